This is an optimization exercise on Yosys and OpenROAD, whose aim is small area, not a production implementation.
In this exercise RTL edits were held to simulation tests only and were not proved equivalent to the original.
Runs are listed by start time; runs that overlapped did not see each other's results, and the first one shown may already differ from the original design.
Some runs may be left out. An edit can pass the tests and still lose a function that they never use.

==> flow/design.v <==
module sync_fifo
#(
	parameter integer WIDTH = 8,
	parameter integer DEPTH = 32,
	parameter integer FWFT  = 0
)
(
	input  wire             clk,
	input  wire             srst,
	input  wire [WIDTH-1:0] din,
	input  wire             wr_en,
	input  wire             rd_en,
	output wire [WIDTH-1:0] dout,
	output wire             full,
	output wire             almost_full,
	output wire             empty,
	output wire             almost_empty
);
localparam integer AW = (DEPTH > 1) ? $clog2(DEPTH) : 1;
localparam integer CW = $clog2(DEPTH + 1);
reg [WIDTH-1:0] mem [0:DEPTH-1];
reg [AW-1:0] wr_ptr, rd_ptr;
reg [CW-1:0] count;
reg [WIDTH-1:0] dout_r;
wire do_rd = rd_en && (count != 0);
wire do_wr = wr_en && ((count != DEPTH) || do_rd);
assign full         = (count == DEPTH);
assign almost_full  = (count >= DEPTH - 1);
assign empty        = (count == 0);
assign almost_empty = (count <= 1);
always @(posedge clk)
begin
	if(do_wr)
		mem[wr_ptr] <= din;
end
always @(posedge clk)
begin
	if(srst)
		begin
			wr_ptr <= 0;
			rd_ptr <= 0;
			count  <= 0;
			dout_r <= 0;
		end
	else
		begin
			if(do_wr)
				wr_ptr <= (wr_ptr == DEPTH - 1) ? {AW{1'b0}} : wr_ptr + 1'b1;
			if(do_rd)
				begin
					rd_ptr <= (rd_ptr == DEPTH - 1) ? {AW{1'b0}} : rd_ptr + 1'b1;
					dout_r <= mem[rd_ptr];
				end
			count <= count + (do_wr ? 1'b1 : 1'b0) - (do_rd ? 1'b1 : 1'b0);
		end
end
assign dout = (FWFT != 0) ? mem[rd_ptr] : dout_r;
endmodule
module line_shift_register
#(
	parameter integer WIDTH = 8,
	parameter integer DEPTH = 32
)
(
	input  wire             CLK,
	input  wire             RST,
	input  wire             CE,
	input  wire [WIDTH-1:0] D,
	output wire [WIDTH-1:0] Q
);
reg [WIDTH-1:0] sr [0:DEPTH-1];
integer i;
always @(posedge CLK)
begin
	if(!RST)
		begin
			for(i=0;i<DEPTH;i=i+1)
				sr[i]<=0;
		end
	else if(CE)
		begin
			sr[0]<=D;
			for(i=1;i<DEPTH;i=i+1)
				sr[i]<=sr[i-1];
		end
end
assign Q = sr[DEPTH-1];
endmodule
module gray_shift
(
	input clk,
	input rst,
	input ce,
	input [23:0] rgb,
	output reg [7:0] gray
);
wire [7:0] red;
wire [7:0] green;
wire [7:0] blue;
reg [15:0] gray_r,gray_g,gray_b;
wire [15:0] gray_w;
assign red = rgb[23:16];
assign green = rgb[15:8];
assign blue = rgb[7:0];
assign gray_w = gray_r + gray_g + gray_b;
always@(posedge clk)
begin
    if(!rst)
		begin
			gray_r <= 0;
			gray_g <= 0;
			gray_b <= 0;
		end
    else if(ce)
		begin
			gray_r <= (red <<6) + (red <<3) + (red <<2) + red     ;
			gray_g <= (green<<7) + (green<<4) + (green<<2) + green;
			gray_b <= (blue <<4) + (blue <<3) + (blue <<2) + 1'b1 ;
		end
	else
		begin
			gray_r <= gray_r;
			gray_g <= gray_g;
			gray_b <= gray_b;
		end
end
always@(posedge clk)
begin
    if(!rst)
        gray <= 0;
    else if(ce)
		gray <= gray_w[15:8];
	else
		gray <= gray;
end
endmodule
module u_sort
(  
input	clk,
input	rst,
input	ce,    
input  [7:0] data1, data2, data3,  
output reg [7:0] max_data, mid_data, min_data 
); 
always@(posedge clk) 
begin  
	if(!rst)   
		begin   
			max_data <= 0;   
			mid_data <= 0;   
			min_data <= 0;   
		end  
	else if(ce)
		begin
			if(data1 >= data2 && data1 >= data3)    
				max_data <= data1;   
			else if(data2 >= data1 && data2 >= data3)    
				max_data <= data2;   
			else   
				max_data <= data3; 
			if((data1 >= data2 && data1 <= data3) || (data1 >= data3 && data1 <= data2))    
				mid_data <= data1;   
			else if((data2 >= data1 && data2 <= data3) || (data2 >= data3 && data2 <= data1))   
				mid_data <= data2;   
			else   
				mid_data <= data3;   
			if(data1 <= data2 && data1 <= data3)    
				min_data <= data1;   
			else if(data2 <= data1 && data2 <= data3)    
				min_data <= data2;   
			else    
				min_data <= data3;  
		end
	else	
		begin      
			max_data <= max_data;   
			mid_data <= mid_data;   
			min_data <= min_data;   		
		end 
end 
endmodule
module u_media_value
(
	input clk,
	input rst,
	input ce,
	input [7:0] data11,data12,data13,data21,data22,data23,data31,data32,data33,
	output [7:0] final_media_data
);
wire [7:0] max_data1, mid_data1, min_data1; 
wire [7:0] max_data2, mid_data2, min_data2;
wire [7:0] max_data3, mid_data3, min_data3;
wire [7:0] max_min_data, mid_mid_data, min_max_data; 
u_sort unit0 
(  
.clk  (clk),  
.rst  (rst), 
.ce   (ce),   
.data1  (data11),   
.data2  (data12),   
.data3  (data13),    
.max_data (max_data1),  
.mid_data (mid_data1),  
.min_data (min_data1) 
); 
u_sort unit1
(  
.clk  (clk),  
.rst  (rst),  
.ce   (ce),   
.data1  (data21),   
.data2  (data22),   
.data3  (data23),    
.max_data (max_data2),  
.mid_data (mid_data2),  
.min_data (min_data2) 
); 
u_sort unit2
(  
.clk  (clk),  
.rst  (rst),  
.ce   (ce),   
.data1  (data31),   
.data2  (data32),   
.data3  (data33),    
.max_data (max_data3),  
.mid_data (mid_data3),  
.min_data (min_data3) 
); 
u_sort unit3
(  
.clk  (clk),  
.rst  (rst), 
.ce   (ce),    
.data1  (max_data1),   
.data2  (max_data2),   
.data3  (max_data3),    
.max_data (),  
.mid_data (),  
.min_data (max_min_data) 
); 
u_sort unit4
(  
.clk  (clk),  
.rst  (rst), 
.ce   (ce),    
.data1  (mid_data1),   
.data2  (mid_data2),   
.data3  (mid_data3),    
.max_data (),  
.mid_data (mid_mid_data),  
.min_data () 
); 
u_sort unit5
(  
.clk  (clk), 
.rst  (rst), 
.ce   (ce),    
.data1  (min_data1),   
.data2  (min_data2),   
.data3  (min_data3),    
.max_data (min_max_data),  
.mid_data (),  
.min_data ()
);
u_sort unit6
(  
.clk  (clk),  
.rst  (rst),  
.ce   (ce),   
.data1  (max_min_data),   
.data2  (mid_mid_data),   
.data3  (min_max_data),    
.max_data (),  
.mid_data (final_media_data),  
.min_data   () 
);
endmodule
module u_3_3_matrix
(
	input clk,
	input rst,
	input ce,
	input [7:0] data_line_0,data_line_1,data_line_2,
	output reg [7:0] data11,data12,data13,data21,data22,data23,data31,data32,data33
);
always @(posedge clk)
begin
	if(!rst)
		begin
			data11<=0;
			data12<=0;
			data13<=0;
			data21<=0;
			data22<=0;
			data23<=0;
			data31<=0;
			data32<=0;
			data33<=0;
		end
	else if(ce)
		begin
			data11<=data_line_0;
			data12<=data_line_1;
			data13<=data_line_2;
			data21<=data11;
			data22<=data12;
			data23<=data13;
			data31<=data21;
			data32<=data22;
			data33<=data23;		
		end
	else
		begin
			data11<=data11;
			data12<=data12;
			data13<=data13;
			data21<=data21;
			data22<=data22;
			data23<=data23;
			data31<=data31;
			data32<=data32;
			data33<=data33;		
		end
end
endmodule
module u_2_2_matrix
(
	input clk,
	input rst,
	input ce,
	input [7:0] data_line_0,data_line_1,
	output reg [7:0] data11,data12,data21,data22
);
always @(posedge clk)
begin
	if(!rst)
		begin
			data11<=0;
			data12<=0;
			data21<=0;
			data22<=0;
		end
	else if(ce)
		begin
			data11<=data_line_0;
			data12<=data_line_1;
			data21<=data11;
			data22<=data12;
		end
	else
		begin
			data11<=data11;
			data12<=data12;
			data21<=data21;
			data22<=data22;
		end
end
endmodule
module u_average_value
(
	input clk,
	input rst,
	input ce,
	input [7:0] data11,data12,data21,data22,
	output reg [9:0] average_value
);
reg [8:0] av_buffer1,av_buffer2;
always @(posedge clk)
begin
	if(!rst)
		begin
		av_buffer1<=0;
		av_buffer2<=0;
		average_value<=0;
		end
	else if(ce)
		begin
		av_buffer1<=data11+data12;
		av_buffer2<=data21+data22;
		average_value<=av_buffer1+av_buffer2;
		end
	else
		begin
		av_buffer1<=av_buffer1;
		av_buffer2<=av_buffer2;
		average_value<=average_value;
		end
end 
endmodule
module u_block_value_generator
#(
	parameter integer IMG_W = 32,
	parameter integer IMG_H = 24
)
(
	input clk,
	input rst,
	input ce,
	input [9:0] average_value,
	input [7:0] gray_int,
	output reg [23:0] threshold_data
);
reg [9:0] x1_ns,x2_ns;
reg [8:0] y1_ns,y2_ns;
reg [9:0] x1_cs,x2_cs;
reg [8:0] y1_cs,y2_cs;
reg [9:0] cnt_x;
reg [8:0] cnt_y;
reg [10:0] cnt;
reg [16:0] bf_cnt;
reg [9:0] value_generated,bf_generated;
reg wr;
wire rd;
wire [9:0] fifo_gen,fifo_gen_bf;
reg backframe_rd_valid;
wire [9:0] back_pixel;
reg [9:0] sub_data1,sub_data2;
reg [9:0] abs_data;
reg [7:0] gray_bf_0,gray_bf_1,gray_bf_2;
assign rd = (cnt>=IMG_W) && ce;
always @(posedge clk)
begin
    if(!rst)
        wr<=0;
    else 
        wr<=(cnt<IMG_W) && ce;
end
always @(posedge clk)
begin
	if(!rst)
		cnt<=0;
	else if( ce && (cnt==(2*IMG_W-1)) )
		cnt<=0;
	else if( ce && (cnt!=(2*IMG_W-1)) )
		cnt<=cnt+1;
	else
	   cnt<=cnt;
end
always @(posedge clk)
begin
	if(!rst)
		bf_cnt<=0;
	else if( (cnt[0]==0) && (cnt<IMG_W) && ce && (bf_cnt==(IMG_W/2)*(IMG_H/2)-1) )
		bf_cnt<=(IMG_W/2)*(IMG_H/2);
	else if( (cnt[0]==0) && (cnt<IMG_W) && ce && (bf_cnt<(IMG_W/2)*(IMG_H/2)-1) )
		bf_cnt<=bf_cnt+1;
	else
	    bf_cnt<=bf_cnt;
end
always @(posedge clk)
begin
    if(!rst)
        backframe_rd_valid<=0;
    else if( ce && (bf_cnt==(IMG_W/2)*(IMG_H/2)-1) )
        backframe_rd_valid<=1;
    else
        backframe_rd_valid<=backframe_rd_valid;
end
sync_fifo #(.WIDTH(10), .DEPTH(IMG_W), .FWFT(0)) unit_fifo_block_av_gen
(
.clk(clk),
.srst(!rst),
.din(value_generated),
.wr_en(wr),
.rd_en(rd),
.dout(fifo_gen),
.full(),
.almost_full(),
.empty(),
.almost_empty()
);
sync_fifo #(.WIDTH(10), .DEPTH(IMG_W), .FWFT(0)) unit_fifo_block_bf_gen
(
.clk(clk),
.srst(!rst),
.din(bf_generated),
.wr_en(wr),
.rd_en(rd),
.dout(fifo_gen_bf),
.full(),
.almost_full(),
.empty(),
.almost_empty()
);
sync_fifo #(.WIDTH(10), .DEPTH((IMG_W/2)*(IMG_H/2)), .FWFT(0)) unit_fifo_backframe
(
.clk(clk),
.srst(!rst),
.din(average_value), 
.wr_en( (cnt[0]==0) && (cnt<IMG_W) && ce),
.rd_en( (cnt[0]==0) && (cnt<IMG_W) && ce && backframe_rd_valid),
.dout(back_pixel),
.full(),
.almost_full(),
.empty(),
.almost_empty()
);
always @(posedge clk)
begin
	if(!rst)
		value_generated<=0;
	else if( (cnt[0]==0) && (cnt<IMG_W) && ce ) 
		value_generated<=average_value;
	else if( (cnt[0]==1) && (cnt<IMG_W) && ce )
		value_generated<=value_generated;
	else if( (cnt>=IMG_W) && ce )
		value_generated<=fifo_gen;	
	else
		value_generated<=value_generated;
end
always @(posedge clk)
begin
    if(!rst)
        gray_bf_0<=0;
    else if(ce)
        gray_bf_0<=gray_int;
    else
        gray_bf_0<=gray_bf_0;
end
always @(posedge clk)
begin
	if(!rst)
		bf_generated<=0;
	else if( (cnt[0]==0) && (cnt<IMG_W) && ce ) 
		bf_generated<=back_pixel;
	else if( (cnt[0]==1) && (cnt<IMG_W) && ce )
		bf_generated<=bf_generated;
	else if( (cnt>=IMG_W) && ce )
		bf_generated<=fifo_gen_bf;	
	else
		bf_generated<=bf_generated;
end
always @(posedge clk)
begin
    if(!rst)
        begin
            sub_data1<=0;
            sub_data2<=0;
        end
    else if(ce)
        begin
            sub_data1<=value_generated;
            sub_data2<=bf_generated;
        end
    else
        begin
            sub_data1<=sub_data1;
            sub_data2<=sub_data2;
        end
end
always @(posedge clk)
begin
    if(!rst)
        gray_bf_1<=0;
    else if(ce)
        gray_bf_1<=gray_bf_0;
    else
        gray_bf_1<=gray_bf_1;
end
always @(posedge clk)
begin
    if(!rst)
        abs_data<=0;
    else if(ce)
        begin
            if(sub_data1>sub_data2)
                abs_data<=sub_data1-sub_data2;
            else
                abs_data<=sub_data2-sub_data1;
        end
    else
        abs_data<=abs_data;
end
always @(posedge clk)
begin
    if(!rst)
        gray_bf_2<=0;
    else if(ce)
        gray_bf_2<=gray_bf_1;
    else
        gray_bf_2<=gray_bf_2;
end
reg [7:0] gray_buffer;
wire gray_1bit_end;
assign gray_1bit_end = (sub_data1[2] || sub_data1[1]);
always @(posedge clk)
begin
    if(!rst)
        gray_buffer<=0;
    else if(ce)
        gray_buffer<={sub_data1[9:3],gray_1bit_end};
    else
        gray_buffer<=gray_buffer;
end
reg ce_buf;
reg ce_0,ce_1;
always @(posedge clk)
begin
    if(!rst)
        begin
        ce_0<=0;
        ce_1<=0;
        ce_buf<=0;
        end
    else
        begin
        ce_0<=ce;
        ce_1<=ce_0;
        ce_buf<=ce_1;
        end
end
always  @(posedge clk)
begin
    if(!rst)
        cnt_x<=0;
    else if(cnt_x<(IMG_W-1) && ce_buf)
        cnt_x<=cnt_x+1;
    else if(cnt_x==(IMG_W-1) && ce_buf)
        cnt_x<=0;
    else
        cnt_x<=cnt_x;
end
always  @(posedge clk)
begin
    if(!rst)
        cnt_y<=0;
    else if(cnt_y<(IMG_H-1) && ce_buf && cnt_x==(IMG_W-1))
        cnt_y<=cnt_y+1;
    else if(cnt_y==(IMG_H-1) && ce_buf && cnt_x==(IMG_W-1))
        cnt_y<=0;
    else
        cnt_y<=cnt_y;
end
always @(posedge clk)
begin
    if(!rst)
        begin
            x1_cs<=0;
            x2_cs<=0;
            y1_cs<=0;
            y2_cs<=0;
        end
     else if(cnt_y==(IMG_H-1) && ce_buf && cnt_x==(IMG_W-1))
        begin
            x1_cs<=x1_ns;
            x2_cs<=x2_ns;
            y1_cs<=y1_ns;
            y2_cs<=y2_ns;      
        end
     else
        begin
            x1_cs<=x1_cs;
            x2_cs<=x2_cs;
            y1_cs<=y1_cs;
            y2_cs<=y2_cs;   
        end
end
always @(posedge clk)
begin
    if(!rst)
        x1_ns<=0;
    else if(cnt_y==(IMG_H-1) && ce_buf && cnt_x==(IMG_W-1))
        x1_ns<=(IMG_W-1);
    else if(cnt_x<x1_ns && (abs_data>70) && ce_buf && (cnt_x>5) && (cnt_x<(IMG_W-6)))
        x1_ns<=cnt_x;
    else
        x1_ns<=x1_ns;
end         
always @(posedge clk)
begin
    if(!rst)
        x2_ns<=0;
    else if(cnt_y==(IMG_H-1) && ce_buf && cnt_x==(IMG_W-1))
        x2_ns<=0;
    else if(cnt_x>x2_ns && (abs_data>70) && ce_buf && (cnt_x>5) && (cnt_x<(IMG_W-6)))
        x2_ns<=cnt_x;
    else
        x2_ns<=x2_ns;
end         
always @(posedge clk)
begin
    if(!rst)
        y1_ns<=0;
    else if(cnt_y==(IMG_H-1) && ce_buf && cnt_x==(IMG_W-1))
        y1_ns<=(IMG_H-11);
    else if(cnt_y<y1_ns && (abs_data>70) && ce_buf  && (cnt_y>5) && (cnt_y<(IMG_H-6)))
        y1_ns<=cnt_y;
    else
        y1_ns<=y1_ns;
end  
always @(posedge clk)
begin
    if(!rst)
        y2_ns<=0;
    else if(cnt_y==(IMG_H-1) && ce_buf && cnt_x==(IMG_W-1))
        y2_ns<=0;
    else if(cnt_y>y2_ns && (abs_data>70) && ce_buf && (cnt_y>5) && (cnt_y<(IMG_H-6))  )
        y2_ns<=cnt_y;
    else
        y2_ns<=y2_ns;
end  
always @(posedge clk)
begin
    if(!rst)
        threshold_data<=0;
    else if(ce)
        begin
            if( (cnt_x<10) ||(cnt_x>(IMG_W-11)) || (cnt_y<10) || (cnt_y>(IMG_H-11)) )
                threshold_data<=24'd0;
            if(abs_data>70)
                threshold_data<={8'd255,8'd0,8'd0};
            else if(cnt_y==y1_cs && cnt_x<=x2_cs && cnt_x>=x1_cs)
                threshold_data<={8'd0,8'd0,8'd255};
            else if(cnt_y==y2_cs && cnt_x<=x2_cs && cnt_x>=x1_cs)
                threshold_data<={8'd0,8'd0,8'd255};          
            else if(cnt_x==x1_cs && cnt_y<y2_cs && cnt_y>y1_cs)
                threshold_data<={8'd0,8'd0,8'd255};            
            else if(cnt_x==x2_cs && cnt_y<y2_cs && cnt_y>y1_cs)
                threshold_data<={8'd0,8'd0,8'd255};              
            else 
                threshold_data<={gray_bf_2,gray_bf_2,gray_bf_2};
        end
    else
        threshold_data<=threshold_data;
end
endmodule
module image_process_v1_0 #
(
	parameter integer IMG_W = 32,
	parameter integer IMG_H = 24,
	parameter integer C_M00_AXIS_TDATA_WIDTH	= 32,
	parameter integer C_M00_AXIS_START_COUNT	= 32,
	parameter integer C_S00_AXIS_TDATA_WIDTH	= 32
)
(
	input wire  m00_axis_aclk,
	input wire  m00_axis_aresetn,
	output reg  m00_axis_tvalid,
	output wire [C_M00_AXIS_TDATA_WIDTH-1 : 0] m00_axis_tdata,
	output wire [(C_M00_AXIS_TDATA_WIDTH/8)-1 : 0] m00_axis_tstrb,
	output wire  m00_axis_tlast,
	input wire  m00_axis_tready,
	output reg  s00_axis_tready,
	input wire [C_S00_AXIS_TDATA_WIDTH-1 : 0] s00_axis_tdata,
	input wire [(C_S00_AXIS_TDATA_WIDTH/8)-1 : 0] s00_axis_tstrb,
	input wire  s00_axis_tlast,
	input wire  s00_axis_tvalid
);
wire ce;
wire [7:0] gray_r;
wire [7:0] gray_data0;
wire [7:0] gray_data1;
wire [7:0] gray_data2;	
wire rnext,wnext;
wire [7:0] data11,data12,data13,data21,data22,data23,data31,data32,data33;
wire [7:0] media_value;
wire [23:0] data_out;
wire signal_empty,signal_full,signal_almost_empty,signal_almost_full;
reg [9:0] cnt;
wire [9:0] average_value;
wire [7:0] av_din0,av_din1;
wire [7:0] av_11,av_12,av_21,av_22;
wire [23:0] threshold_data;
assign rnext = s00_axis_tready && s00_axis_tvalid;
assign wnext = m00_axis_tvalid && m00_axis_tready;
assign ce = rnext;
assign m00_axis_tdata = {8'd0, data_out};
assign m00_axis_tstrb = {(C_M00_AXIS_TDATA_WIDTH/8){1'b1}};
always @(posedge m00_axis_aclk)
begin
	if(!m00_axis_aresetn)
		cnt<=0;
	else if(cnt==IMG_W-1 && wnext)
		cnt<=0;
	else if( (cnt!=IMG_W-1) && wnext)
		cnt<=cnt+1;
	else 
		cnt<=cnt;
end
assign m00_axis_tlast = wnext && (cnt==IMG_W-1);
always @(posedge m00_axis_aclk)
begin
	if(!m00_axis_aresetn)
		m00_axis_tvalid<=1'b0;
	else if(signal_empty)
		m00_axis_tvalid<=1'b0;
	else if( signal_almost_empty && wnext )
		m00_axis_tvalid<=1'b0;
	else if( (!signal_empty) && (!m00_axis_tvalid) && m00_axis_tready )
		m00_axis_tvalid<=1'b1;
	else 
		m00_axis_tvalid<=1'b1;
end
always @(posedge m00_axis_aclk)
begin
	if(!m00_axis_aresetn)
		s00_axis_tready<=1'b0;
	else if(signal_full)
		s00_axis_tready<=1'b0;
	else if( signal_almost_full && rnext )
		s00_axis_tready<=1'b0;
	else if( (!signal_full) && (!s00_axis_tready) && s00_axis_tvalid )
		s00_axis_tready<=1'b1;
	else 
		s00_axis_tready<=1'b1;
end
gray_shift unit_gray_shift 
(
.clk(m00_axis_aclk),
.rst(m00_axis_aresetn),
.ce(ce),
.rgb(s00_axis_tdata[23:0]),
.gray(gray_r)
);
line_shift_register #(.DEPTH(IMG_W)) unit_line_shift_register_0
(
.RST(m00_axis_aresetn),
.D(gray_r),
.CLK(m00_axis_aclk),
.CE(ce),
.Q(gray_data0)
);
line_shift_register #(.DEPTH(IMG_W)) unit_line_shift_register_1
(
.RST(m00_axis_aresetn),
.D(gray_data0),
.CLK(m00_axis_aclk),
.CE(ce),
.Q(gray_data1)
);
line_shift_register #(.DEPTH(IMG_W)) unit_line_shift_register_2
(
.RST(m00_axis_aresetn),
.D(gray_data1),
.CLK(m00_axis_aclk),
.CE(ce),
.Q(gray_data2)
);
u_3_3_matrix unit_3_3_matrix
(
.clk(m00_axis_aclk),
.rst(m00_axis_aresetn),
.ce(ce),
.data_line_0(gray_data0),
.data_line_1(gray_data1),
.data_line_2(gray_data2),
.data11(data11),
.data12(data12),
.data13(data13),
.data21(data21),
.data22(data22),
.data23(data23),
.data31(data31),
.data32(data32),
.data33(data33)
);
u_media_value unit_media_value
(
.clk(m00_axis_aclk),
.rst(m00_axis_aresetn),
.ce(ce),
.data11(data11),
.data12(data12),
.data13(data13),
.data21(data21),
.data22(data22),
.data23(data23),
.data31(data31),
.data32(data32),
.data33(data33),
.final_media_data(media_value)
);
reg fifo_wr_valid,av_valid;
reg [11:0] valid_cnt;
always @(posedge m00_axis_aclk)
begin
	if(!m00_axis_aresetn)
		valid_cnt<=0;
    else if(rnext)
        valid_cnt<=valid_cnt+1;
	else 
		valid_cnt<=valid_cnt;
end
always @(posedge m00_axis_aclk)
begin
	if(!m00_axis_aresetn)
		av_valid<=1'b0;
	else if(valid_cnt==4*IMG_W+10)
		av_valid<=1'b1;
	else 
		av_valid<=av_valid;
end
always @(posedge m00_axis_aclk)
begin
	if(!m00_axis_aresetn)
		fifo_wr_valid<=1'b0;
	else if(valid_cnt==4*IMG_W+15)
		fifo_wr_valid<=1'b1;
	else 
		fifo_wr_valid<=fifo_wr_valid;
end
line_shift_register #(.DEPTH(IMG_W)) unit_line_average_0
(
.RST(m00_axis_aresetn),
.D(media_value),
.CLK(m00_axis_aclk),
.CE(ce),
.Q(av_din0)
);
line_shift_register #(.DEPTH(IMG_W)) unit_line_average_1
(
.RST(m00_axis_aresetn),
.D(av_din0),
.CLK(m00_axis_aclk),
.CE(ce),
.Q(av_din1)
);
u_2_2_matrix unit_2_2_matrix
(
.clk(m00_axis_aclk),
.rst(m00_axis_aresetn),
.ce(ce),
.data_line_0(av_din0),
.data_line_1(av_din1),
.data11(av_11),
.data12(av_12),
.data21(av_21),
.data22(av_22)
);
u_average_value unit_average_value
(
.clk(m00_axis_aclk),
.rst(m00_axis_aresetn),
.ce(ce),
.data11(av_11),
.data12(av_12),
.data21(av_21),
.data22(av_22),
.average_value(average_value)
);
u_block_value_generator #(.IMG_W(IMG_W), .IMG_H(IMG_H)) unit_block_value_generator_av
(
.clk(m00_axis_aclk),
.rst(m00_axis_aresetn),
.ce(ce && av_valid),
.average_value(average_value),
.gray_int(av_22),
.threshold_data(threshold_data)
);
sync_fifo #(.WIDTH(24), .DEPTH(32), .FWFT(1)) unit_fifo_0
(
.clk(m00_axis_aclk),
.srst(!m00_axis_aresetn),
.din(threshold_data), 
.wr_en(ce && fifo_wr_valid),
.rd_en(wnext),
.dout(data_out),
.full(signal_full),
.almost_full(signal_almost_full),
.empty(signal_empty),
.almost_empty(signal_almost_empty)
);
endmodule
==> flow/run.sh <==
#!/bin/bash
# synth_recipe.tcl (not shown) runs the flow's synth.tcl, then flattens the netlist and writes it again
# the make line also repeats each setting of config.mk as NAME=value (left out here)
make -C /OpenROAD-flow-scripts/flow DESIGN_CONFIG=/design/flow/config.mk WORK_HOME=/design/flow/orfs CLKGATE_MAP_FILE= SYNTH_SCRIPT=/design/flow/synth_recipe.tcl finish
==> flow/config.mk <==
export PLATFORM = sky130hd
export DESIGN_NAME = image_process_v1_0
export DESIGN_NICKNAME = image_process_v1_0
export VERILOG_FILES = /design/flow/design.v
export SDC_FILE = /design/flow/constraint.sdc
export NUM_CORES = 4
export LEC_CHECK = 0
export CAP_MARGIN = 20
export CORE_MARGIN = 2
export CORE_UTILIZATION = 45
export PLACE_DENSITY = 0.6
export SLEW_MARGIN = 20
==> flow/constraint.sdc <==
create_clock -name core_clock -period 10.0 [get_ports {m00_axis_aclk}]
set_input_delay 2.0000 -clock core_clock [delete_from_list [all_inputs] [get_ports {m00_axis_aclk}]]
set_output_delay 2.0000 -clock core_clock [all_outputs]
set_load 0.01 [all_outputs]
==> results.sh, run 1 <==
export IMPL_status="timing/DRC/antenna clean"
export IMPL_portBuffers=54
export IMPL_ant_nets=0
export IMPL_drive_gt1_frac=0.137
export IMPL_crit_type="flip-flop to output pin"
export IMPL_start_kind="flip-flop"
export IMPL_worstSkewPairLatency_ps=1060
export IMPL_syn_to_final_growth_pct=11.6
export IMPL_skew_ps=62.0
export IMPL_syn_cell_area_mm2=0.206
export IMPL_finalHoldViolations=0
export IMPL_synth_flop_cell="edfxtp_1"
export IMPL_synthDistinctLibCells=91
export IMPL_firstDrtPassIters=5
export IMPL_wl_per_cell_um=21.4
export IMPL_cts_buffer_depth=4
export IMPL_n_fill_cell=38600
export IMPL_cts_tree="built"
export IMPL_cp_arrival_ps=4650
export IMPL_grt_overflow_total=0
export IMPL_grt_use_total=0.194
export IMPL_cts_max_level=6
export IMPL_worstHoldPathType="flip-flop to flip-flop"
export IMPL_hpwl_um=266000
export IMPL_rsz0062_at_grt="no"
export IMPL_numCtsBuffers=548
export IMPL_worstMarginPinSlew_ps=1110
export IMPL_gp_congestion=0.802
export IMPL_first_global_vias=115000
export IMPL_ctsHoldBuffers=0
export IMPL_cts_setup_buffers=0
export IMPL_ys_seq_area_frac=0.668
export IMPL_die_area_mm2=0.462
export IMPL_syn_inst=15000
export IMPL_maxCapViolations=0
export IMPL_fp_dieW_um=680
export IMPL_synth_warnings=12
export IMPL_io_pins=80
export IMPL_synth_seq_cells=5192
export IMPL_drc_errors=0
export IMPL_relSlewSlack=0.255
export IMPL_nNetsFinal=15400
export IMPL_core_area_mm2=0.456
export IMPL_async_flop_share=0
export IMPL_rows=248
export IMPL_tns_ps=0
export IMPL_required_ps=8000
export IMPL_start_util=0.451
export IMPL_grt_pass1_wl_um=699000
export IMPL_max_freq_mhz=150
export IMPL_cts_resized=0
export IMPL_cp_end_kind="output pin"
export IMPL_via_count=117000
export IMPL_slew_violations=0
export IMPL_cts_root_buf="clkbuf_16"
export IMPL_die_height_um=680
export IMPL_period_minus_slack_ps=6650
export IMPL_cp_max_fo=137
export IMPL_routed_wl_um=456000
export IMPL_synth_edff_count=3328
export IMPL_grt_max_degree=243
export IMPL_setup_viol=0
export IMPL_antenna_found_initial=9
export IMPL_avgSynthCellArea_um2=13.7
export IMPL_clock_sinks=5192
export IMPL_finalCritPeriodShare=0.665
export IMPL_clkSlewWorstSetupHoldPaths_ps=60
export IMPL_first_iter_violations=10900
export IMPL_viasPerCell=5.49
==> cells in the final DEF (no fill, tap or decap), types with 23 or more instances in the layout <==
master           instances
a211oi_1                39
a21o_1                  91
a21oi_1               1660
a22oi_1                 90
and2_1                  36
buf_12                  23
buf_4                  171
bufinv_16               24
clkbuf_1               167
clkbuf_16              562
clkbuf_8                39
clkdlybuf4s50_1         53
clkinv_1                74
clkinv_2                59
dfxtp_1               1823
edfxtp_1              3328
fa_1                    38
ha_1                   433
inv_1                  331
mux2_2                  60
mux2i_1                360
mux4_2                 936
nand2_1               3099
nand2b_1                26
nand3_1                198
nand4_1                 83
nor2_1                 509
nor2_4                  34
nor2b_1                 48
nor3_1                  63
o21a_1                  42
o21ai_0                222
o21bai_1                27
o221ai_1                24
xnor2_1                 61
xor2_1                  62
==> registers in the layout, summed over array words and instances, names as in the netlist, 232 cells and up, named ones only <==
signal and count:
unit_line_shift_register_1.sr 232, unit_line_shift_register_2.sr 232, unit_line_shift_register_0.sr 256, unit_fifo_0.mem 768, unit_block_value_generator_av.unit_fifo_block_bf_gen.mem 320, unit_line_average_1.sr 248
unit_block_value_generator_av.unit_fifo_backframe.mem 1920, unit_line_average_0.sr 256, unit_block_value_generator_av.unit_fifo_block_av_gen.mem 320
==> worst paths after layout <==
check        cells after the start  slack [ps]                     startpoint                       endpoint
max                              5        3350                      flip-flop             m00_axis_tdata[19]
min                              2         410  unit_line_average_1.sr[28][2]  unit_line_average_1.sr[29][2]
min reg2reg                      2         410  unit_line_average_1.sr[28][2]  unit_line_average_1.sr[29][2]
max reg2reg                      7        4990                s00_axis_tready                      flip-flop
==> layer usage <==
layer | vias to the layer above | global-route usage | share of wire
met1 | 59100 | 0.272 | 0.44
met5 | - | 0 | 0.000028
met3 | 644 | 0.0268 | 0.052
li1 | 54800 | - | -
met2 | 2651 | 0.319 | 0.48
met4 | 2 | 0.0480 | 0.023
==> cells in the mapped netlist, types with 39 or more instances <==
master       n  area share
mux4_2     936        0.10
nor2b_1     50      0.0015
buf_2       98      0.0024
a21oi_1   1661       0.040
mux2i_1    360       0.018
nand4_1     83      0.0025
clkbuf_1   677       0.012
xor2_1      62      0.0026
mux2_2      60      0.0033
nor3_1      67      0.0016
buf_1       83      0.0015
inv_1      332      0.0061
xnor2_1     61      0.0026
a22oi_1     90      0.0033
o21ai_0    222      0.0054
a21o_1      91      0.0033
buf_4       56      0.0020
nand3_1    198      0.0048
dfxtp_1   1864        0.18
nor2_1     558       0.010
edfxtp_1  3328        0.49
a211oi_1    39      0.0014
ha_1       433       0.026
o21a_1      42      0.0015
nand2_1   3105       0.057
==> cells by family after synthesis <==
family	count (synthesis)	share of synthesized area
muxes	1358	0.124
buffers and inverters	1252	0.0246
adders and majority gates	471	0.0301
and+or+nand+nor	4257	0.0841
other	2	0.0000365
AOI/OAI and AO/OA	2370	0.0647
xor gates and xnor gates	123	0.00524
DFF	5192	0.668
==> worst max-delay path, cell delays in order (launching register included) <==
cell,delay [ps]
dfxtp_4,930
buf_12,590
mux4_2,450
mux4_2,510
mux2_2,300
clkdlybuf4s50_1,530
==> layout make-up <==
| cell class | count | area, um^2 | share of cell area |
|---|---|---|---|
| sequential | 5192 | 137000 | 0.599 |
| tap | 6000 | 7510 | 0.0327 |
| clock buffer | 769 | 15200 | 0.0664 |
| multi-input combinational | 8593 | 63600 | 0.277 |
| inverter | 336 | 1270 | 0.00553 |
| antenna | 3 | 7.51 | 0.0000327 |
| timing repair buffer | 251 | 2330 | 0.0101 |
| clock inverter | 213 | 2050 | 0.00896 |
==> through the flow <==
step	utilization	hold slack [ps]	setup WS, ps	area, um^2	cells
global route	0.504	415	3160	229000	21400
finish	0.504	407	3350	229000	21400
global placement	0.465	420	3000	212000	20400
floorplan	-	412	5100	206000	15000
CTS	0.503	385	3210	229000	21300
detailed placement	0.465	420	2860	212000	20400
Power of run 1 is not shown: the default activity estimate is doubtful for this run.
==> inputs of run 2 (changes only) <==
==> flow/design.v (replaced) <==
module image_process_v1_0 #
(
	parameter integer IMG_W = 32,
	parameter integer IMG_H = 24,
	parameter integer C_M00_AXIS_TDATA_WIDTH	= 32,
	parameter integer C_M00_AXIS_START_COUNT	= 32,
	parameter integer C_S00_AXIS_TDATA_WIDTH	= 32
)
(
	input wire  m00_axis_aclk,
	input wire  m00_axis_aresetn,
	output reg  m00_axis_tvalid,
	output wire [C_M00_AXIS_TDATA_WIDTH-1 : 0] m00_axis_tdata,
	output wire [(C_M00_AXIS_TDATA_WIDTH/8)-1 : 0] m00_axis_tstrb,
	output wire  m00_axis_tlast,
	input wire  m00_axis_tready,
	output reg  s00_axis_tready,
	input wire [C_S00_AXIS_TDATA_WIDTH-1 : 0] s00_axis_tdata,
	input wire [(C_S00_AXIS_TDATA_WIDTH/8)-1 : 0] s00_axis_tstrb,
	input wire  s00_axis_tlast,
	input wire  s00_axis_tvalid
);
localparam integer NBLK = (IMG_W/2)*(IMG_H/2);	 
localparam integer GLEN = 3*IMG_W + 3;			 
localparam integer MLEN = 2*IMG_W + 5;			 
wire clk = m00_axis_aclk;
wire rst = m00_axis_aresetn;			 
wire rnext = s00_axis_tready && s00_axis_tvalid;
wire wnext = m00_axis_tvalid && m00_axis_tready;
wire ce    = rnext;
reg [7:0] n;
always @(posedge clk)
begin
	if(!rst)
		n<=0;
	else if(ce && n!=4*IMG_W+16)
		n<=n+1'b1;
end
reg av_valid, fifo_wr_valid;
always @(posedge clk)
begin
	if(!rst)
		begin
			av_valid<=1'b0;
			fifo_wr_valid<=1'b0;
		end
	else
		begin
			if(n==4*IMG_W+10)
				av_valid<=1'b1;
			if(n==4*IMG_W+15)
				fifo_wr_valid<=1'b1;
		end
end
wire [15:0] gray_w = s00_axis_tdata[23:16]*8'd77 + s00_axis_tdata[15:8]*8'd149
                   + s00_axis_tdata[7:0]*8'd28 + 16'd1;
reg [8*GLEN-1:0] dch;
always @(posedge clk)
begin
	if(ce)
		dch<={dch[8*GLEN-9:0],gray_w[15:8]};
end
wire [7:0] t1 = (n>IMG_W+2)   ? dch[8*(IMG_W+2)+:8]   : 8'd0;
wire [7:0] t2 = (n>2*IMG_W+2) ? dch[8*(2*IMG_W+2)+:8] : 8'd0;
wire [7:0] t3 = (n>3*IMG_W+2) ? dch[8*(3*IMG_W+2)+:8] : 8'd0;
function [7:0] max3;
	input [7:0] a,b,c;
	reg [7:0] m;
	begin
		m = (a>b) ? a : b;
		max3 = (m>c) ? m : c;
	end
endfunction
function [7:0] min3;
	input [7:0] a,b,c;
	reg [7:0] m;
	begin
		m = (a<b) ? a : b;
		min3 = (m<c) ? m : c;
	end
endfunction
function [7:0] mid3;
	input [7:0] a,b,c;
	reg [7:0] hi,lo;
	begin
		hi = (a>b) ? a : b;
		lo = (a>b) ? b : a;
		mid3 = (c>=hi) ? hi : ((c<=lo) ? lo : c);
	end
endfunction
reg [7:0] mx0,md0,mn0,mx1,md1,mn1,mx2,md2,mn2;
reg [7:0] min_max,mid_mid,max_min;
reg [7:0] med;
always @(posedge clk)
begin
	if(!rst)
		begin
			mx0<=0; md0<=0; mn0<=0;
			mx1<=0; md1<=0; mn1<=0;
			mx2<=0; md2<=0; mn2<=0;
			min_max<=0; mid_mid<=0; max_min<=0;
			med<=0;
		end
	else if(ce)
		begin
			mx0<=max3(t1,t2,t3);
			md0<=mid3(t1,t2,t3);
			mn0<=min3(t1,t2,t3);
			mx1<=mx0; md1<=md0; mn1<=mn0;
			mx2<=mx1; md2<=md1; mn2<=mn1;
			min_max<=min3(mx0,mx1,mx2);
			mid_mid<=mid3(md0,md1,md2);
			max_min<=max3(mn0,mn1,mn2);
			med<=mid3(min_max,mid_mid,max_min);
		end
end
reg [8*MLEN-1:0] ech;
always @(posedge clk)
begin
	if(ce)
		ech<={ech[8*MLEN-9:0],med};
end
wire [7:0] e35 = ech[8*(IMG_W+2)+:8];
wire [7:0] e36 = ech[8*(IMG_W+3)+:8];
wire [7:0] e67 = ech[8*(2*IMG_W+2)+:8];
wire [7:0] e68 = ech[8*(2*IMG_W+3)+:8];
wire [9:0] average_value = e35 + e36 + e67 + e68;
wire [7:0] gray_bf_2 = ech[8*(2*IMG_W+4)+:8];		 
wire ceb = ce && av_valid;
reg [5:0] cnt;
always @(posedge clk)
begin
	if(!rst)
		cnt<=0;
	else if(ceb)
		cnt<=cnt+1'b1;
end
wire row_a = (cnt<IMG_W);
wire wcond = ceb && row_a && !cnt[0];
reg [7:0] bf_cnt;
always @(posedge clk)
begin
	if(!rst)
		bf_cnt<=0;
	else if(wcond && bf_cnt!=NBLK)
		bf_cnt<=bf_cnt+1'b1;
end
reg [10*NBLK-1:0] bg;
always @(posedge clk)
begin
	if(wcond)
		bg<={bg[10*NBLK-11:0],average_value};
end
wire [9:0] back_pixel = (bf_cnt==NBLK) ? bg[10*NBLK-1-:10] : 10'd0;
wire [10:0] diff = {1'b0,average_value} - {1'b0,back_pixel};
wire [10:0] ndiff = {1'b0,back_pixel} - {1'b0,average_value};
wire moving = (!diff[10] && diff>11'd70) || (!ndiff[10] && ndiff>11'd70);
reg [IMG_W/2-1:0] rowflag;
reg rf_out;
reg flag, flag_1, flag_2;
always @(posedge clk)
begin
	if(wcond)
		rowflag<={rowflag[IMG_W/2-2:0],moving};
	else if(ceb && !row_a && cnt[0])
		rowflag<={rowflag[IMG_W/2-2:0],1'b0};
end
always @(posedge clk)
begin
	if(!rst)
		begin
			rf_out<=0;
			flag<=0;
			flag_1<=0;
			flag_2<=0;
		end
	else if(ceb)
		begin
			if(!row_a)
				rf_out<=rowflag[IMG_W/2-1];
			if(row_a && !cnt[0])
				flag<=moving;
			else if(!row_a)
				flag<=rf_out;
			flag_1<=flag;
			flag_2<=flag_1;
		end
end
reg ce_0,ce_1,ce_buf;
always @(posedge clk)
begin
	if(!rst)
		begin
			ce_0<=0;
			ce_1<=0;
			ce_buf<=0;
		end
	else
		begin
			ce_0<=ceb;
			ce_1<=ce_0;
			ce_buf<=ce_1;
		end
end
reg [4:0] cnt_x,cnt_y;
reg [4:0] x1_ns,x2_ns,y1_ns,y2_ns;
reg [4:0] x1_cs,x2_cs,y1_cs,y2_cs;
wire x_end = (cnt_x==IMG_W-1);
wire f_end = (cnt_y==IMG_H-1) && x_end && ce_buf;
wire x_in  = (cnt_x>5) && (cnt_x<IMG_W-6);
wire y_in  = (cnt_y>5) && (cnt_y<IMG_H-6);
wire trk   = flag_2 && ce_buf;
always @(posedge clk)
begin
	if(!rst)
		begin
			cnt_x<=0;
			cnt_y<=0;
		end
	else if(ce_buf)
		begin
			cnt_x<=x_end ? 5'd0 : cnt_x+1'b1;
			if(x_end)
				cnt_y<=(cnt_y==IMG_H-1) ? 5'd0 : cnt_y+1'b1;
		end
end
always @(posedge clk)
begin
	if(!rst)
		begin
			x1_cs<=0; x2_cs<=0; y1_cs<=0; y2_cs<=0;
			x1_ns<=0; x2_ns<=0; y1_ns<=0; y2_ns<=0;
		end
	else if(f_end)
		begin
			x1_cs<=x1_ns; x2_cs<=x2_ns; y1_cs<=y1_ns; y2_cs<=y2_ns;
			x1_ns<=IMG_W-1; x2_ns<=0; y1_ns<=IMG_H-11; y2_ns<=0;
		end
	else if(trk)
		begin
			if(x_in && cnt_x<x1_ns) x1_ns<=cnt_x;
			if(x_in && cnt_x>x2_ns) x2_ns<=cnt_x;
			if(y_in && cnt_y<y1_ns) y1_ns<=cnt_y;
			if(y_in && cnt_y>y2_ns) y2_ns<=cnt_y;
		end
end
wire in_x = (cnt_x<=x2_cs) && (cnt_x>=x1_cs);
wire in_y = (cnt_y<y2_cs) && (cnt_y>y1_cs);
wire blue = ((cnt_y==y1_cs || cnt_y==y2_cs) && in_x) ||
            ((cnt_x==x1_cs || cnt_x==x2_cs) && in_y);
reg [8:0] th;
always @(posedge clk)
begin
	if(!rst)
		th<=0;
	else if(ceb)
		begin
			if(flag_2)
				th<=9'h100;
			else if(blue)
				th<=9'h101;
			else
				th<={1'b0,gray_bf_2};
		end
end
reg [8:0] mem [0:31];
reg [5:0] wp, rp;
wire [5:0] count = wp - rp;
wire do_wr = ce && fifo_wr_valid;
wire do_rd = wnext;
always @(posedge clk)
begin
	if(do_wr)
		mem[wp[4:0]]<=th;
end
always @(posedge clk)
begin
	if(!rst)
		begin
			wp<=0;
			rp<=0;
		end
	else
		begin
			if(do_wr)
				wp<=wp+1'b1;
			if(do_rd)
				rp<=rp+1'b1;
		end
end
wire empty        = (count==0);
wire almost_empty = (count<=1);
wire full         = (count==32);
wire almost_full  = (count>=31);
wire [8:0] q = mem[rp[4:0]];
wire [7:0] r_o = q[8] ? {8{~q[0]}} : q[7:0];
wire [7:0] g_o = q[8] ? 8'd0 : q[7:0];
wire [7:0] b_o = q[8] ? {8{q[0]}} : q[7:0];
assign m00_axis_tdata = {8'd0, r_o, g_o, b_o};
assign m00_axis_tstrb = {(C_M00_AXIS_TDATA_WIDTH/8){1'b1}};
reg [4:0] ocnt;
always @(posedge clk)
begin
	if(!rst)
		ocnt<=0;
	else if(wnext)
		ocnt<=ocnt+1'b1;
end
assign m00_axis_tlast = wnext && (ocnt==IMG_W-1);
always @(posedge clk)
begin
	if(!rst)
		begin
			m00_axis_tvalid<=1'b0;
			s00_axis_tready<=1'b0;
		end
	else
		begin
			m00_axis_tvalid<=!empty && !(almost_empty && wnext);
			s00_axis_tready<=!full && !(almost_full && rnext);
		end
end
endmodule
==> run 2 against run 1 <==
  * Worst setup slack lost 400 ps
  * Highest routed layer is now met4
  * Critical endpoint is now m00_axis_tdata[23]
  * Die area shrank 38%
  * Critical path type unchanged
  * Cell area shrank 37%
  * Via count shrank 57%
==> results.sh, run 2 <==
export IMPL_cp_end_kind="output pin"
export IMPL_drive_gt1_frac=0.111
export IMPL_avgSynthCellArea_um2=21.6
export IMPL_async_flop_share=0
export IMPL_start_kind="flip-flop"
export IMPL_portBuffers=54
export IMPL_routed_wl_um=173000
export IMPL_slew_violations=0
export IMPL_synth_warnings=1
export IMPL_worstSkewPairLatency_ps=890
export IMPL_via_count=50200
export IMPL_die_area_mm2=0.288
export IMPL_finalCritPeriodShare=0.704
export IMPL_maxCapViolations=0
export IMPL_relSlewSlack=0.280
export IMPL_gp_congestion=0.791
export IMPL_grt_pass1_wl_um=277000
export IMPL_reg_top3="bg x1920, dch x792, ech x552"
export IMPL_yosys_area_top_type="edfxtp_1"
export IMPL_grt_use_total=0.119
export IMPL_cts_root_buf="clkbuf_16"
export IMPL_regMostFlops="bg"
export IMPL_grt_max_degree=195
export IMPL_start_util=0.452
export IMPL_synth_most_common_cell="edfxtp_1"
export IMPL_final_common_cell="edfxtp_1"
export IMPL_skew_ps=69.0
export IMPL_finalHoldViolations=0
export IMPL_period_minus_slack_ps=7040
export IMPL_synth_edff_count=3568
export IMPL_post_place_ws_ps=2200
export IMPL_core_area_mm2=0.282
export IMPL_synth_seq_cells=3786
export IMPL_cts_buffer_depth=4
export IMPL_required_ps=8000
export IMPL_synthDistinctLibCells=76
export IMPL_synth_area_leaders="edfxtp_1 84%, dfxtp_1 3.4%, ha_1 2.7%"
export IMPL_cp_max_fo=43
export IMPL_cp_arrival_ps=5040
export IMPL_syn_cell_area_mm2=0.128
export IMPL_viasPerCell=4.86
export IMPL_rsz0062_at_grt="no"
export IMPL_max_freq_mhz=142
export IMPL_status="timing/DRC/antenna clean"
export IMPL_firstDrtPassIters=5
export IMPL_cts_max_level=5
export IMPL_ant_nets=0
export IMPL_first_global_vias=49800
export IMPL_nNetsFinal=6682
export IMPL_ctsHoldBuffers=0
export IMPL_antenna_found_initial=5
export IMPL_io_pins=80
export IMPL_synth_top_cell_area_share=0.840
export IMPL_worstHoldPathType="flip-flop to flip-flop"
export IMPL_worstMarginPinSlew_ps=1080
export IMPL_first_iter_violations=4703
export IMPL_ys_seq_area_frac=0.874
export IMPL_rows=195
export IMPL_largest_register_ffs=1920
export IMPL_fp_dieW_um=536
export IMPL_final_cell_mix="3568 x edfxtp_1, 379 x clkbuf_16, 280 x inv_1, 272 x nand2_1, 271 x ha_1"
export IMPL_clkSlewWorstSetupHoldPaths_ps=60
export IMPL_setup_slack_ps=2960
export IMPL_hpwl_um=90700
export IMPL_numCtsBuffers=377
export IMPL_cts_tree="built"
export IMPL_synth_flop_cell="edfxtp_1"
export IMPL_drc_errors=0
export IMPL_cts_setup_buffers=0
export IMPL_setup_viol=0
export IMPL_cts_resized=0
export IMPL_ys_top_cells_by_count="3568 x edfxtp_1, 282 x inv_1, 274 x nand2_1"
export IMPL_syn_inst=5909
export IMPL_die_height_um=536
export IMPL_grt_overflow_total=0
export IMPL_clock_sinks=3786
export IMPL_crit_type="flip-flop to output pin"
export IMPL_wl_per_cell_um=16.8
export IMPL_tns_ps=0
export IMPL_syn_to_final_growth_pct=13.7
-- run 2: cell families after synthesis --
family | share of synthesized area
buffers and inverters | 0.0122
multiplexers | 0.0251
adder cells (fa/ha/maj) | 0.0382
XOR/XNOR | 0.00425
flip-flops | 0.874
other | 0.0000589
AND/OR/NAND/NOR | 0.0248
AO/OA/AOI/OAI | 0.0212
-- run 2: metrics by stage --
stage / hold WS (ps) / instance area (um^2) / std cells / utilization
2_1_floorplan: 400 / 128000 / 5919 / -
3_3_place_gp: 401 / 133000 / 9657 / 0.472
3_5_place_dp: 405 / 133000 / 9658 / 0.472
4_1_cts: 348 / 145000 / 10300 / 0.514
5_1_grt: 365 / 145000 / 10300 / 0.514
6_report: 358 / 145000 / 10300 / 0.514
-- run 2: final timing paths --
path | cells after the start | endpoint | start | slack, ps
setup / recovery | 7 | m00_axis_tdata[23] | flip-flop | 2960
hold / removal | 0 | bg[584] | bg[574] | 360
setup reg to reg | 23 | md0[0] | n[0] | 4200
hold reg to reg | 0 | bg[584] | bg[574] | 360
-- run 2: critical path, cell delays in order, from the launching register on --
cell             delay [ps]
dfxtp_4                 740
buf_4                   770
mux4_2                  640
mux4_2                  540
mux2_2                  410
ha_1                    270
or2_1                   250
clkdlybuf4s50_1         480
-- run 2: routing by layer --
metal | share of wire | up-vias | global-route usage
li1 | - | 23600 | -
met1 | 0.51 | 25400 | 0.190
met2 | 0.42 | 847 | 0.164
met3 | 0.048 | 332 | 0.0246
met4 | 0.023 | 0 | 0.0370
met5 | 0 | - | 0
-- run 2: layout make-up --
| type | count | area (um^2) |
|---|---|---|
| Antenna cell | 3 | 7.51 |
| Clock buffer | 455 | 9790 |
| Clock inverter | 219 | 2090 |
| Fill cell | 21900 | 137000 |
| Inverter | 282 | 1080 |
| Multi-Input combinational cell | 1736 | 14600 |
| Sequential cell | 3786 | 112000 |
| Tap cell | 3743 | 4680 |
| Timing Repair Buffer | 113 | 1270 |
Power of run 2 is not shown: the default activity estimate is doubtful for this run.
==> inputs of run 3 (changes only) <==
--- a/flow/design.v
+++ b/flow/design.v
@@ -23,3 +23,3 @@
 localparam integer NBLK = (IMG_W/2)*(IMG_H/2);	 
-localparam integer GLEN = 3*IMG_W + 3;			 
+localparam integer GLEN = 3*IMG_W + 8;			 
 localparam integer MLEN = 2*IMG_W + 5;			 
@@ -54,4 +54,180 @@
 end
-wire [15:0] gray_w = s00_axis_tdata[23:16]*8'd77 + s00_axis_tdata[15:8]*8'd149
-                   + s00_axis_tdata[7:0]*8'd28 + 16'd1;
+wire [7:0] gr = s00_axis_tdata[23:16];
+wire [7:0] gg = s00_axis_tdata[15:8];
+wire [7:0] gb = s00_axis_tdata[7:0];
+wire gray_n1 = gr[0] ^ gg[0] ^ 1'b1;
+wire gray_n2 = (gr[0] & gg[0]) | (gr[0] & 1'b1) | (gg[0] & 1'b1);
+wire gray_n3 = gr[0] ^ gr[2] ^ gg[0];
+wire gray_n4 = (gr[0] & gr[2]) | (gr[0] & gg[0]) | (gr[2] & gg[0]);
+wire gray_n5 = gg[2] ^ ~gb[0] ^ 1'b1;
+wire gray_n6 = (gg[2] & ~gb[0]) | (gg[2] & 1'b1) | (~gb[0] & 1'b1);
+wire gray_n7 = gr[0] ^ gr[1] ^ gr[3];
+wire gray_n8 = (gr[0] & gr[1]) | (gr[0] & gr[3]) | (gr[1] & gr[3]);
+wire gray_n9 = gg[1] ^ gg[3] ^ ~gb[1];
+wire gray_n10 = (gg[1] & gg[3]) | (gg[1] & ~gb[1]) | (gg[3] & ~gb[1]);
+wire gray_n11 = gr[1] ^ gr[2] ^ gr[4];
+wire gray_n12 = (gr[1] & gr[2]) | (gr[1] & gr[4]) | (gr[2] & gr[4]);
+wire gray_n13 = gg[0] ^ gg[2] ^ gg[4];
+wire gray_n14 = (gg[0] & gg[2]) | (gg[0] & gg[4]) | (gg[2] & gg[4]);
+wire gray_n15 = gr[2] ^ gr[3] ^ gr[5];
+wire gray_n16 = (gr[2] & gr[3]) | (gr[2] & gr[5]) | (gr[3] & gr[5]);
+wire gray_n17 = gg[1] ^ gg[3] ^ gg[5];
+wire gray_n18 = (gg[1] & gg[3]) | (gg[1] & gg[5]) | (gg[3] & gg[5]);
+wire gray_n19 = gb[0] ^ ~gb[3];
+wire gray_n20 = gb[0] & ~gb[3];
+wire gray_n21 = gr[0] ^ gr[3] ^ gr[4];
+wire gray_n22 = (gr[0] & gr[3]) | (gr[0] & gr[4]) | (gr[3] & gr[4]);
+wire gray_n23 = gr[6] ^ gg[2] ^ gg[4];
+wire gray_n24 = (gr[6] & gg[2]) | (gr[6] & gg[4]) | (gg[2] & gg[4]);
+wire gray_n25 = gg[6] ^ gb[1] ^ ~gb[4];
+wire gray_n26 = (gg[6] & gb[1]) | (gg[6] & ~gb[4]) | (gb[1] & ~gb[4]);
+wire gray_n27 = gr[1] ^ gr[4] ^ gr[5];
+wire gray_n28 = (gr[1] & gr[4]) | (gr[1] & gr[5]) | (gr[4] & gr[5]);
+wire gray_n29 = gr[7] ^ gg[0] ^ gg[3];
+wire gray_n30 = (gr[7] & gg[0]) | (gr[7] & gg[3]) | (gg[0] & gg[3]);
+wire gray_n31 = gg[5] ^ gg[7] ^ gb[2];
+wire gray_n32 = (gg[5] & gg[7]) | (gg[5] & gb[2]) | (gg[7] & gb[2]);
+wire gray_n33 = gr[2] ^ gr[5] ^ gr[6];
+wire gray_n34 = (gr[2] & gr[5]) | (gr[2] & gr[6]) | (gr[5] & gr[6]);
+wire gray_n35 = gg[1] ^ gg[4] ^ gg[6];
+wire gray_n36 = (gg[1] & gg[4]) | (gg[1] & gg[6]) | (gg[4] & gg[6]);
+wire gray_n37 = gb[3] ^ ~gb[6];
+wire gray_n38 = gb[3] & ~gb[6];
+wire gray_n39 = gr[3] ^ gr[6] ^ gr[7];
+wire gray_n40 = (gr[3] & gr[6]) | (gr[3] & gr[7]) | (gr[6] & gr[7]);
+wire gray_n41 = gg[2] ^ gg[5] ^ gg[7];
+wire gray_n42 = (gg[2] & gg[5]) | (gg[2] & gg[7]) | (gg[5] & gg[7]);
+wire gray_n43 = gb[4] ^ ~gb[7];
+wire gray_n44 = gb[4] & ~gb[7];
+wire gray_n45 = gr[4] ^ gr[7] ^ gg[3];
+wire gray_n46 = (gr[4] & gr[7]) | (gr[4] & gg[3]) | (gr[7] & gg[3]);
+wire gray_n47 = gg[6] ^ gb[5] ^ 1'b1;
+wire gray_n48 = (gg[6] & gb[5]) | (gg[6] & 1'b1) | (gb[5] & 1'b1);
+wire gray_n49 = gr[5] ^ gg[4] ^ gg[7];
+wire gray_n50 = (gr[5] & gg[4]) | (gr[5] & gg[7]) | (gg[4] & gg[7]);
+wire gray_n51 = gb[6] ^ 1'b1;
+wire gray_n52 = gb[6] & 1'b1;
+wire gray_n53 = gr[6] ^ gg[5] ^ gb[7];
+wire gray_n54 = (gr[6] & gg[5]) | (gr[6] & gb[7]) | (gg[5] & gb[7]);
+wire gray_n55 = gr[7] ^ gg[6] ^ 1'b1;
+wire gray_n56 = (gr[7] & gg[6]) | (gr[7] & 1'b1) | (gg[6] & 1'b1);
+wire gray_n57 = gray_n2 ^ gr[1] ^ gg[1];
+wire gray_n58 = (gray_n2 & gr[1]) | (gray_n2 & gg[1]) | (gr[1] & gg[1]);
+wire gray_n59 = gray_n4 ^ gray_n6 ^ gray_n7;
+wire gray_n60 = (gray_n4 & gray_n6) | (gray_n4 & gray_n7) | (gray_n6 & gray_n7);
+wire gray_n61 = gray_n8 ^ gray_n10 ^ gray_n11;
+wire gray_n62 = (gray_n8 & gray_n10) | (gray_n8 & gray_n11) | (gray_n10 & gray_n11);
+wire gray_n63 = gray_n13 ^ ~gb[2];
+wire gray_n64 = gray_n13 & ~gb[2];
+wire gray_n65 = gray_n12 ^ gray_n14 ^ gray_n15;
+wire gray_n66 = (gray_n12 & gray_n14) | (gray_n12 & gray_n15) | (gray_n14 & gray_n15);
+wire gray_n67 = gray_n17 ^ gray_n19;
+wire gray_n68 = gray_n17 & gray_n19;
+wire gray_n69 = gray_n16 ^ gray_n18 ^ gray_n20;
+wire gray_n70 = (gray_n16 & gray_n18) | (gray_n16 & gray_n20) | (gray_n18 & gray_n20);
+wire gray_n71 = gray_n21 ^ gray_n23 ^ gray_n25;
+wire gray_n72 = (gray_n21 & gray_n23) | (gray_n21 & gray_n25) | (gray_n23 & gray_n25);
+wire gray_n73 = gray_n22 ^ gray_n24 ^ gray_n26;
+wire gray_n74 = (gray_n22 & gray_n24) | (gray_n22 & gray_n26) | (gray_n24 & gray_n26);
+wire gray_n75 = gray_n27 ^ gray_n29 ^ gray_n31;
+wire gray_n76 = (gray_n27 & gray_n29) | (gray_n27 & gray_n31) | (gray_n29 & gray_n31);
+wire gray_n77 = gray_n28 ^ gray_n30 ^ gray_n32;
+wire gray_n78 = (gray_n28 & gray_n30) | (gray_n28 & gray_n32) | (gray_n30 & gray_n32);
+wire gray_n79 = gray_n33 ^ gray_n35 ^ gray_n37;
+wire gray_n80 = (gray_n33 & gray_n35) | (gray_n33 & gray_n37) | (gray_n35 & gray_n37);
+wire gray_n81 = gray_n34 ^ gray_n36 ^ gray_n38;
+wire gray_n82 = (gray_n34 & gray_n36) | (gray_n34 & gray_n38) | (gray_n36 & gray_n38);
+wire gray_n83 = gray_n39 ^ gray_n41 ^ gray_n43;
+wire gray_n84 = (gray_n39 & gray_n41) | (gray_n39 & gray_n43) | (gray_n41 & gray_n43);
+wire gray_n85 = gray_n40 ^ gray_n42 ^ gray_n44;
+wire gray_n86 = (gray_n40 & gray_n42) | (gray_n40 & gray_n44) | (gray_n42 & gray_n44);
+wire gray_n87 = gray_n45 ^ gray_n47;
+wire gray_n88 = gray_n45 & gray_n47;
+wire gray_n89 = gray_n46 ^ gray_n48 ^ gray_n49;
+wire gray_n90 = (gray_n46 & gray_n48) | (gray_n46 & gray_n49) | (gray_n48 & gray_n49);
+wire gray_n91 = gray_n50 ^ gray_n52 ^ gray_n53;
+wire gray_n92 = (gray_n50 & gray_n52) | (gray_n50 & gray_n53) | (gray_n52 & gray_n53);
+wire gray_n93 = gray_n56 ^ gg[7] ^ 1'b1;
+wire gray_n94 = (gray_n56 & gg[7]) | (gray_n56 & 1'b1) | (gg[7] & 1'b1);
+wire gray_n95 = gray_n58 ^ gray_n3 ^ gray_n5;
+wire gray_n96 = (gray_n58 & gray_n3) | (gray_n58 & gray_n5) | (gray_n3 & gray_n5);
+wire gray_n97 = gray_n60 ^ gray_n61 ^ gray_n63;
+wire gray_n98 = (gray_n60 & gray_n61) | (gray_n60 & gray_n63) | (gray_n61 & gray_n63);
+wire gray_n99 = gray_n62 ^ gray_n64 ^ gray_n65;
+wire gray_n100 = (gray_n62 & gray_n64) | (gray_n62 & gray_n65) | (gray_n64 & gray_n65);
+wire gray_n101 = gray_n66 ^ gray_n68 ^ gray_n69;
+wire gray_n102 = (gray_n66 & gray_n68) | (gray_n66 & gray_n69) | (gray_n68 & gray_n69);
+wire gray_n103 = gray_n70 ^ gray_n72 ^ gray_n73;
+wire gray_n104 = (gray_n70 & gray_n72) | (gray_n70 & gray_n73) | (gray_n72 & gray_n73);
+wire gray_n105 = gray_n75 ^ ~gb[5];
+wire gray_n106 = gray_n75 & ~gb[5];
+wire gray_n107 = gray_n74 ^ gray_n76 ^ gray_n77;
+wire gray_n108 = (gray_n74 & gray_n76) | (gray_n74 & gray_n77) | (gray_n76 & gray_n77);
+wire gray_n109 = gray_n78 ^ gray_n80 ^ gray_n81;
+wire gray_n110 = (gray_n78 & gray_n80) | (gray_n78 & gray_n81) | (gray_n80 & gray_n81);
+wire gray_n111 = gray_n82 ^ gray_n84 ^ gray_n85;
+wire gray_n112 = (gray_n82 & gray_n84) | (gray_n82 & gray_n85) | (gray_n84 & gray_n85);
+wire gray_n113 = gray_n86 ^ gray_n88 ^ gray_n89;
+wire gray_n114 = (gray_n86 & gray_n88) | (gray_n86 & gray_n89) | (gray_n88 & gray_n89);
+wire gray_n115 = gray_n90 ^ gray_n91 ^ 1'b1;
+wire gray_n116 = (gray_n90 & gray_n91) | (gray_n90 & 1'b1) | (gray_n91 & 1'b1);
+wire gray_n117 = gray_n92 ^ gray_n54 ^ gray_n55;
+wire gray_n118 = (gray_n92 & gray_n54) | (gray_n92 & gray_n55) | (gray_n54 & gray_n55);
+wire gray_n119 = gray_n96 ^ gray_n59 ^ gray_n9;
+wire gray_n120 = (gray_n96 & gray_n59) | (gray_n96 & gray_n9) | (gray_n59 & gray_n9);
+wire gray_n121 = gray_n98 ^ gray_n99 ^ gray_n67;
+wire gray_n122 = (gray_n98 & gray_n99) | (gray_n98 & gray_n67) | (gray_n99 & gray_n67);
+wire gray_n123 = gray_n100 ^ gray_n101 ^ gray_n71;
+wire gray_n124 = (gray_n100 & gray_n101) | (gray_n100 & gray_n71) | (gray_n101 & gray_n71);
+wire gray_n125 = gray_n102 ^ gray_n103 ^ gray_n105;
+wire gray_n126 = (gray_n102 & gray_n103) | (gray_n102 & gray_n105) | (gray_n103 & gray_n105);
+wire gray_n127 = gray_n104 ^ gray_n106 ^ gray_n107;
+wire gray_n128 = (gray_n104 & gray_n106) | (gray_n104 & gray_n107) | (gray_n106 & gray_n107);
+wire gray_n129 = gray_n108 ^ gray_n109 ^ gray_n83;
+wire gray_n130 = (gray_n108 & gray_n109) | (gray_n108 & gray_n83) | (gray_n109 & gray_n83);
+wire gray_n131 = gray_n110 ^ gray_n111 ^ gray_n87;
+wire gray_n132 = (gray_n110 & gray_n111) | (gray_n110 & gray_n87) | (gray_n111 & gray_n87);
+wire gray_n133 = gray_n112 ^ gray_n113 ^ gray_n51;
+wire gray_n134 = (gray_n112 & gray_n113) | (gray_n112 & gray_n51) | (gray_n113 & gray_n51);
+wire gray_n135 = gray_n126 ^ gray_n127 ^ gray_n79;
+wire gray_n136 = (gray_n126 & gray_n127) | (gray_n126 & gray_n79) | (gray_n127 & gray_n79);
+wire gray_n137 = gray_n134 ^ gray_n114 ^ gray_n115;
+wire gray_n138 = (gray_n134 & gray_n114) | (gray_n134 & gray_n115) | (gray_n114 & gray_n115);
+wire gray_n139 = gray_n136 ^ gray_n128 ^ gray_n129;
+wire gray_n140 = (gray_n136 & gray_n128) | (gray_n136 & gray_n129) | (gray_n128 & gray_n129);
+wire gray_n141 = gray_n138 ^ gray_n116 ^ gray_n117;
+wire gray_n142 = (gray_n138 & gray_n116) | (gray_n138 & gray_n117) | (gray_n116 & gray_n117);
+wire gray_n143 = gray_n140 ^ gray_n130 ^ gray_n131;
+wire gray_n144 = (gray_n140 & gray_n130) | (gray_n140 & gray_n131) | (gray_n130 & gray_n131);
+wire gray_n145 = gray_n142 ^ gray_n118 ^ gray_n93;
+wire gray_n146 = (gray_n142 & gray_n118) | (gray_n142 & gray_n93) | (gray_n118 & gray_n93);
+wire gray_n147 = gray_n144 ^ gray_n132 ^ gray_n133;
+wire gray_n148 = (gray_n144 & gray_n132) | (gray_n144 & gray_n133) | (gray_n132 & gray_n133);
+wire gray_n149 = gray_n146 ^ gray_n94 ^ 1'b1;
+wire gray_n150 = (gray_n146 & gray_n94) | (gray_n146 & 1'b1) | (gray_n94 & 1'b1);
+wire gray_n151 = gray_n120 ^ gray_n97;
+wire gray_n152 = gray_n120 & gray_n97;
+wire gray_n153 = gray_n121 ^ gray_n152;
+wire gray_n154 = gray_n121 & gray_n152;
+wire gray_n155 = gray_n122 ^ gray_n123 ^ gray_n154;
+wire gray_n156 = (gray_n122 & gray_n123) | (gray_n122 & gray_n154) | (gray_n123 & gray_n154);
+wire gray_n157 = gray_n124 ^ gray_n125 ^ gray_n156;
+wire gray_n158 = (gray_n124 & gray_n125) | (gray_n124 & gray_n156) | (gray_n125 & gray_n156);
+wire gray_n159 = gray_n135 ^ gray_n158;
+wire gray_n160 = gray_n135 & gray_n158;
+wire gray_n161 = gray_n139 ^ gray_n160;
+wire gray_n162 = gray_n139 & gray_n160;
+wire gray_n163 = gray_n143 ^ gray_n162;
+wire gray_n164 = gray_n143 & gray_n162;
+wire gray_n165 = gray_n147 ^ gray_n164;
+wire gray_n166 = gray_n147 & gray_n164;
+wire gray_n167 = gray_n148 ^ gray_n137 ^ gray_n166;
+wire gray_n168 = (gray_n148 & gray_n137) | (gray_n148 & gray_n166) | (gray_n137 & gray_n166);
+wire gray_n169 = gray_n141 ^ gray_n168;
+wire gray_n170 = gray_n141 & gray_n168;
+wire gray_n171 = gray_n145 ^ gray_n170;
+wire gray_n172 = gray_n145 & gray_n170;
+wire gray_n173 = gray_n149 ^ gray_n172;
+wire gray_n174 = gray_n149 & gray_n172;
+wire [7:0] gray = {gray_n173, gray_n171, gray_n169, gray_n167, gray_n165, gray_n163, gray_n161, gray_n159};
 reg [8*GLEN-1:0] dch;
@@ -60,22 +236,35 @@
 	if(ce)
-		dch<={dch[8*GLEN-9:0],gray_w[15:8]};
+		dch<={dch[8*GLEN-9:0],gray};
 end
-wire [7:0] t1 = (n>IMG_W+2)   ? dch[8*(IMG_W+2)+:8]   : 8'd0;
-wire [7:0] t2 = (n>2*IMG_W+2) ? dch[8*(2*IMG_W+2)+:8] : 8'd0;
-wire [7:0] t3 = (n>3*IMG_W+2) ? dch[8*(3*IMG_W+2)+:8] : 8'd0;
-function [7:0] max3;
-	input [7:0] a,b,c;
-	reg [7:0] m;
+function [7:0] tap;
+	input [8*GLEN-1:0] ch;
+	input [7:0] cnt;
+	input integer p;
+	tap = (cnt>p) ? ch[8*p+:8] : 8'd0;
+endfunction
+function gt;
+	input [7:0] a,b;
+	integer i;
+	reg g;
 	begin
-		m = (a>b) ? a : b;
-		max3 = (m>c) ? m : c;
+		g = 1'b0;
+		for(i=0;i<8;i=i+1)
+			g = (a[i] & ~b[i]) | ((a[i] | ~b[i]) & g);
+		gt = g;
 	end
 endfunction
+function [7:0] sel3;
+	input [7:0] a,b,c;
+	input sa,sb,sc;
+	sel3 = ({8{sa}} & a) | ({8{sb}} & b) | ({8{sc}} & c);
+endfunction
+function [7:0] max3;
+	input [7:0] a,b,c;
+	input ab,ac,bc;
+	max3 = sel3(a,b,c, ab&ac, ~ab&bc, ~(ab&ac)&~(~ab&bc));
+endfunction
 function [7:0] min3;
 	input [7:0] a,b,c;
-	reg [7:0] m;
-	begin
-		m = (a<b) ? a : b;
-		min3 = (m<c) ? m : c;
-	end
+	input ab,ac,bc;
+	min3 = sel3(a,b,c, ~ab&~ac, ab&~bc, (ab&bc)|(~ab&ac));
 endfunction
@@ -83,12 +272,22 @@
 	input [7:0] a,b,c;
-	reg [7:0] hi,lo;
-	begin
-		hi = (a>b) ? a : b;
-		lo = (a>b) ? b : a;
-		mid3 = (c>=hi) ? hi : ((c<=lo) ? lo : c);
-	end
+	input ab,ac,bc;
+	mid3 = sel3(a,b,c, (ab&~bc&~ac)|(~ab&ac), (ab&bc)|(~ab&~ac&~bc), (ab&~bc&ac)|(~ab&~ac&bc));
 endfunction
-reg [7:0] mx0,md0,mn0,mx1,md1,mn1,mx2,md2,mn2;
-reg [7:0] min_max,mid_mid,max_min;
-reg [7:0] med;
+wire [7:0] a0 = dch[8*(IMG_W+5)+:8], a1 = dch[8*(IMG_W+6)+:8], a2 = dch[8*(IMG_W+7)+:8];
+wire [7:0] b0 = tap(dch,n,2*IMG_W+5), b1 = tap(dch,n,2*IMG_W+6), b2 = tap(dch,n,2*IMG_W+7);
+wire [7:0] c0 = tap(dch,n,3*IMG_W+5), c1 = tap(dch,n,3*IMG_W+6), c2 = tap(dch,n,3*IMG_W+7);
+wire ab0 = gt(a0,b0), ac0 = gt(a0,c0), bc0 = gt(b0,c0);
+reg  ab1,ac1,bc1,ab2,ac2,bc2;
+wire [7:0] mx0 = max3(a0,b0,c0,ab0,ac0,bc0), md0 = mid3(a0,b0,c0,ab0,ac0,bc0), mn0 = min3(a0,b0,c0,ab0,ac0,bc0);
+wire [7:0] mx1 = max3(a1,b1,c1,ab1,ac1,bc1), md1 = mid3(a1,b1,c1,ab1,ac1,bc1), mn1 = min3(a1,b1,c1,ab1,ac1,bc1);
+wire [7:0] mx2 = max3(a2,b2,c2,ab2,ac2,bc2), md2 = mid3(a2,b2,c2,ab2,ac2,bc2), mn2 = min3(a2,b2,c2,ab2,ac2,bc2);
+wire x01 = gt(mx0,mx1), x02 = gt(mx0,mx2);
+wire d01 = gt(md0,md1), d02 = gt(md0,md2);
+wire n01 = gt(mn0,mn1), n02 = gt(mn0,mn2);
+reg  x12, d12, n12;
+wire [7:0] min_max = min3(mx0,mx1,mx2,x01,x02,x12);
+wire [7:0] mid_mid = mid3(md0,md1,md2,d01,d02,d12);
+wire [7:0] max_min = max3(mn0,mn1,mn2,n01,n02,n12);
+wire [7:0] med = mid3(min_max,mid_mid,max_min,
+                      gt(min_max,mid_mid),gt(min_max,max_min),gt(mid_mid,max_min));
 always @(posedge clk)
@@ -97,7 +296,5 @@
 		begin
-			mx0<=0; md0<=0; mn0<=0;
-			mx1<=0; md1<=0; mn1<=0;
-			mx2<=0; md2<=0; mn2<=0;
-			min_max<=0; mid_mid<=0; max_min<=0;
-			med<=0;
+			ab1<=0; ac1<=0; bc1<=0;
+			ab2<=0; ac2<=0; bc2<=0;
+			x12<=0; d12<=0; n12<=0;
 		end
@@ -105,11 +302,5 @@
 		begin
-			mx0<=max3(t1,t2,t3);
-			md0<=mid3(t1,t2,t3);
-			mn0<=min3(t1,t2,t3);
-			mx1<=mx0; md1<=md0; mn1<=mn0;
-			mx2<=mx1; md2<=md1; mn2<=mn1;
-			min_max<=min3(mx0,mx1,mx2);
-			mid_mid<=mid3(md0,md1,md2);
-			max_min<=max3(mn0,mn1,mn2);
-			med<=mid3(min_max,mid_mid,max_min);
+			ab1<=ab0; ac1<=ac0; bc1<=bc0;
+			ab2<=ab1; ac2<=ac1; bc2<=bc1;
+			x12<=x01; d12<=d01; n12<=n01;
 		end
@@ -155,4 +346,3 @@
 wire [10:0] diff = {1'b0,average_value} - {1'b0,back_pixel};
-wire [10:0] ndiff = {1'b0,back_pixel} - {1'b0,average_value};
-wire moving = (!diff[10] && diff>11'd70) || (!ndiff[10] && ndiff>11'd70);
+wire moving = diff[10] ? (diff < 11'h7ba) : (diff > 11'd70);	 
 reg [IMG_W/2-1:0] rowflag;
@@ -265,5 +455,4 @@
 end
-reg [8:0] mem [0:31];
-reg [5:0] wp, rp;
-wire [5:0] count = wp - rp;
+reg [9*32-1:0] fq;
+reg [5:0] count;
 wire do_wr = ce && fifo_wr_valid;
@@ -273,3 +462,3 @@
 	if(do_wr)
-		mem[wp[4:0]]<=th;
+		fq<={fq[9*31-1:0],th};
 end
@@ -278,13 +467,7 @@
 	if(!rst)
-		begin
-			wp<=0;
-			rp<=0;
-		end
-	else
-		begin
-			if(do_wr)
-				wp<=wp+1'b1;
-			if(do_rd)
-				rp<=rp+1'b1;
-		end
+		count<=0;
+	else if(do_wr && !do_rd)
+		count<=count+1'b1;
+	else if(!do_wr && do_rd)
+		count<=count-1'b1;
 end
@@ -294,3 +477,4 @@
 wire almost_full  = (count>=31);
-wire [8:0] q = mem[rp[4:0]];
+wire [4:0] ridx = count[4:0]-1'b1;
+wire [8:0] q = fq[9*ridx+:9];
 wire [7:0] r_o = q[8] ? {8{~q[0]}} : q[7:0];
==> flow/flow/run.sh (new file) <==
#!/bin/bash
# Layout: the standard flow (standard.sh), with these changes:
#  - ports are buffered with buf_1 instead of the default buffer;
set -uo pipefail
here=$(pwd)
export BUFFER_PORTS_ARGS="-buffer_cell sky130_fd_sc_hd__buf_1"
results=$here/orfs/results/sky130hd/image_process_v1_0/base
for cfg in "30 60" "24 50" "20 45"; do
  set -- $cfg
  tag=cts_${1}_${2}
  export CTS_ARGS="-sink_clustering_enable -repair_clock_nets -sink_clustering_size $1 -sink_clustering_max_diameter $2 -buf_list sky130_fd_sc_hd__clkbuf_16 -dont_use_dummy_load"
  rm -rf "$here/orfs" "$here/out/final.def"
  if ! bash standard.sh > "standard_$tag.log" 2>&1; then
    echo "standard flow failed for $tag"
    continue
  fi
  openroad -no_init -exit flow/clkslew.tcl > "clkslew_$tag.log" 2>&1 || true
  slew=$(sed -n 's/^MAXCLKSLEW //p' "clkslew_$tag.log")
  echo "$tag: max clock pin slew ${slew:-unknown} ns"
  if [[ -n "$slew" ]] && awk -v s="$slew" 'BEGIN { exit !(s <= 0.118) }'; then
    exit 0
  fi
done
# keep the last layout
exit 0
==> flow/flow/clkslew.tcl (new file) <==
# Largest slew at a flip-flop clock pin of the routed layout.
set res orfs/results/sky130hd/image_process_v1_0/base
read_db $res/6_final.odb
read_liberty $::env(FLOW_HOME)/platforms/sky130hd/lib/sky130_fd_sc_hd__tt_025C_1v80.lib
read_sdc $res/6_final.sdc
read_spef $res/6_final.spef
set mx 0
foreach p [get_pins -hierarchical */CLK] {
  set s [get_property $p slew_max]
  if {$s > $mx} { set mx $s }
}
puts "MAXCLKSLEW $mx"
==> flow/standard.sh (new file) <==
#!/bin/bash
# synth_recipe.tcl (not shown) runs the flow's synth.tcl, then flattens the netlist and writes it again
# the make line also repeats each setting of config.mk as NAME=value (left out here)
make -C /OpenROAD-flow-scripts/flow DESIGN_CONFIG=/design/flow/config.mk WORK_HOME=/design/flow/orfs CLKGATE_MAP_FILE= SYNTH_SCRIPT=/design/flow/synth_recipe.tcl "${@:-finish}"
--- a/flow/config.mk
+++ b/flow/config.mk
@@ -7,6 +7,6 @@
 export LEC_CHECK = 0
-export CAP_MARGIN = 20
+export CAP_MARGIN = 0
 export CORE_MARGIN = 2
-export CORE_UTILIZATION = 45
-export PLACE_DENSITY = 0.6
-export SLEW_MARGIN = 20
+export CORE_UTILIZATION = 70
+export PLACE_DENSITY = 0.8
+export SLEW_MARGIN = 0
removed: flow/run.sh
==> run 3 against run 2 <==
  * Synthesized cell count shrank 4.5%
  * Non-clock buffer count is 10 lower
  * Synthesized area fell by 2.3%
  * Critical path type is now flip-flop to flip-flop
  * Highest routed layer is now met5
==> results.sh, run 3 <==
export IMPL_avgSynthCellArea_um2=22.1
export IMPL_crit_type="flip-flop to flip-flop"
export IMPL_fp_dieW_um=426
export IMPL_synth_top_cell_area_share=0.869
export IMPL_worstSkewPairLatency_ps=860
export IMPL_firstDrtPassIters=6
export IMPL_slew_violations=0
export IMPL_synth_seq_cells=3720
export IMPL_design_area_mm2=0.133
export IMPL_timing_rr_end="ech[3]"
export IMPL_ctsHoldBuffers=0
export IMPL_period_minus_slack_ps=9280
export IMPL_clkSlewWorstSetupHoldPaths_ps=100
export IMPL_via_count=51000
export IMPL_die_height_um=426
export IMPL_r2r_setup_slack_ps=720
export IMPL_synth_edff_count=3608
export IMPL_nNetsFinal=6062
export IMPL_hpwl_um=112000
export IMPL_maxCapViolations=0
export IMPL_grt_use_total=0.247
export IMPL_synth_area_leaders="edfxtp_1 87%, dfxtp_1 1.8%, mux4_2 1.6%"
export IMPL_finalCritPeriodShare=0.928
export IMPL_antenna_found_initial=14
export IMPL_synth_most_common_cell="edfxtp_1"
export IMPL_max_freq_mhz=108
export IMPL_final_cell_mix="3608 x edfxtp_1, 284 x nand2_1, 210 x clkbuf_16, 175 x inv_1, 169 x nor2_1"
export IMPL_cts_tree="built"
export IMPL_portBuffers=54
export IMPL_worstHoldPathType="flip-flop to flip-flop"
export IMPL_syn_inst=5645
export IMPL_tns_ps=0
export IMPL_ys_top_cells_by_count="3608 x edfxtp_1, 286 x nand2_1, 176 x inv_1"
export IMPL_syn_to_final_growth_pct=6.89
export IMPL_synthDistinctLibCells=105
export IMPL_routed_wl_um=222000
export IMPL_finalHoldViolations=0
export IMPL_gp_congestion=0.852
export IMPL_cts_max_level=4
export IMPL_worstRegToRegCells=26
export IMPL_required_ps=10630
export IMPL_synth_flop_cell="edfxtp_1"
export IMPL_die_area_mm2=0.181
export IMPL_first_global_vias=51400
export IMPL_syn_cell_area_mm2=0.125
export IMPL_rows=154
export IMPL_cp_max_fo=17
export IMPL_ys_seq_area_frac=0.887
export IMPL_final_common_cell="edfxtp_1"
export IMPL_clock_sinks=3720
export IMPL_viasPerCell=6.22
export IMPL_grt_pass1_wl_um=329000
export IMPL_drive_gt1_frac=0.0742
export IMPL_start_kind="flip-flop"
export IMPL_critPathCapture="ech[3]"
export IMPL_cts_root_buf="clkbuf_16"
export IMPL_io_pins=80
export IMPL_grt_overflow_total=0
export IMPL_relSlewSlack=0.0765
export IMPL_cts_resized=0
export IMPL_ant_nets=0
export IMPL_skew_ps=84.3
export IMPL_grt_max_degree=250
export IMPL_cts_buffer_depth=3
export IMPL_cts_setup_buffers=0
export IMPL_crit_start="n[0]"
export IMPL_first_iter_violations=6496
export IMPL_regMostFlops="bg"
export IMPL_synth_warnings=1
export IMPL_drc_errors=0
export IMPL_cp_end_kind="flip-flop"
export IMPL_setup_viol=0
export IMPL_cp_arrival_ps=9910
export IMPL_yosys_area_top_type="edfxtp_1"
export IMPL_async_flop_share=0
export IMPL_status="timing/DRC/antenna clean"
export IMPL_place_area_mm2=0.128
export IMPL_wl_per_cell_um=27.1
export IMPL_rsz0062_at_grt="no"
export IMPL_start_util=0.706
export IMPL_numCtsBuffers=210
export IMPL_largest_register_ffs=1920
export IMPL_worstMarginPinSlew_ps=1390
export IMPL_r2r_start="n[0]"
export IMPL_reg_top3="bg x1920, dch x832, ech x552"
export IMPL_core_area_mm2=0.176
==> run 3: cell count changes after synthesis, moves of 21 or more <==
cell / delta
a211oi_1: +26
and2_1: +21
dfxtp_1: -106
edfxtp_1: +40
ha_1: -175
inv_1: -106
mux2i_1: -45
o21ai_0: +57
o221ai_1: +21
==> run 3: logic make-up after synthesis <==
group	count (synthesis)	synth area share
AO/OA/AOI/OAI	572	0.0315
XOR/XNOR	47	0.00336
adder cells (fa/ha/maj)	179	0.0223
buffers and inverters	299	0.00974
flip-flops	3720	0.887
multiplexers	141	0.0205
other	2	0.0000603
AND/OR/NAND/NOR	685	0.0251
==> run 3: area by class of cell <==
class                      instances  area [um^2]
sequential                      3720       111000
fill                            9106        43300
multi-input combinational       1636        13000
clock buffer                     210         5260
tap                             2340         2930
timing repair buffer             103          783
inverter                         179          698
antenna                            1         2.50
==> run 3: per-layer routing <==
metal | routed length (um) | track usage
met3 | 12100 | 0.0368
met5 | 64 | 0
met1 | 90900 | 0.353
met2 | 111000 | 0.404
met4 | 7310 | 0.0806
==> run 3: worst max-delay path: stages (launching register included) <==
cell and delay [ps]:
dfxtp_1 460, inv_1 100, ha_1 230, or3b_1 430, o211ai_1 880, nand2_1 370, a22oi_1 320, o31ai_1 160
a21boi_1 430, nor3_1 150, o21ai_0 530, a21oi_1 210, a22oi_1 340, o2111ai_1 270, a31oi_1 330, nor2_1 100
o21ai_2 690, mux2_2 350, nor2_1 50, a311oi_1 640, o31ai_1 180, a31oi_1 340, o221ai_1 220, nand3_1 340
xor2_2 550, nand2_1 210, o221ai_1 170
==> run 3: worst min path at each step <==
| stage | start | to | depth (start not counted) | slack, ps |
|---|---|---|---|---|
| after CTS | ech[416] | ech[424] | 0 | 360 |
| after global placement | dch[453] | dch[461] | 0 | 400 |
| after floorplan | bg[990] | bg[1000] | 0 | 400 |
| final | ech[169] | ech[177] | 0 | 360 |
| after global routing | ech[169] | ech[177] | 0 | 360 |
| after detailed placement | bg[1063] | bg[1073] | 0 | 400 |
==> run 3: metrics by stage <==
step,instances,hold WS [ps],utilization,setup WS [ps]
floorplan,5655,400,-,-41910
global placement,7978,401,0.725,1810
detailed placement,7978,405,0.725,1360
CTS,8188,355,0.755,1030
global route,8189,359,0.755,279
finish,8189,361,0.755,715
Power of run 3 is not shown: the default activity estimate is doubtful for this run.
==> inputs of run 4 (changes only) <==
--- a/flow/flow/run.sh
+++ b/flow/flow/run.sh
@@ -19,3 +19,3 @@
   echo "$tag: max clock pin slew ${slew:-unknown} ns"
-  if [[ -n "$slew" ]] && awk -v s="$slew" 'BEGIN { exit !(s <= 0.118) }'; then
+  if [[ -n "$slew" ]] && awk -v s="$slew" 'BEGIN { exit !(s <= 0.124) }'; then
     exit 0
==> run 4 against run 3 <==
  * Die area is the same
  * Flip-flop and latch count unchanged
  * Synthesized area unchanged
  * Non-clock buffer count stayed put
  * Still clean on timing, DRC and antenna
  * Critical path depth is 1 lower
  * Via count down 1.1%
==> results.sh, run 4 <==
export IMPL_fp_dieW_um=426
export IMPL_drc_errors=0
export IMPL_yosys_area_top_type="edfxtp_1"
export IMPL_io_pins=80
export IMPL_crit_path_max_incr_delay_ps=1050
export IMPL_avgSynthCellArea_um2=22.1
export IMPL_synth_warnings=1
export IMPL_antenna_found_initial=8
export IMPL_regMostFlops="bg"
export IMPL_synth_edff_count=3608
export IMPL_crit_start="n[0]"
export IMPL_async_flop_share=0
export IMPL_synth_flop_cell="edfxtp_1"
export IMPL_first_iter_violations=6354
export IMPL_timing_rr_end="ech[3]"
export IMPL_ys_seq_area_frac=0.887
export IMPL_gr_usage_met1=0.348
export IMPL_n_fill_cell=9201
export IMPL_rows=154
export IMPL_critPathCapture="ech[3]"
export IMPL_largest_register_ffs=1920
export IMPL_grtUsageMet3=0.0309
export IMPL_worstRegToRegCells=25
export IMPL_viasPerCell=6.18
export IMPL_hpwl_um=112000
export IMPL_worstHoldPathType="flip-flop to flip-flop"
export IMPL_final_common_cell="edfxtp_1"
export IMPL_cp_arrival_ps=9940
export IMPL_max_freq_mhz=106
export IMPL_portBuffers=54
export IMPL_wl_per_cell_um=26.6
export IMPL_clkSlewWorstSetupHoldPaths_ps=100
export IMPL_cts_resized=0
export IMPL_firstDrtPassIters=8
export IMPL_cts_tree="built"
export IMPL_grt_overflow_total=0
export IMPL_start_kind="flip-flop"
export IMPL_synth_seq_cells=3720
export IMPL_ctsHoldBuffers=0
export IMPL_worstSkewPairLatency_ps=850
export IMPL_clock_sinks=3720
export IMPL_syn_to_final_growth_pct=6.19
export IMPL_die_height_um=426
export IMPL_die_area_mm2=0.181
export IMPL_setup_viol=0
export IMPL_r2r_start="n[0]"
export IMPL_via_count=50400
export IMPL_syn_inst=5645
export IMPL_synth_top_cell_area_share=0.869
export IMPL_ys_top_cells_by_count="3608 x edfxtp_1, 286 x nand2_1, 176 x inv_1"
export IMPL_grt_use_total=0.242
export IMPL_reg_top3="bg x1920, dch x832, ech x552"
export IMPL_worstMarginPinSlew_ps=1330
export IMPL_period_minus_slack_ps=9440
export IMPL_busiest_layer="met2"
export IMPL_tns_ps=0
export IMPL_synth_area_leaders="edfxtp_1 87%, dfxtp_1 1.8%, mux4_2 1.6%"
export IMPL_synth_most_common_cell="edfxtp_1"
export IMPL_cp_end_kind="flip-flop"
export IMPL_r2r_setup_slack_ps=560
export IMPL_finalCritPeriodShare=0.944
export IMPL_critPathTopFamily="compound AO/OA/AOI/OAI gates"
export IMPL_cts_setup_buffers=0
export IMPL_skew_ps=102
export IMPL_numCtsBuffers=175
export IMPL_synthDistinctLibCells=105
export IMPL_cts_buffer_depth=3
export IMPL_core_area_mm2=0.176
export IMPL_status="timing/DRC/antenna clean"
export IMPL_cts_max_level=4
export IMPL_multi_input_area_mm2=0.0130
export IMPL_first_global_vias=50200
export IMPL_syn_cell_area_mm2=0.125
export IMPL_start_util=0.706
export IMPL_slew_violations=0
export IMPL_cts_root_buf="clkbuf_16"
export IMPL_seq_area_mm2=0.111
export IMPL_cp_max_fo=14
export IMPL_cp_num_buf_inv=1
export IMPL_gp_congestion=0.852
export IMPL_final_cell_mix="3608 x edfxtp_1, 284 x nand2_1, 175 x inv_1, 175 x clkbuf_16, 170 x nor2_1"
export IMPL_drive_gt1_frac=0.0685
export IMPL_required_ps=10500
export IMPL_gr_usage_met2=0.401
export IMPL_grt_max_degree=250
export IMPL_crit_path_top_delay_cell="a221oi_1"
export IMPL_crit_type="flip-flop to flip-flop"
export IMPL_ant_nets=0
export IMPL_routed_wl_um=217000
export IMPL_grt_pass1_wl_um=322000
export IMPL_finalHoldViolations=0
export IMPL_maxCapViolations=0
export IMPL_cp_depth=25
export IMPL_nNetsFinal=6027
export IMPL_rsz0062_at_grt="no"
export IMPL_relSlewSlack=0.111
-- run 4: cell counts after synthesis --
Identical to the previous run, type by type.
-- run 4: cells by family (layout without fill, tap and decap cells) --
family | count (synthesis) | after routing | share of synthesized area
AND/OR/NAND/NOR | 685 | 685 | 0.0251
other | 2 | 15 | 0.0000603
XOR/XNOR | 47 | 47 | 0.00336
multiplexers | 141 | 141 | 0.0205
adder cells (fa/ha/maj) | 179 | 179 | 0.0223
flip-flops | 3720 | 3720 | 0.887
AO/OA/AOI/OAI | 572 | 572 | 0.0315
buffers and inverters | 299 | 457 | 0.00974
-- run 4: final cells by class --
type	instances	share of cell area
Antenna cell	3	0.0000567
Clock buffer	175	0.0331
Inverter	179	0.00528
Multi-Input combinational cell	1636	0.0979
Sequential cell	3720	0.836
Tap cell	2340	0.0221
Timing Repair Buffer	103	0.00592
-- run 4: layer usage --
metal	vias up	wire, um
met5	-	13
met4	2	6690
met3	445	11400
met2	1871	110000
met1	25900	89300
li1	22200	-
-- run 4: worst min-delay path by stage --
stage               slack, ps        to  cells past startpoint  startpoint
floorplan                 400  bg[1000]                      0     bg[990]
global route              360  dch[586]                      0    dch[578]
finish                    360   bg[998]                      0     bg[988]
global placement          400  dch[461]                      0    dch[453]
CTS                       360   bg[998]                      0     bg[988]
detailed placement        400  bg[1073]                      0    bg[1063]
-- run 4: worst register-to-register path, delay by kind of cell, from the launching register on --
kind                     cells  cell delay (ps)
AO/OA/AOI/OAI               17             6310
XOR/XNOR                     1              510
adder cells (fa/ha/maj)      2              570
buffers and inverters        1              100
flip-flops                   1              460
AND/OR/NAND/NOR              4             1190
-- run 4: stage by stage --
stage / cell area (um^2) / worst slack [ps] / hold WS [ps] / std cells / util
after floorplan: 125000 / -41910 / 400 / 5655 / -
after global routing: 132000 / 175 / 364 / 8153 / 0.750
after CTS: 132000 / 898 / 361 / 8153 / 0.750
final: 132000 / 561 / 361 / 8156 / 0.750
after global placement: 128000 / 1810 / 401 / 7978 / 0.725
after detailed placement: 128000 / 1360 / 405 / 7978 / 0.725
Power of run 4 is not shown: the default activity estimate is doubtful for this run.
==> inputs of run 5 (changes only) <==
--- a/flow/flow/run.sh
+++ b/flow/flow/run.sh
@@ -2,2 +2,6 @@
 # Layout: the standard flow (standard.sh), with these changes:
+#  - synthesis maps logic with ABC using flow/abc_area.script (an
+#    area-oriented script) in place of ORFS's; everything else in synthesis,
+#    and every other step, is ORFS's own script (a copy of ORFS's scripts
+#    folder in which only abc_area.script is replaced);
 #  - ports are buffered with buf_1 instead of the default buffer;
@@ -5,4 +9,7 @@
 here=$(pwd)
+scripts=$here/orfs_scripts
+rm -rf "$scripts"
+cp -r "$FLOW_HOME/scripts" "$scripts"
+cp flow/abc_area.script "$scripts/abc_area.script"
 export BUFFER_PORTS_ARGS="-buffer_cell sky130_fd_sc_hd__buf_1"
-results=$here/orfs/results/sky130hd/image_process_v1_0/base
 for cfg in "30 60" "24 50" "20 45"; do
@@ -12,3 +19,3 @@
   rm -rf "$here/orfs" "$here/out/final.def"
-  if ! bash standard.sh > "standard_$tag.log" 2>&1; then
+  if ! bash standard.sh SCRIPTS_DIR="$scripts" finish > "standard_$tag.log" 2>&1; then
     echo "standard flow failed for $tag"
==> flow/flow/abc_area.script (new file) <==
strash; &get -n; &fraig -x; &put; scorr; dc2; dretime; strash; &get -n; &dch -f; &nf -R 1000; &put; topo; dnsize
--- a/flow/config.mk
+++ b/flow/config.mk
@@ -7,2 +7,3 @@
 export LEC_CHECK = 0
+export ABC_AREA = 1
 export CAP_MARGIN = 0
==> run 5 against run 4 <==
  * Clock skew increased by 2.7 ps
  * Routed wire length decreased by 5.4%
  * Critical path type unchanged
  * Still clean
  * Non-clock buffer count increased by 134
==> results.sh, run 5 <==
export IMPL_status="timing/DRC/antenna clean"
export IMPL_syn_cell_area_mm2=0.122
export IMPL_cts_buffer_depth=3
export IMPL_cp_end_kind="flip-flop"
export IMPL_antenna_found_initial=8
export IMPL_synth_area_leaders="edfxtp_1 89%, dfxtp_1 1.8%, fa_1 1.2%"
export IMPL_r2r_start="n[6]"
export IMPL_async_flop_share=0
export IMPL_finalHoldViolations=0
export IMPL_cts_tree="built"
export IMPL_drive_gt1_frac=0.0916
export IMPL_gp_congestion=0.854
export IMPL_hold_end="ech[154]"
export IMPL_cp_max_fo=5
export IMPL_cp_num_buf_inv=3
export IMPL_fp_dieW_um=421
export IMPL_synthDistinctLibCells=59
export IMPL_final_cell_mix="3608 x edfxtp_1, 176 x nand2_1, 173 x nor2_1, 173 x clkbuf_16, 163 x clkinv_1"
export IMPL_routed_wl_um=205000
export IMPL_maxCapViolations=0
export IMPL_worstHoldPathType="flip-flop to flip-flop"
export IMPL_skew_ps=105
export IMPL_cts_root_buf="clkbuf_16"
export IMPL_hold_start="ech[146]"
export IMPL_max_freq_mhz=104
export IMPL_firstDrtPassIters=6
export IMPL_ant_nets=0
export IMPL_avgSynthCellArea_um2=23.1
export IMPL_core_area_mm2=0.173
export IMPL_grt_pass1_wl_um=308000
export IMPL_syn_to_final_growth_pct=7.85
export IMPL_io_pins=80
export IMPL_final_common_cell="edfxtp_1"
export IMPL_synth_flop_cell="edfxtp_1"
export IMPL_required_ps=10520
export IMPL_ctsHoldBuffers=0
export IMPL_tns_ps=0
export IMPL_synth_edff_count=3608
export IMPL_clkSlewWorstSetupHoldPaths_ps=100
export IMPL_ys_seq_area_frac=0.907
export IMPL_cts_max_level=4
export IMPL_finalCritPeriodShare=0.965
export IMPL_place_area_mm2=0.127
export IMPL_start_util=0.703
export IMPL_first_global_vias=48500
export IMPL_drc_errors=0
export IMPL_crit_type="flip-flop to flip-flop"
export IMPL_slew_violations=0
export IMPL_via_count=48000
export IMPL_start_kind="flip-flop"
export IMPL_largest_register_ffs=1920
export IMPL_regMostFlops="bg"
export IMPL_r2r_setup_slack_ps=350
export IMPL_reg_top3="bg x1920, dch x832, ech x552"
export IMPL_worstRegToRegCells=39
export IMPL_hold_depth=0
export IMPL_final_cells=8006
export IMPL_setup_viol=0
export IMPL_crit_path_top_delay_cell="maj3_2"
export IMPL_rows=153
export IMPL_syn_inst=5271
export IMPL_synth_warnings=1
export IMPL_clock_sinks=3720
export IMPL_grt_overflow_total=0
export IMPL_die_area_mm2=0.177
export IMPL_cp_arrival_ps=10170
export IMPL_first_iter_violations=5756
export IMPL_post_place_ws_ps=-902
export IMPL_path_common_cell="maj3_2"
export IMPL_ys_top_cells_by_count="3608 x edfxtp_1, 183 x nand2_1, 182 x nor2_1"
export IMPL_period_minus_slack_ps=9650
export IMPL_dp_cells=7807
export IMPL_synth_top_cell_area_share=0.889
export IMPL_portBuffers=54
export IMPL_worstSkewPairLatency_ps=850
export IMPL_yosys_area_top_type="edfxtp_1"
export IMPL_viasPerCell=6.00
export IMPL_synth_most_common_cell="edfxtp_1"
export IMPL_grt_max_degree=219
export IMPL_die_height_um=421
export IMPL_crit_path_max_incr_delay_ps=390
export IMPL_grt_use_total=0.234
export IMPL_synth_seq_cells=3720
export IMPL_hpwl_um=104000
export IMPL_timing_rr_end="ech[6]"
export IMPL_critPathTopFamily="adder cells"
export IMPL_design_area_mm2=0.131
export IMPL_setup_slack_ps=350
export IMPL_worstMarginPinSlew_ps=1280
export IMPL_numCtsBuffers=173
export IMPL_relSlewSlack=0.144
export IMPL_wl_per_cell_um=25.6
export IMPL_nNetsFinal=5893
## run 5: cell families (layout without fill, tap and decap cells)
kind of cell	count (synthesis)	count (layout)	synth area share
adder cells (fa/ha/maj)	221	221	0.0263
XOR/XNOR	30	30	0.00216
multiplexers	69	69	0.0111
flip-flops	3720	3720	0.907
other	2	14	0.0000616
buffers and inverters	182	580	0.00598
AND/OR/NAND/NOR	525	525	0.0193
AO/OA/AOI/OAI	522	522	0.0277
## run 5: through the flow
step	util	hold slack (ps)
floorplan	-	400
global placement	0.729	401
detailed placement	0.729	405
CTS	0.756	364
global route	0.758	371
finish	0.758	357
## run 5: per-layer routing
metal | vias up | track usage | routed length (um)
met5 | - | 0 | 16
met4 | 2 | 0.0655 | 5400
met3 | 309 | 0.0298 | 9720
met2 | 1446 | 0.379 | 103000
met1 | 24800 | 0.346 | 87100
li1 | 21400 | - | -
## run 5: cell type report
type | instances | area [um^2]
Inverter | 170 | 693
Sequential cell | 3720 | 111000
Fill cell | 8909 | 42000
Clock buffer | 173 | 4330
Antenna cell | 2 | 5.00
Timing Repair Buffer | 237 | 1770
Tap cell | 2325 | 2910
Multi-Input combinational cell | 1379 | 11100
## run 5: timing repair
action,CTS,global route
setup endpoints to repair,8,8
setup buffers,16,8
pin swaps,26,38
resized for setup,58,61
## run 5: how the worst max path moves through the flow
stage,from,endpoint,slack (ps),depth (start not counted)
2_1_floorplan,n[0],ech[0],-440,38
3_3_place_gp,n[0],ech[0],-940,39
3_5_place_dp,n[0],ech[7],-900,38
4_1_cts,n[0],ech[3],8,39
5_1_grt,n[7],ech[3],-90,39
6_report,n[6],ech[6],350,39
## run 5: worst register-to-register path, delay by kind of cell (launching register included)
kind                       cells  cell delay (ps)
xor gates and xnor gates       1              190
and+or+nand+nor                8             1330
buffers and inverters          3              480
AOI/OAI and AO/OA             10             1500
adders and majority gates     17             5540
DFF                            1              340
Power of run 5 is not shown: the default activity estimate is doubtful for this run.
==> inputs of run 6 (changes only) <==
--- a/flow/design.v
+++ b/flow/design.v
@@ -238,8 +238,2 @@
 end
-function [7:0] tap;
-	input [8*GLEN-1:0] ch;
-	input [7:0] cnt;
-	input integer p;
-	tap = (cnt>p) ? ch[8*p+:8] : 8'd0;
-endfunction
 function gt;
@@ -275,7 +269,30 @@
 endfunction
+reg v68,v69,v70,v71,v100,v101,v102,v103;
+always @(posedge clk)
+begin
+	if(!rst)
+		{v68,v69,v70,v71,v100,v101,v102,v103}<=8'd0;
+	else if(ce)
+		begin
+			if(n==2*IMG_W+4) v68<=1'b1;
+			if(n==2*IMG_W+5) v69<=1'b1;
+			if(n==2*IMG_W+6) v70<=1'b1;
+			if(n==2*IMG_W+7) v71<=1'b1;
+			if(n==3*IMG_W+4) v100<=1'b1;
+			if(n==3*IMG_W+5) v101<=1'b1;
+			if(n==3*IMG_W+6) v102<=1'b1;
+			if(n==3*IMG_W+7) v103<=1'b1;
+		end
+end
 wire [7:0] a0 = dch[8*(IMG_W+5)+:8], a1 = dch[8*(IMG_W+6)+:8], a2 = dch[8*(IMG_W+7)+:8];
-wire [7:0] b0 = tap(dch,n,2*IMG_W+5), b1 = tap(dch,n,2*IMG_W+6), b2 = tap(dch,n,2*IMG_W+7);
-wire [7:0] c0 = tap(dch,n,3*IMG_W+5), c1 = tap(dch,n,3*IMG_W+6), c2 = tap(dch,n,3*IMG_W+7);
-wire ab0 = gt(a0,b0), ac0 = gt(a0,c0), bc0 = gt(b0,c0);
-reg  ab1,ac1,bc1,ab2,ac2,bc2;
+wire [7:0] b0 = v69 ? dch[8*(2*IMG_W+5)+:8] : 8'd0;
+wire [7:0] b1 = v70 ? dch[8*(2*IMG_W+6)+:8] : 8'd0;
+wire [7:0] b2 = v71 ? dch[8*(2*IMG_W+7)+:8] : 8'd0;
+wire [7:0] c0 = v101 ? dch[8*(3*IMG_W+5)+:8] : 8'd0;
+wire [7:0] c1 = v102 ? dch[8*(3*IMG_W+6)+:8] : 8'd0;
+wire [7:0] c2 = v103 ? dch[8*(3*IMG_W+7)+:8] : 8'd0;
+wire [7:0] an = dch[8*(IMG_W+4)+:8];
+wire [7:0] bn = v68 ? dch[8*(2*IMG_W+4)+:8] : 8'd0;
+wire [7:0] cn = v100 ? dch[8*(3*IMG_W+4)+:8] : 8'd0;
+reg  ab0,ac0,bc0,ab1,ac1,bc1,ab2,ac2,bc2;
 wire [7:0] mx0 = max3(a0,b0,c0,ab0,ac0,bc0), md0 = mid3(a0,b0,c0,ab0,ac0,bc0), mn0 = min3(a0,b0,c0,ab0,ac0,bc0);
@@ -296,2 +313,3 @@
 		begin
+			ab0<=0; ac0<=0; bc0<=0;
 			ab1<=0; ac1<=0; bc1<=0;
@@ -302,2 +320,3 @@
 		begin
+			ab0<=gt(an,bn); ac0<=gt(an,cn); bc0<=gt(bn,cn);
 			ab1<=ab0; ac1<=ac0; bc1<=bc0;
==> run 6 against run 5 <==
  * Synthesized area is 0.32% higher
  * Highest routed layer unchanged
  * Global-route usage down 0.28 points
  * Hold slack better by 7.3 ps
  * Critical endpoint is now ech[7]
  * Sequential share of layout area grew 0.87 points
  * Die area rose by 0.31%
  * Cell area is 0.83% lower
  * Routed wire length down 0.89%
  * Still clean
==> results.sh, run 6 <==
export IMPL_nNetsFinal=5831
export IMPL_rows=153
export IMPL_cts_setup_buffers=0
export IMPL_cts_max_level=4
export IMPL_numCtsBuffers=177
export IMPL_final_cell_mix="3608 x edfxtp_1, 190 x nor2_1, 179 x o21ai_0, 177 x clkbuf_16, 175 x nand2_1"
export IMPL_clock_sinks=3731
export IMPL_synth_area_leaders="edfxtp_1 89%, dfxtp_1 2.0%, fa_1 1.2%"
export IMPL_viasPerCell=6.12
export IMPL_path_cells="and2_0 -> nor2_1 -> a32oi_1 -> o21ai_0 -> a22o_1 -> o22a_1 -> maj3_1 -> maj3_1 -> maj3_1 -> nor2_1 -> a21oi_1 -> a221oi_1 -> clkinv_1 -> maj3_1 -> maj3_1 -> maj3_1 -> maj3_1 -> maj3_1 -> maj3_1 -> maj3_1 -> xnor2_1 -> nand2b_1 -> o221ai_1"
export IMPL_setup_viol=0
export IMPL_cp_max_fo=15
export IMPL_slew_violations=0
export IMPL_crit_path_max_incr_delay_ps=880
export IMPL_routed_wl_um=203000
export IMPL_r2r_setup_slack_ps=650
export IMPL_io_pins=80
export IMPL_cts_tree="built"
export IMPL_firstDrtPassIters=6
export IMPL_rsz0062_at_grt="no"
export IMPL_synth_top_cell_area_share=0.886
export IMPL_finalHoldViolations=0
export IMPL_grt_overflow_total=0
export IMPL_drc_errors=0
export IMPL_cts_buffer_depth=3
export IMPL_syn_to_final_growth_pct=6.61
export IMPL_synth_edff_count=3608
export IMPL_crit_type="flip-flop to flip-flop"
export IMPL_yosys_area_top_type="edfxtp_1"
export IMPL_cts_resized=0
export IMPL_drive_gt1_frac=0.0506
export IMPL_first_iter_violations=5785
export IMPL_worstHoldPathType="flip-flop to flip-flop"
export IMPL_core_area_mm2=0.174
export IMPL_largest_register_ffs=1920
export IMPL_max_freq_mhz=107
export IMPL_critPathCapture="ech[7]"
export IMPL_synth_flop_cell="edfxtp_1"
export IMPL_hold_start="dch[75]"
export IMPL_first_global_vias=48800
export IMPL_ys_seq_area_frac=0.906
export IMPL_cp_end_kind="flip-flop"
export IMPL_r2r_start="ab1"
export IMPL_skew_ps=88.1
export IMPL_path_common_cell="maj3_1"
export IMPL_die_height_um=422
export IMPL_status="timing/DRC/antenna clean"
export IMPL_timing_rr_end="ech[7]"
export IMPL_finalCritPeriodShare=0.935
export IMPL_period_minus_slack_ps=9350
export IMPL_antenna_found_initial=7
export IMPL_final_common_cell="edfxtp_1"
export IMPL_final_cells=7943
export IMPL_syn_cell_area_mm2=0.122
export IMPL_dp_cells=7765
export IMPL_cp_arrival_ps=9870
export IMPL_hpwl_um=104000
export IMPL_synth_most_common_cell="edfxtp_1"
export IMPL_ctsHoldBuffers=0
export IMPL_ant_nets=0
export IMPL_maxCapViolations=0
export IMPL_relSlewSlack=0.114
export IMPL_worstSkewPairLatency_ps=870
export IMPL_reg_top3="bg x1920, dch x832, ech x552"
export IMPL_cts_root_buf="clkbuf_16"
export IMPL_worstMarginPinSlew_ps=1320
export IMPL_synth_seq_cells=3731
export IMPL_grt_max_degree=217
export IMPL_synth_warnings=1
export IMPL_ys_top_cells_by_count="3608 x edfxtp_1, 190 x nor2_1, 179 x o21ai_0"
export IMPL_async_flop_share=0
export IMPL_required_ps=10530
export IMPL_synthDistinctLibCells=58
export IMPL_gp_congestion=0.848
export IMPL_regMostFlops="bg"
export IMPL_wl_per_cell_um=25.6
export IMPL_worstRegToRegCells=23
export IMPL_portBuffers=54
export IMPL_start_kind="flip-flop"
export IMPL_die_area_mm2=0.178
export IMPL_start_util=0.704
export IMPL_grt_use_total=0.231
export IMPL_via_count=48600
export IMPL_avgSynthCellArea_um2=22.9
export IMPL_clkSlewWorstSetupHoldPaths_ps=100
export IMPL_crit_path_top_delay_cell="a221oi_1"
export IMPL_fp_dieW_um=422
export IMPL_grt_pass1_wl_um=305000
export IMPL_crit_start="ab1"
export IMPL_syn_inst=5342
## run 6: cell types whose count changed in the layout (fill, tap and decap cells not counted), moves of 8 or more
cell	before	now
buf_6	8	0
a31oi_1	9	25
dfxtp_1	108	122
maj3_1	20	42
o22ai_1	28	42
buf_4	162	36
a21oi_1	103	139
maj3_2	30	0
nor2_1	173	190
o21ai_0	149	179
## run 6: cell families (layout without fill, tap and decap cells)
logic type	after synthesis	after routing	synth area share
flops	3731	3731	0.906
fa+ha+maj	213	213	0.0255
xor+xnor	29	29	0.00208
compound gates	584	584	0.0297
simple gates	533	533	0.0196
mux	68	68	0.0107
buf+inv	182	447	0.00596
other cells	2	13	0.0000614
## run 6: layout make-up
class                      count  area, um^2
antenna                        1        2.50
clock buffer                 177        4430
fill                        8975       43300
inverter                     170         691
multi-input combinational   1439       10800
sequential                  3731      111000
tap                         2325        2910
timing repair buffer         100         674
## run 6: routing by layer
layer,part of all wire,vias to the layer above,GRT usage
met3,0.058,391,0.0348
met4,0.026,4,0.0640
met1,0.41,25000,0.335
met5,0.00014,-,0
li1,-,21500,-
met2,0.50,1781,0.378
## run 6: worst min-delay path by stage
| stage | endpoint | cells after the start | slack [ps] |
|---|---|---|---|
| detailed placement | bg[1046] | 0 | 400 |
| CTS | dch[83] | 0 | 360 |
| floorplan | bg[1000] | 0 | 400 |
| global placement | dch[665] | 0 | 400 |
| finish | dch[83] | 0 | 360 |
| global route | bg[993] | 0 | 370 |
## run 6: critical path, delay by kind of cell (launching register included)
family / cells / cell delay, ps
adders and majority gates: 10 / 3970
AOI/OAI and AO/OA: 7 / 2210
and+or+nand+nor: 4 / 1530
xor gates and xnor gates: 1 / 650
DFF: 1 / 470
buffers and inverters: 1 / 190
## run 6: through the flow
step,hold slack (ps),instance area [um^2],util,worst slack (ps),setup TNS (ps)
floorplan,400,122000,-,-2510,-1878740
global placement,400,126000,0.725,1390,0
detailed placement,405,126000,0.725,1210,0
CTS,363,130000,0.751,935,0
global route,372,130000,0.751,306,0
finish,365,130000,0.751,654,0
Power of run 6 is not shown: the default activity estimate is doubtful for this run.
==> inputs of run 7 (changes only) <==
--- a/flow/design.v
+++ b/flow/design.v
@@ -349,3 +349,3 @@
 wire wcond = ceb && row_a && !cnt[0];
-reg [7:0] bf_cnt;
+reg [3:0] pairs;
 always @(posedge clk)
@@ -353,6 +353,7 @@
 	if(!rst)
-		bf_cnt<=0;
-	else if(wcond && bf_cnt!=NBLK)
-		bf_cnt<=bf_cnt+1'b1;
+		pairs<=0;
+	else if(ceb && cnt==6'd63 && pairs!=NBLK/(IMG_W/2))
+		pairs<=pairs+1'b1;
 end
+wire bg_full = (pairs==NBLK/(IMG_W/2)) || (pairs==NBLK/(IMG_W/2)-1 && cnt>=IMG_W-1);
 reg [10*NBLK-1:0] bg;
@@ -363,3 +364,3 @@
 end
-wire [9:0] back_pixel = (bf_cnt==NBLK) ? bg[10*NBLK-1-:10] : 10'd0;
+wire [9:0] back_pixel = bg_full ? bg[10*NBLK-1-:10] : 10'd0;
 wire [10:0] diff = {1'b0,average_value} - {1'b0,back_pixel};
--- a/flow/flow/run.sh
+++ b/flow/flow/run.sh
@@ -17,3 +17,3 @@
   tag=cts_${1}_${2}
-  export CTS_ARGS="-sink_clustering_enable -repair_clock_nets -sink_clustering_size $1 -sink_clustering_max_diameter $2 -buf_list sky130_fd_sc_hd__clkbuf_16 -dont_use_dummy_load"
+  export CTS_ARGS="-sink_clustering_enable -repair_clock_nets -sink_clustering_size $1 -sink_clustering_max_diameter $2 -buf_list sky130_fd_sc_hd__clkbuf_16 -tree_buf sky130_fd_sc_hd__clkbuf_8 -dont_use_dummy_load"
   rm -rf "$here/orfs" "$here/out/final.def"
==> run 7 against run 6 <==
  * First-iteration DRC count decreased by 1.6%
  * Clock skew is 26 ps higher
  * Non-clock buffer count grew 7
  * Cell area shrank 0.27%
  * Synthesized cell count up 0.17%
  * Critical endpoint is now ech[6]
==> results.sh, run 7 <==
export IMPL_final_cell_mix="3608 x edfxtp_1, 202 x o21ai_0, 191 x nor2_1, 178 x clkinv_1, 174 x nand2_1"
export IMPL_ys_top_cells_by_count="3608 x edfxtp_1, 202 x o21ai_0, 191 x nor2_1"
export IMPL_hold_depth=0
export IMPL_synth_warnings=1
export IMPL_maxCapViolations=0
export IMPL_max_freq_mhz=109
export IMPL_nNetsFinal=5842
export IMPL_synth_most_common_cell="edfxtp_1"
export IMPL_worstHoldPathType="flip-flop to flip-flop"
export IMPL_synth_area_leaders="edfxtp_1 89%, dfxtp_1 2.0%, fa_1 1.2%"
export IMPL_status="timing/DRC/antenna clean"
export IMPL_reg_top3="bg x1920, dch x832, ech x552"
export IMPL_path_common_cell="maj3_1"
export IMPL_routed_wl_um=197000
export IMPL_hpwl_um=103000
export IMPL_async_flop_share=0
export IMPL_relSlewSlack=0.149
export IMPL_antenna_found_initial=9
export IMPL_portBuffers=54
export IMPL_ctsHoldBuffers=0
export IMPL_syn_cell_area_mm2=0.122
export IMPL_crit_type="flip-flop to flip-flop"
export IMPL_finalHoldViolations=0
export IMPL_start_util=0.704
export IMPL_grt_use_total=0.224
export IMPL_largest_register_ffs=1920
export IMPL_die_area_mm2=0.178
export IMPL_wl_per_cell_um=24.8
export IMPL_gp_congestion=0.854
export IMPL_die_height_um=422
export IMPL_grt_pass1_wl_um=298000
export IMPL_synth_flop_cell="edfxtp_1"
export IMPL_timing_rr_end="ech[6]"
export IMPL_numCtsBuffers=172
export IMPL_cts_tree="built"
export IMPL_viasPerCell=6.03
export IMPL_skew_ps=114
export IMPL_grt_overflow_total=0
export IMPL_synth_seq_cells=3727
export IMPL_cp_arrival_ps=9740
export IMPL_drc_errors=0
export IMPL_rows=153
export IMPL_cp_max_fo=11
export IMPL_fp_dieW_um=422
export IMPL_tns_ps=0
export IMPL_crit_path_top_delay_cell="a21oi_1"
export IMPL_first_global_vias=48400
export IMPL_crit_path_max_incr_delay_ps=520
export IMPL_r2r_start="ab1"
export IMPL_timing_hold_ws_ps=336
export IMPL_rsz0062_at_grt="no"
export IMPL_hold_end="ech[425]"
export IMPL_avgSynthCellArea_um2=22.8
export IMPL_clkSlewWorstSetupHoldPaths_ps=90
export IMPL_syn_inst=5351
export IMPL_finalCritPeriodShare=0.917
export IMPL_yosys_area_top_type="edfxtp_1"
export IMPL_final_common_cell="edfxtp_1"
export IMPL_cts_setup_buffers=0
export IMPL_slew_violations=0
export IMPL_cts_root_buf="clkbuf_16"
export IMPL_via_count=48000
export IMPL_io_pins=80
export IMPL_worstMarginPinSlew_ps=1280
export IMPL_drive_gt1_frac=0.0508
export IMPL_setup_viol=0
export IMPL_worstRegToRegCells=27
export IMPL_grt_max_degree=237
export IMPL_ys_seq_area_frac=0.906
export IMPL_r2r_setup_slack_ps=830
export IMPL_hold_start="ech[417]"
export IMPL_synth_edff_count=3608
export IMPL_core_area_mm2=0.174
export IMPL_firstDrtPassIters=13
export IMPL_start_kind="flip-flop"
export IMPL_regMostFlops="bg"
export IMPL_first_iter_violations=5693
export IMPL_worstSkewPairLatency_ps=880
export IMPL_ant_nets=0
export IMPL_diodes=0
export IMPL_synth_top_cell_area_share=0.887
export IMPL_synthDistinctLibCells=57
export IMPL_period_minus_slack_ps=9170
export IMPL_cts_max_level=4
export IMPL_clock_sinks=3727
export IMPL_n_fill_cell=9060
export IMPL_cp_end_kind="flip-flop"
export IMPL_cts_buffer_depth=3
export IMPL_required_ps=10570
export IMPL_cts_resized=0
export IMPL_syn_to_final_growth_pct=6.41
[run 7: cell count changes in the layout (fill, tap and decap cells not counted), moves of 12 or more]
| cell | before | now |
|---|---|---|
| a21oi_1 | 139 | 155 |
| clkbuf_8 | 0 | 16 |
| o21a_1 | 17 | 5 |
| o21ai_0 | 179 | 202 |
| clkbuf_16 | 177 | 156 |
| a32oi_1 | 17 | 4 |
[run 7: per-layer routing]
metal  part of all wire  global-route usage
met5           0.000066                   0
met4              0.024              0.0596
met3              0.052              0.0302
met2               0.50               0.363
met1               0.43               0.333
[run 7: cell type report]
| type | count | area, um^2 | area share |
|---|---|---|---|
| multi-input combinational | 1443 | 10800 | 0.0829 |
| clock buffer | 172 | 4120 | 0.0317 |
| sequential | 3727 | 111000 | 0.852 |
| tap | 2325 | 2910 | 0.0224 |
| inverter | 179 | 698 | 0.00537 |
| timing repair buffer | 107 | 752 | 0.00579 |
[run 7: cell families (layout without fill, tap and decap cells)]
logic type,count (synthesis),after routing,synth area share
other cells,2,12,0.0000615
buf+inv,191,458,0.00624
flops,3727,3727,0.906
xor+xnor,31,31,0.00222
mux,66,66,0.0108
compound gates,586,586,0.0290
fa+ha+maj,214,214,0.0256
simple gates,534,534,0.0196
[run 7: how the worst max path moves through the flow]
stage | startpoint | cells after the start | to
after detailed placement | ab1 | 27 | ech[2]
after global routing | ab0 | 30 | ech[6]
after CTS | ab0 | 27 | ech[6]
after floorplan | s00_axis_tvalid | 5 | rowflag[0]
final | ab1 | 27 | ech[6]
after global placement | ab0 | 27 | ech[2]
[run 7: per-stage QoR]
| step | cells | instance area, um^2 | setup WS, ps | util |
|---|---|---|---|---|
| 3_3_place_gp | 7781 | 126000 | 1120 | 0.725 |
| 5_1_grt | 7953 | 130000 | 564 | 0.749 |
| 3_5_place_dp | 7781 | 126000 | 1190 | 0.725 |
| 6_report | 7953 | 130000 | 834 | 0.749 |
| 4_1_cts | 7953 | 130000 | 1020 | 0.749 |
| 2_1_floorplan | 5361 | 122000 | -42170 | - |
[run 7: worst max-delay path, delay by kind of cell, from the launching register on]
kind,cells,cell delay [ps]
adders and majority gates,12,4630
AOI/OAI and AO/OA,8,1920
and+or+nand+nor,5,1210
xor gates and xnor gates,1,510
DFF,1,480
buffers and inverters,1,170
Power of run 7 is not shown: the default activity estimate is doubtful for this run.
==> inputs of run 8 (changes only) <==
--- a/flow/design.v
+++ b/flow/design.v
@@ -311,10 +311,3 @@
 begin
-	if(!rst)
-		begin
-			ab0<=0; ac0<=0; bc0<=0;
-			ab1<=0; ac1<=0; bc1<=0;
-			ab2<=0; ac2<=0; bc2<=0;
-			x12<=0; d12<=0; n12<=0;
-		end
-	else if(ce)
+	if(ce)
 		begin
@@ -463,5 +456,3 @@
 begin
-	if(!rst)
-		th<=0;
-	else if(ceb)
+	if(ceb)
 		begin
--- a/flow/flow/run.sh
+++ b/flow/flow/run.sh
@@ -14,3 +14,3 @@
 export BUFFER_PORTS_ARGS="-buffer_cell sky130_fd_sc_hd__buf_1"
-for cfg in "30 60" "24 50" "20 45"; do
+for cfg in "32 62" "30 60" "24 50"; do
   set -- $cfg
==> run 8 against run 7 <==
  * Hold slack better by 23 ps
  * Critical path depth decreased by 2
  * Flip-flop and latch count unchanged
  * Routed wire length shrank 0.15%
  * Cell area fell by 0.16%
  * Critical path type unchanged
  * Clock-buffer cell count shrank 9
  * Synthesized area is essentially flat
  * Global-route usage is essentially flat
  * Highest routed layer is now met4
  * Still clean on timing, DRC and antenna
  * Cell count is 0.98% lower
==> results.sh, run 8 <==
export IMPL_status="timing/DRC/antenna clean"
export IMPL_synth_edff_count=3629
export IMPL_cts_root_buf="clkbuf_16"
export IMPL_synth_most_common_cell="edfxtp_1"
export IMPL_start_kind="flip-flop"
export IMPL_clock_sinks=3727
export IMPL_ys_seq_area_frac=0.909
export IMPL_cts_max_level=4
export IMPL_cp_arrival_ps=10080
export IMPL_numCtsBuffers=163
export IMPL_syn_to_final_growth_pct=6.28
export IMPL_finalHoldViolations=0
export IMPL_grt_pass1_wl_um=297000
export IMPL_grt_use_total=0.224
export IMPL_maxCapViolations=0
export IMPL_syn_inst=5275
export IMPL_required_ps=10510
export IMPL_cts_setup_buffers=0
export IMPL_yosys_area_top_type="edfxtp_1"
export IMPL_final_common_cell="edfxtp_1"
export IMPL_finalCritPeriodShare=0.957
export IMPL_setup_viol=0
export IMPL_n_fill_cell=9060
export IMPL_portBuffers=54
export IMPL_synth_flop_cell="edfxtp_1"
export IMPL_syn_cell_area_mm2=0.122
export IMPL_synth_top_cell_area_share=0.892
export IMPL_die_area_mm2=0.178
export IMPL_hpwl_um=103000
export IMPL_cp_max_fo=11
export IMPL_worstSkewPairLatency_ps=860
export IMPL_synth_warnings=1
export IMPL_worstHoldPathType="flip-flop to flip-flop"
export IMPL_first_iter_violations=5466
export IMPL_antenna_found_initial=9
export IMPL_routed_wl_um=197000
export IMPL_synth_area_leaders="edfxtp_1 89%, dfxtp_1 1.6%, fa_1 1.2%"
export IMPL_via_count=47400
export IMPL_period_minus_slack_ps=9570
export IMPL_slew_violations=0
export IMPL_cp_end_kind="flip-flop"
export IMPL_cts_buffer_depth=3
export IMPL_firstDrtPassIters=8
export IMPL_path_common_cell="maj3_1"
export IMPL_worstMarginPinSlew_ps=1300
export IMPL_crit_path_top_delay_cell="xnor2_1"
export IMPL_synthDistinctLibCells=57
export IMPL_cts_tree="built"
export IMPL_rsz0062_at_grt="no"
export IMPL_tns_ps=0
export IMPL_max_freq_mhz=104
export IMPL_first_global_vias=47600
export IMPL_cts_resized=0
export IMPL_rows=153
export IMPL_synth_seq_cells=3727
export IMPL_cp_num_buf_inv=2
export IMPL_crit_path_max_incr_delay_ps=700
export IMPL_final_cell_mix="3629 x edfxtp_1, 179 x nand2_1, 173 x clkinv_1, 168 x o21ai_0, 160 x nor2_1"
export IMPL_drive_gt1_frac=0.0501
export IMPL_core_area_mm2=0.174
export IMPL_ctsHoldBuffers=0
export IMPL_critPathTopFamily="adder cells"
export IMPL_ant_nets=0
export IMPL_largest_register_ffs=1920
export IMPL_skew_ps=97.4
export IMPL_async_flop_share=0
export IMPL_ys_top_cells_by_count="3629 x edfxtp_1, 180 x nand2_1, 174 x clkinv_1"
export IMPL_io_pins=80
export IMPL_drc_errors=0
export IMPL_fp_dieW_um=422
export IMPL_viasPerCell=6.02
export IMPL_clkSlewWorstSetupHoldPaths_ps=110
export IMPL_start_util=0.703
export IMPL_grt_overflow_total=0
export IMPL_gp_congestion=0.846
export IMPL_grt_max_degree=215
export IMPL_nNetsFinal=5761
export IMPL_crit_type="flip-flop to flip-flop"
export IMPL_regMostFlops="bg"
export IMPL_die_height_um=422
export IMPL_reg_top3="bg x1920, dch x832, ech x552"
export IMPL_wl_per_cell_um=25.0
export IMPL_avgSynthCellArea_um2=23.1
export IMPL_relSlewSlack=0.129
run 8: changes by cell type after synthesis, moves of 9 or more:
cell / previous run / this run
a21oi_1: 155 / 115
a22oi_1: 26 / 17
a31oi_1: 20 / 33
a32oi_1: 4 / 26
dfxtp_1: 119 / 98
edfxtp_1: 3608 / 3629
nor2_1: 191 / 160
nor2b_1: 34 / 23
o21ai_0: 202 / 168
run 8: worst register-to-register path: cells and delay by family (launching register included):
kind                     cells  cell delay [ps]
adder cells (fa/ha/maj)     12             4660
AO/OA/AOI/OAI                7             2100
flip-flops                   1              480
XOR/XNOR                     1              700
AND/OR/NAND/NOR              3              950
buffers and inverters        2              360
run 8: through the flow:
stage / hold WS [ps] / setup WS [ps] / util / area, um^2 / cells
2_1_floorplan: 400 / -41920 / - / 122000 / 5285
3_3_place_gp: 400 / 1100 / 0.725 / 126000 / 7709
3_5_place_dp: 405 / 996 / 0.725 / 126000 / 7709
4_1_cts: 358 / 683 / 0.747 / 130000 / 7872
5_1_grt: 362 / 250 / 0.747 / 130000 / 7872
6_report: 359 / 425 / 0.747 / 130000 / 7875
run 8: path summary, 6_finish.rpt:
path            from      end  slack [ps]  cells after the start
max              ab0   ech[6]         430                     25
min          bg[735]  bg[745]         360                      0
max reg2reg      ab0   ech[6]         430                     25
min reg2reg  bg[735]  bg[745]         360                      0
run 8: routing by layer:
layer  GRT usage  routed length [um]  share of wire
met3      0.0320                9470          0.048
met2       0.363               98500           0.50
met5           0                   0              0
met4      0.0517                3950          0.020
met1       0.335               85300           0.43
run 8: logic make-up (layout without fill, tap and decap cells):
group,after synthesis,count (layout),share of synthesized area
AOI/OAI and AO/OA,548,548,0.0283
xor gates and xnor gates,32,32,0.00230
adders and majority gates,217,217,0.0259
buffers and inverters,186,448,0.00609
DFF,3727,3727,0.909
muxes,70,70,0.0108
other,2,15,0.0000615
and+or+nand+nor,493,493,0.0180
run 8: area by class of cell:
| cell class | count | area [um^2] | share of cell area |
|---|---|---|---|
| multi-input combinational | 1372 | 10500 | 0.0811 |
| timing repair buffer | 111 | 807 | 0.00622 |
| clock buffer | 163 | 3900 | 0.0300 |
| antenna | 3 | 7.51 | 0.0000578 |
| tap | 2325 | 2910 | 0.0224 |
| sequential | 3727 | 111000 | 0.855 |
| inverter | 174 | 679 | 0.00524 |
Power of run 8 is not shown: the default activity estimate is doubtful for this run.

==> afterwards: timing with drivers on the ports <==
In the flow no input, the clock included, has a driving cell. The finished layouts below were timed again as built, in two steps. Step 1 assumes that a clkbuf_16 drives the clock port and a buf_2 every other input. Step 2 times the ports against the registers' clock, not the clock port: input delays grow and output delays shrink by t, the midpoint of the rising clock arrivals with the driver on. a / b / c = ideal / step 1 / step 2; a / b = the first two.
| run | t (ns) | setup slack, ns | hold WS [ns] | worst setup path after step 2 | worst slew at a driven data input, ns |
|---|---|---|---|---|---|
| run 1 | 1.147 | 3.352 / 3.239 / 2.915 | 0.407 / 0.407 / 0.407 | input to register | 0.32 |
| run 2 | 0.942 | 2.956 / 2.865 / 2.185 | 0.358 / 0.358 / 0.358 | input to register | 0.06 |
| run 3 | 0.913 | 0.715 / 0.715 / 0.715 | 0.361 / 0.361 / 0.361 | register to register | 0.05 |
| run 4 | 0.892 | 0.561 / 0.561 / 0.561 | 0.361 / 0.361 / 0.361 | register to register | 0.05 |
| run 5 | 0.895 | 0.350 / 0.350 / 0.350 | 0.357 / 0.357 / 0.357 | register to register | 0.08 |
| run 6 | 0.888 | 0.654 / 0.654 / 0.654 | 0.365 / 0.365 / 0.365 | register to register | 0.05 |
| run 7 | 0.915 | 0.834 / 0.834 / 0.834 | 0.336 / 0.336 / 0.336 | register to register | 0.06 |
| run 8 | 0.908 | 0.425 / 0.425 / 0.425 | 0.359 / 0.359 / 0.359 | register to register | 0.05 |
After both steps every run listed still meets setup and hold. The setup slack of run 2, which loses most, moves by -0.091 ns with the drivers and by -0.771 ns with both steps.
